This design comes from an exercise in tuning for small area on the open sky130 flow, not from production work. RTL that was checked went through simulation tests only; none was proved equivalent to the original. The runs stand in the order in which they began. Some may have run side by side, so a run need not build on the results above it, and the first need not be the original design. The series may have gaps, and a smaller design here may also do less where the tests do not look. Only the layout flow was run in run 3; the RTL was not checked for function there.

==> flow/constraint.sdc <==
create_clock -name core_clock -period 40.0 [get_ports {CLK}]
set_input_delay 8.0000 -clock core_clock [delete_from_list [all_inputs] [get_ports {CLK}]]
set_output_delay 8.0000 -clock core_clock [all_outputs]
set_load 0.01 [all_outputs]
==> flow/config.mk <==
export PLATFORM = sky130hd
export DESIGN_NAME = TRON_game
export DESIGN_NICKNAME = TRON_game
export VERILOG_FILES = /design/flow/design.v
export SDC_FILE = /design/flow/constraint.sdc
export NUM_CORES = 4
export LEC_CHECK = 0
export CAP_MARGIN = 20
export CORE_MARGIN = 2
export CORE_UTILIZATION = 40
export PLACE_DENSITY = 0.6
export SLEW_MARGIN = 20
==> flow/design.v <==
module VGA_controller(H_sync_out, V_sync_out, COLOR_OUT, COMP_ADDR, xpos, ypos,   CLK_VGA, RST, VIDBUFF);
	input CLK_VGA, RST;
	input [7:0] VIDBUFF;
	output H_sync_out;
	output V_sync_out;
	output [9:0] xpos;
	output [9:0] ypos;
	output [7:0] COLOR_OUT;
	output [17:0] COMP_ADDR;
	reg [9:0] xpos;
	reg [9:0] ypos;
	reg H_sync_out, V_sync_out;
	reg H_data_on, V_data_on;
	assign COMP_ADDR = (xpos - 100) + (440 * (ypos - 20));
	always @(posedge CLK_VGA)
		if (RST)
		begin
			xpos = 0;
			ypos = 0;
			H_sync_out = 1;
			V_sync_out = 1;
			H_data_on = 1;
			V_data_on = 1;
		end
		else
		begin
			xpos = xpos + 1;
			if (xpos == 640) H_data_on = 0;
			if (xpos == 660) H_sync_out = 0;
			if (xpos == 755) H_sync_out = 1;
			if (xpos == 800)
				begin
					H_data_on = 1;
					xpos = 0;
					ypos = ypos + 1;
				end
			if (ypos == 480) V_data_on = 0;
			if (ypos == 494) V_sync_out = 0;
			if (ypos == 496) V_sync_out = 1;
			if (ypos == 528)
				begin
					V_data_on = 1;
					ypos = 0;
				end
		end
	assign RED_out2 = (VIDBUFF[7] && H_data_on && V_data_on);
	assign RED_out1 = (VIDBUFF[6] && H_data_on && V_data_on);
	assign RED_out0 = (VIDBUFF[5] && H_data_on && V_data_on);
	assign GREEN_out2 = (VIDBUFF[4] && H_data_on && V_data_on);
	assign GREEN_out1 = (VIDBUFF[3] && H_data_on && V_data_on);
	assign GREEN_out0 = (VIDBUFF[2] && H_data_on && V_data_on);
	assign BLUE_out1 = (VIDBUFF[1] && H_data_on && V_data_on);
	assign BLUE_out0 = (VIDBUFF[0] && H_data_on && V_data_on);
	assign COLOR_OUT = {RED_out2, RED_out1, RED_out0, GREEN_out2, GREEN_out1, GREEN_out0, BLUE_out1, BLUE_out0};
endmodule
module VBUFF_controller(VIDBUFF, LOSS_flag,   ypos, xpos, P1_xpos, P1_ypos, P2_xpos, P2_ypos, VRAM_in);
	input [9:0] ypos;
	input [9:0] xpos;
	input [9:0] P1_xpos;
	input [9:0] P2_xpos;
	input [9:0] P1_ypos;
	input [9:0] P2_ypos;
	input VRAM_in;
	output [7:0] VIDBUFF;
	output LOSS_flag;
	reg [7:0] VIDBUFF;
	wire LOSS_flag;
	wire LOSS_status;
	wire traila;
	wire [7:0] wVIDBUFF_LOSS_P1;
	wire [7:0] wVIDBUFF_LOSS_P2;
	DISP_OUTLINE border(outline_true, xpos, ypos);
	COLLISION_WALL wall_p1(collision_wall_true_p1, P1_xpos, P1_ypos);
	COLLISION_WALL wall_p2(collision_wall_true_p2, P2_xpos, P2_ypos);
	COLLISION_TRAIL trail_p1(collision_trail_true_p1, xpos, xpos, P1_xpos, P1_ypos, P2_xpos, P2_xpos, VRAM_in);
	COLLISION_TRAIL trail_p2(collision_trail_true_p2, xpos, xpos, P2_xpos, P2_ypos, P1_xpos, P1_xpos, VRAM_in);
	LOSS_P1 loss_p1(wVIDBUFF_LOSS_P1, xpos, ypos);
	LOSS_P2 loss_p2(wVIDBUFF_LOSS_P2, xpos, ypos);
	assign LOSS_flag = (collision_wall_true_p2 || collision_trail_true_p2 || collision_wall_true_p1 || collision_trail_true_p1 || traila);
	assign LOSS_status = (collision_wall_true_p1 || collision_trail_true_p1) ? 0:1;
	always @ (*)
		begin
			if(LOSS_flag)
				begin
					if(LOSS_status == 0)  
						begin
							VIDBUFF = wVIDBUFF_LOSS_P1;
						end
					else  
						begin
							VIDBUFF = wVIDBUFF_LOSS_P2;
						end
				end
			else if((!outline_true) && (!LOSS_flag))
				begin
					if((ypos == P1_ypos) && (xpos == P1_xpos)) VIDBUFF[7:0] = 8'b00011100;  
					else if((ypos == P2_ypos) && (xpos == P2_xpos)) VIDBUFF[7:0] = 8'b11100000;  
					else if(VRAM_in == 1) VIDBUFF[7:0] = 8'b00000010;  
					else VIDBUFF[7:0] = 8'b00000000;
				end
			else
				VIDBUFF = 8'b00000001;  
		end
		assign traila = ((P2_ypos == P1_ypos) && (P2_xpos == P1_xpos));  
	endmodule
module DISP_OUTLINE(outline_true, xpos, ypos);
		input [9:0] xpos;
		input [9:0] ypos;
		output outline_true;
		wire outline_true;
		wire xbound_left_low = (0 <= xpos[9:0]);
		wire xbound_left_high = (xpos[9:0] < 100);
		wire xbound_right_low = (540 <= xpos[9:0]);
		wire xbound_right_high = (xpos[9:0] < 641);
		wire ybound_top_low = (0 <= ypos[9:0]);
		wire ybound_top_high = (ypos[9:0] < 20);
		wire ybound_bottom_low = (460 <= ypos[9:0]);
		wire ybound_bottom_high = (ypos[9:0] < 481);
		and(xbound_left, xbound_left_low, xbound_left_high);
		and(xbound_right, xbound_right_low, xbound_right_high);
		and(ybound_top, ybound_top_low, ybound_top_high);
		and(ybound_bottom, ybound_bottom_low, ybound_bottom_high);
		or(outline_true, xbound_left, xbound_right, ybound_top, ybound_bottom);
endmodule
module COLLISION_WALL(collision_wall_true, pxpos, pypos);
		input [9:0] pxpos;
		input [9:0] pypos;
		output collision_wall_true;
		wire collision_wall_true;
		wire xbound_left = (pxpos[9:0] <= 100);
		wire xbound_right = (pxpos[9:0] >= 540);
		wire ybound_top = (pypos[9:0] <= 20);
		wire ybound_bottom = (pypos[9:0] >= 460);
		or(collision_wall_true, xbound_left, xbound_right, ybound_top, ybound_bottom);
endmodule
module COLLISION_TRAIL(collision_trail_true, xpos, ypos, p1xpos, p1ypos, p2xpos, p2ypos, VRAM_in);
		input [9:0] xpos;
		input [9:0] ypos;
		input [9:0] p1xpos;
		input [9:0] p1ypos;
		input [9:0] p2xpos;
		input [9:0] p2ypos;
		input VRAM_in;
		output collision_trail_true;
		wire collision_trail_true;
			wire present_x = (xpos == p1xpos);
			wire present_y = (ypos == p1ypos);
			and(present, present_x, present_y);
			and(collision_trail_true, present, VRAM_in);
endmodule
module LOSS_P1(VIDBUFF_LOSS_P1, xpos, ypos);
	input [9:0] xpos;
	input [9:0] ypos;
	output [7:0] VIDBUFF_LOSS_P1;
	reg [7:0] VIDBUFF_LOSS_P1;
	wire [4:0] ptext;
	wire [4:0] wintext;
	wire text;
	always @ (*)
		begin
			if(text) VIDBUFF_LOSS_P1 = 8'b11100000;
			else VIDBUFF_LOSS_P1 = 8'b00000000;
		end
		assign text = (ptext[0] | ptext[1] | ptext[2] | ptext[3] | ptext[4] | wintext[0] | wintext[1] | wintext[2] | wintext[3] | wintext[4]);
		assign ptext[0] = ( (((223<=xpos)&&(xpos<=334)) || ((372<=xpos)&&(xpos<=488))) && ((28<=ypos)&&(ypos<=65)) );
		assign ptext[1] = ( (((223<=xpos)&&(xpos<=260)) || ((298<=xpos)&&(xpos<=334))) && ((66<=ypos)&&(ypos<=102)) );
		assign ptext[2] = ( ((223<=xpos)&&(xpos<=334)) && ((103<=ypos)&&(ypos<=139)) );
		assign ptext[3] = ( ((223<=xpos)&&(xpos<=260)) && ((140<=ypos)&&(ypos<=213)) );
		assign ptext[4] = ( (((223<=xpos)&&(xpos<=260)) || ((372<=xpos)&&(xpos<=488))) && ((140<=ypos)&&(ypos<=213)) );
		assign wintext[0] = ( (((52<=xpos)&&(xpos <= 88)) || ((126<=xpos)&&(xpos<=162)) || ((200<=xpos)&&(xpos<=236)) || ((274<=xpos)&&(xpos<=310)) || ((348<=xpos)&&(xpos<=458)) || ((496<=xpos)&&(xpos<=606))) && ((286<=ypos)&&(ypos<=323)) );
		assign wintext[1] = ( (((52<=xpos)&&(xpos <= 88)) || ((126<=xpos)&&(xpos<=162)) || ((200<=xpos)&&(xpos<=236)) || ((274<=xpos)&&(xpos<=310)) || ((348<=xpos)&&(xpos<=384)) || ((422<=xpos)&&(xpos<=458)) || ((496<=xpos)&&(xpos<=532)) ) && ((324<=ypos)&&(ypos<=360)));
		assign wintext[2] = ( (((52<=xpos)&&(xpos <= 88)) || ((126<=xpos)&&(xpos<=162)) || ((200<=xpos)&&(xpos<=236)) || ((274<=xpos)&&(xpos<=310)) || ((348<=xpos)&&(xpos<=384)) || ((422<=xpos)&&(xpos<=458)) || ((496<=xpos)&&(xpos<=606)) ) && ((361<=ypos)&&(ypos<=397)));
		assign wintext[3] = ( (((52<=xpos)&&(xpos <= 236)) || ((274<=xpos)&&(xpos<=310)) || ((348<=xpos)&&(xpos<=384)) || ((422<=xpos)&&(xpos<=458)) || ((570<=xpos)&&(xpos<=606))) && ((398<=ypos)&&(ypos<=434)) );
		assign wintext[4] = ( (((52<=xpos)&&(xpos <= 236)) || ((274<=xpos)&&(xpos<=310)) || ((348<=xpos)&&(xpos<=384)) || ((422<=xpos)&&(xpos<=458)) || ((496<=xpos)&&(xpos<=606))) && ((435<=ypos)&&(ypos<=471)) );
endmodule
module LOSS_P2(VIDBUFF_LOSS_P2, xpos, ypos);
	input [9:0] xpos;
	input [9:0] ypos;
	output [7:0] VIDBUFF_LOSS_P2;
	reg [7:0] VIDBUFF_LOSS_P2;
	wire [3:0] ptext;
	wire [4:0] wintext;
	wire text;
	always @ (*)
		begin
			if (text) VIDBUFF_LOSS_P2 = 8'b11100000;
			else VIDBUFF_LOSS_P2 = 8'b00000000;
		end
		assign text = (ptext[0] | ptext[1] | ptext[2] | ptext[3] | wintext[0] | wintext[1] | wintext[2] | wintext[3] | wintext[4]);
		assign ptext[0] = ( (((223<=xpos)&&(xpos<=334)) || ((372<=xpos)&&(xpos<=488))) && ((28<=ypos)&&(ypos<=65)) );
		assign ptext[1] = ( (((223<=xpos)&&(xpos<=260)) || ((298<=xpos)&&(xpos<=334)) || ((372<=xpos)&&(xpos<=488))) && ((66<=ypos)&&(ypos<=102)) );
		assign ptext[2] = ( (((223<=xpos)&&(xpos<=334)) || ((372<=xpos)&&(xpos<=488))) && ((103<=ypos)&&(ypos<=139)) );
		assign ptext[3] = ( (((223<=xpos)&&(xpos<=260)) || ((372<=xpos)&&(xpos<=488))) && ((140<=ypos)&&(ypos<=213)) );
		assign wintext[0] = ( (((52<=xpos)&&(xpos <= 88)) || ((126<=xpos)&&(xpos<=162)) || ((200<=xpos)&&(xpos<=236)) || ((274<=xpos)&&(xpos<=310)) || ((348<=xpos)&&(xpos<=458)) || ((496<=xpos)&&(xpos<=606))) && ((286<=ypos)&&(ypos<=323)));
		assign wintext[1] = ( (((52<=xpos)&&(xpos <= 88)) || ((126<=xpos)&&(xpos<=162)) || ((200<=xpos)&&(xpos<=236)) || ((274<=xpos)&&(xpos<=310)) || ((348<=xpos)&&(xpos<=384)) || ((422<=xpos)&&(xpos<=458)) || ((496<=xpos)&&(xpos<=532))) && ((324<=ypos)&&(ypos<=360)));
		assign wintext[2] = ( (((52<=xpos)&&(xpos <= 88)) || ((126<=xpos)&&(xpos<=162)) || ((200<=xpos)&&(xpos<=236)) || ((274<=xpos)&&(xpos<=310)) || ((348<=xpos)&&(xpos<=384)) || ((422<=xpos)&&(xpos<=458)) || ((496<=xpos)&&(xpos<=606))) && ((361<=ypos)&&(ypos<=397)));
		assign wintext[3] = ( (((52<=xpos)&&(xpos <= 236)) || ((274<=xpos)&&(xpos<=310)) || ((348<=xpos)&&(xpos<=384)) || ((422<=xpos)&&(xpos<=458)) || ((570<=xpos)&&(xpos<=606))) && ((398<=ypos)&&(ypos<=434)));
		assign wintext[4] = ( (((52<=xpos)&&(xpos <= 236)) || ((274<=xpos)&&(xpos<=310)) || ((348<=xpos)&&(xpos<=384)) || ((422<=xpos)&&(xpos<=458)) || ((496<=xpos)&&(xpos<=606))) && ((435<=ypos)&&(ypos<=471)));
endmodule
module PLAYERS(P1_xpos, P1_ypos, P2_xpos, P2_ypos, WEB, COMP_ADDR_B,   CLK_VGA, P1_left, P1_right, P2_left, P2_right, RST, LOSS_flag);
	input CLK_VGA, RST, LOSS_flag;
	input P1_left, P1_right, P2_left, P2_right;
	output [9:0] P1_xpos;
	output [9:0] P1_ypos;
	output [9:0] P2_xpos;
	output [9:0] P2_ypos;
	output WEB;
	output [17:0] COMP_ADDR_B;
	reg [9:0] P1_xpos, P1_xpos_old;
	reg [9:0] P1_ypos, P1_ypos_old;
	reg [9:0] P2_xpos, P2_xpos_old;
	reg [9:0] P2_ypos, P2_ypos_old;
	reg [1:0] P1_dir;
	reg [1:0] P2_dir;
	reg WEB;
	reg RAM_toggle;
	reg [21:0] CLK_GAME;
	reg [21:0] CLK_RAM;
	wire [17:0] COMP_ADDR_B;
	wire P1_left, P1_right, P2_left, P2_right;
	wire wP1_left_down, wP1_right_down, wP2_left_down, wP2_right_down;
	assign COMP_ADDR_B = RAM_toggle ? (P1_xpos_old - 100) + (440 * (P1_ypos_old - 20)):(P2_xpos_old - 100) + (440 * (P2_ypos_old - 20));
	always @ (posedge CLK_VGA)
		begin
				if(!LOSS_flag)
					begin
						CLK_GAME = CLK_GAME + 1;
						CLK_RAM = CLK_RAM + 1;
					end
			if(RST)
				begin
					P1_xpos = 300;
					P1_ypos = 240;
					P2_xpos = 340;
					P2_ypos = 240;
					P1_xpos_old = 0;
					P1_ypos_old = 0;
					P2_xpos_old = 0;
					P2_ypos_old = 0;
					P1_dir = 1;
					P2_dir = 3;
					CLK_GAME = 0;
					CLK_RAM = 0;
					RAM_toggle = 0;
					WEB = 0;
				end
			if(CLK_GAME == 62500)
				begin
					CLK_GAME = 0; 
						P1_xpos_old = P1_xpos;
						P1_ypos_old = P1_ypos;
						P2_xpos_old = P2_xpos;
						P2_ypos_old = P2_ypos;
						if(P1_dir == 0) P1_ypos = P1_ypos - 1;
						else if(P1_dir == 1) P1_xpos = P1_xpos + 1;
						else if(P1_dir == 2) P1_ypos = P1_ypos + 1;
						else if(P1_dir == 3) P1_xpos = P1_xpos - 1;
						if(P2_dir == 0) P2_ypos = P2_ypos - 1;
						else if(P2_dir == 1) P2_xpos = P2_xpos + 1;
						else if(P2_dir == 2) P2_ypos = P2_ypos + 1;
						else if(P2_dir == 3) P2_xpos = P2_xpos - 1;
				end
				if(CLK_RAM == 1)
					begin
						RAM_toggle = 1;
						WEB = 1;
					end
				if(CLK_RAM == 15625)WEB = 0;
				if(CLK_RAM == 31250)
					begin
						RAM_toggle = 0;
						WEB = 1;
					end
				if(CLK_RAM == 62500)
					begin
						WEB = 0;
						CLK_RAM = 0;
					end
			if(wP1_left_down == 1) P1_dir = P1_dir - 1;
			else if(wP1_right_down == 1) P1_dir = P1_dir + 1;
			if(wP2_left_down == 1) P2_dir = P2_dir - 1;
			else if(wP2_right_down == 1) P2_dir = P2_dir + 1;
		end
		DEBOUNCE P1L(CLK_VGA, RST, P1_left, wP1_left_down); 
		DEBOUNCE P1R(CLK_VGA, RST, P1_right, wP1_right_down);
		DEBOUNCE P2L(CLK_VGA, RST, P2_left, wP2_left_down);
		DEBOUNCE P2R(CLK_VGA, RST, P2_right, wP2_right_down);
endmodule
module DEBOUNCE(clk, rst, button, button_down);  
	input clk;
	input rst;
	input button;
	output button_down;
	reg button_sync_0;  always @(posedge clk) button_sync_0 <= rst ? 1'b1 : ~button;
	reg button_sync_1;  always @(posedge clk) button_sync_1 <= rst ? 1'b1 : button_sync_0;
	reg [15:0] button_cnt;
	reg button_state;
	wire button_idle = (button_state == button_sync_1);
	wire button_cnt_ovf = &button_cnt;
	always @(posedge clk)
		if(rst)
			begin
				button_cnt <= 0;
				button_state <= 1'b1;
			end
		else if(button_idle)
			button_cnt <= 0;
		else
			begin
				button_cnt <= button_cnt + 1;
				if(button_cnt_ovf) button_state <= ~button_state;
			end
	wire button_down = ~button_state & ~button_idle & button_cnt_ovf;
endmodule
module TRON_game(CLK, P1_left, P1_right, P2_left, P2_right, H_sync_out, V_sync_out, COLOR_OUT, RST,
	VRAM_ADDR_A, VRAM_WE_A, VRAM_DOUT_A, VRAM_ADDR_B, VRAM_WE_B);
	input CLK, RST;
	input P1_left, P1_right, P2_left, P2_right;
	output H_sync_out, V_sync_out;
	output [7:0] COLOR_OUT;
	output [17:0] VRAM_ADDR_A;
	output VRAM_WE_A;
	input VRAM_DOUT_A;
	output [17:0] VRAM_ADDR_B;
	output VRAM_WE_B;
	wire [9:0] wP1_xpos, wP1_ypos, wP2_xpos, wP2_ypos;
	wire [17:0] wCOMP_ADDR_A;
	wire [17:0] wCOMP_ADDR_B;
	wire [9:0] wxpos, wypos;
	wire [7:0] wVIDBUFF;
	wire web;
	wire LOSS_flag;
	wire douta = VRAM_DOUT_A & ~RST;
	assign VRAM_ADDR_A = wCOMP_ADDR_A;
	assign VRAM_WE_A = RST;
	assign VRAM_ADDR_B = wCOMP_ADDR_B;
	assign VRAM_WE_B = web;
	VGA_controller display(H_sync_out, V_sync_out, COLOR_OUT, wCOMP_ADDR_A, wxpos, wypos,   CLK, RST, wVIDBUFF);
	VBUFF_controller vmem(wVIDBUFF, LOSS_flag,  wypos, wxpos, wP1_xpos, wP1_ypos, wP2_xpos, wP2_ypos, douta);
	PLAYERS controls(wP1_xpos, wP1_ypos, wP2_xpos, wP2_ypos, web, wCOMP_ADDR_B,   CLK, P1_left, P1_right, P2_left, P2_right, RST, LOSS_flag);
endmodule
==> flow/run.sh <==
#!/bin/bash
# synth_recipe.tcl (not shown) runs the flow's synth.tcl, then flattens the netlist and writes it again
# the make line also repeats each setting of config.mk as NAME=value (left out here)
make -C /OpenROAD-flow-scripts/flow DESIGN_CONFIG=/design/flow/config.mk WORK_HOME=/design/flow/orfs CLKGATE_MAP_FILE= SYNTH_SCRIPT=/design/flow/synth_recipe.tcl finish
==> run notes, run 1 <==
Detailed Routing Iterations Pass 1 5; share of layout cells above drive strength 1 4.53%; status no timing/DRC/antenna violations; cell type with the highest aggregate area in the netlist sky130_fd_sc_hd__dfxtp_1; Cells after Synth 2568; wire length of the first global-routing pass 82800 µm; # resized after CTS 0; unique cell type count in the Yosys netlist 83; detailed placer's ending HPWL 37200 µm; final clock period utilization by the worst path 48.7%; endpoint kind of the worst setup timing path output port; antenna diode count 0; core region area 51200 µm²; final max-slew violation count 0; worst setup path category in2out; Area contributors post-synth sky130_fd_sc_hd__dfxtp_1 18%, sky130_fd_sc_hd__ha_1 10%, sky130_fd_sc_hd__xnor2_1 8.2%; proportion of synthesized chip area in sequential cells 24.2%; number of global-route vias before repair 16.6k; Worst EP required 32.00 ns; clock insertion delay at the later pin of the skew report 0.54 ns; number of antenna violations at the first check in global routing 0; Register Area 5000 µm²; via count of the routed design 17.1k; synthesized area per cell 8.04 µm²; Initial Util 40.3%; Detail Route Antenna Nets 0; count of flip-flops with a built-in enable after synthesis 40; Area growth syn-to-layout 8.53%; unrepaired setup endpoints after global routing false; residual DRC count 0; PortBufs 54; Finished Cell Area 22400 µm²; Mapped Nets 2811; setup-violating endpoint count in the final report 0; skew final 0.00792 ns; CTS Root Buffer Type sky130_fd_sc_hd__clkbuf_16; type of the tightest min-delay check reg2reg; actual transition at the worst max-transition pin 0.924 ns; area share of the largest cell type after synthesis 18.4%; pin count of the biggest net entering global routing 69; DIE WIDTH 231 µm; number of filler instances in the final layout 5023; number of synthesized register bits 230; post-synthesis instance area 20700 µm²; height of the die 231 µm; count leader, synth sky130_fd_sc_hd__nor2_1; area occupied by multi-input gates 14000 µm²; WP data arrival 11.48 ns; Yosys warning count 24; remaining global-route overflow 0; maximum clock insertion buffer count 3; postcts setup bufs 0; Synth top cells by count 309 x sky130_fd_sc_hd__nor2_1, 244 x sky130_fd_sc_hd__inv_1, 194 x sky130_fd_sc_hd__xnor2_1; Setup crit start kind primary input; Final Hold Vio Count 0; vias per inst 5.30; total CTS buffers 26; overall fraction of global-route tracks in use 18.3%; sum of negative setup slack 0 ns; async set-or-reset flop fraction in the synthesized netlist 0%; iteration-0 DRC count of the detailed router 1162; gp weighted congestion 0.889; quantity of hold-fixing buffers added after cts 0; Relative slew margins 38.4%; clock sinks 230; maximum capacitance violations 0; num ports 55; top_reg_cell synth sky130_fd_sc_hd__dfxtp_1; H-tree depth reported by CTS 1; clock tree from TritonCTS built; row count 83; achievable frequency 51.3 MHz; clock slew at reported path FFs 0.06 ns; wire per inst 15.4 µm; Die Footprint 53500 µm²; Placement Cell Area 21500 µm²; layout net count 2763; DRT Wirelength 49500 µm; min cycle time layout 19.48 ns; maximum fanout along the worst path 55
==> kinds of logic after synthesis <==
family / share of synthesized area [%]
simple gates: 23.4
buf+inv: 7.86
compound gates: 11.7
xor+xnor: 15.0
fa+ha+maj: 16.8
flops: 24.2
mux: 1.08
==> layout make-up <==
class,count,area share (%)
Inverter,246,4.12
Clock inverter,12,0.726
Tap cell,680,3.80
Clock buffer,35,3.29
Timing Repair Buffer,74,3.07
Sequential cell,230,22.3
Multi-Input combinational cell,1942,62.7
==> metrics by stage <==
stage / utilization, % / hold slack [ns] / setup slack [ns] / instances
global placement: 42.0 / 0.405 / 20.56 / 3172
CTS: 43.8 / 0.416 / 20.45 / 3219
global route: 43.8 / 0.424 / 20.20 / 3219
floorplan: - / 0.389 / 21.87 / 2568
detailed placement: 42.0 / 0.404 / 20.47 / 3172
finish: 43.8 / 0.411 / 20.52 / 3219
==> sequential cells by signal, indices dropped and copies added (netlist names), 16 cells and up <==
| register | cells |
|---|---|
| controls.P1L.button_cnt | 16 |
| controls.CLK_RAM | 22 |
| controls.P2L.button_cnt | 16 |
| controls.P1R.button_cnt | 16 |
| controls.CLK_GAME | 22 |
| controls.P2R.button_cnt | 16 |
==> layout by cell type, fill, tap and decap left out, types with 69 or more instances in the layout <==
cell,n
sky130_fd_sc_hd__nor2_1,309
sky130_fd_sc_hd__inv_1,244
sky130_fd_sc_hd__xnor2_1,194
sky130_fd_sc_hd__dfxtp_1,190
sky130_fd_sc_hd__nand2_1,179
sky130_fd_sc_hd__ha_1,167
sky130_fd_sc_hd__xor2_1,159
sky130_fd_sc_hd__a21oi_1,105
sky130_fd_sc_hd__o21ai_0,88
sky130_fd_sc_hd__nand3_1,86
sky130_fd_sc_hd__fa_1,69
==> critical path: stages <==
cell	delay, ns
sky130_fd_sc_hd__buf_4	0.28
sky130_fd_sc_hd__nand2b_1	0.35
sky130_fd_sc_hd__or4_4	0.46
sky130_fd_sc_hd__nor3_2	0.24
sky130_fd_sc_hd__a21oi_1	0.15
sky130_fd_sc_hd__nand3_1	0.66
sky130_fd_sc_hd__nor2_1	0.11
sky130_fd_sc_hd__a211oi_1	0.55
sky130_fd_sc_hd__clkdlybuf4s50_1	0.65
==> path summary, 6_finish.rpt <==
path / startpoint / to / slack, ns / cells past startpoint
worst max-delay path: RST / COLOR_OUT[7] / 20.52 / 9
worst min-delay path: controls.P2L.button_sync_0 / controls.P2L.button_sync_1 / 0.41 / 1
worst max register to register: display.xpos[2] / controls.P2_ypos_old[8] / 34.95 / 12
worst min register to register: controls.P2L.button_sync_0 / controls.P2L.button_sync_1 / 0.41 / 1
==> per-layer routing <==
layer	vias up	track usage [%]	routed length (µm)
li1	8584	-	-
met1	8075	25.0	23400
met2	338	31.2	23200
met3	60	2.01	2180
met4	0	3.87	789
met5	-	0	0
Power of run 1 is not shown: the default activity estimate is doubtful for this run.
==> run 2: changes to the inputs <==
==> flow/design.v (replaced) <==
module VGA_controller(CLK, RST, xpos, ypos, H_sync_out, V_sync_out, ADDR);
	input CLK, RST;
	output reg [9:0] xpos;
	output reg [9:0] ypos;
	output H_sync_out, V_sync_out;
	output reg [17:0] ADDR;
	wire x_end = xpos[9] & xpos[8] & (&xpos[4:0]);    
	wire y_end = ypos[9] & (&ypos[3:0]);              
	always @(posedge CLK)
		if (RST | (x_end & y_end)) begin
			xpos <= 0;
			ypos <= 0;
			ADDR <= 18'd253244;                       
		end else if (x_end) begin
			xpos <= 0;
			ypos <= ypos + 1'b1;
			ADDR <= ADDR - 18'd359;
		end else begin
			xpos <= xpos + 1'b1;
			ADDR <= ADDR + 1'b1;
		end
	assign H_sync_out = ~((xpos >= 660) & (xpos <= 754));
	assign V_sync_out = ~(ypos[9:1] == 9'd247);       
endmodule
module VBUFF_controller(xpos, ypos, P1_xpos, P1_ypos, P2_xpos, P2_ypos, VRAM_in, LOSS_flag, COLOR_OUT);
	input [9:0] xpos, ypos;
	input [9:0] P1_xpos, P2_xpos;
	input [8:0] P1_ypos, P2_ypos;
	input VRAM_in;
	output LOSS_flag;
	output [7:0] COLOR_OUT;
	wire data_on = (xpos < 640) & (ypos < 480);
	wire outline = (xpos < 100) | (xpos >= 540) | (ypos < 20) | (ypos >= 460);
	wire wall1 = (P1_xpos <= 100) | (P1_xpos >= 540) | (P1_ypos <= 20) | (P1_ypos >= 460);
	wire wall2 = (P2_xpos <= 100) | (P2_xpos >= 540) | (P2_ypos <= 20) | (P2_ypos >= 460);
	wire x_p1 = (xpos == P1_xpos);
	wire x_p2 = (xpos == P2_xpos);
	wire trail1 = x_p1 & (xpos == {1'b0, P1_ypos}) & VRAM_in;
	wire trail2 = x_p2 & (xpos == {1'b0, P2_ypos}) & VRAM_in;
	wire meet = (P1_xpos == P2_xpos) & (P1_ypos == P2_ypos);
	wire p1_lost = wall1 | trail1;
	assign LOSS_flag = p1_lost | wall2 | trail2 | meet;
	wire p1_here = x_p1 & (ypos == {1'b0, P1_ypos});
	wire p2_here = x_p2 & (ypos == {1'b0, P2_ypos});
	wire t1, t2;
	LOSS_TEXT ltext(.xpos(xpos), .ypos(ypos), .t_p1_lost(t1), .t_p2_lost(t2));
	wire text = p1_lost ? t1 : t2;
	wire field = ~LOSS_flag & ~outline;
	wire red   = LOSS_flag ? text : (field & ~p1_here & p2_here);
	wire green = field & p1_here;
	wire blue1 = field & ~p1_here & ~p2_here & VRAM_in;
	wire blue0 = ~LOSS_flag & outline;
	assign COLOR_OUT = {red, red, red, green, green, green, blue1, blue0} & {8{data_on}};
endmodule
module LOSS_TEXT(xpos, ypos, t_p1_lost, t_p2_lost);
	input [9:0] xpos, ypos;
	output t_p1_lost, t_p2_lost;
	wire xa = (223 <= xpos) & (xpos <= 260);
	wire xb = (261 <= xpos) & (xpos <= 297);
	wire xc = (298 <= xpos) & (xpos <= 334);
	wire xd = (372 <= xpos) & (xpos <= 488);
	wire y0 = (28 <= ypos) & (ypos <= 65);
	wire y1 = (66 <= ypos) & (ypos <= 102);
	wire y2 = (103 <= ypos) & (ypos <= 139);
	wire y3 = (140 <= ypos) & (ypos <= 213);
	wire p_common = (y0 & (xa | xb | xc | xd)) | (y1 & (xa | xc)) | (y2 & (xa | xb | xc)) | (y3 & xa);
	wire p2_extra = y3 & xd;                        
	wire p1_extra = (y1 | y2 | y3) & xd;            
	wire w0 = (286 <= ypos) & (ypos <= 323);
	wire w1 = (324 <= ypos) & (ypos <= 360);
	wire w2 = (361 <= ypos) & (ypos <= 397);
	wire w3 = (398 <= ypos) & (ypos <= 434);
	wire w4 = (435 <= ypos) & (ypos <= 471);
	wire c1 = (52 <= xpos) & (xpos <= 88);
	wire c2 = (89 <= xpos) & (xpos <= 125);
	wire c3 = (126 <= xpos) & (xpos <= 162);
	wire c4 = (163 <= xpos) & (xpos <= 199);
	wire c5 = (200 <= xpos) & (xpos <= 236);
	wire c6 = (274 <= xpos) & (xpos <= 310);
	wire c7 = (348 <= xpos) & (xpos <= 384);
	wire c8 = (385 <= xpos) & (xpos <= 421);
	wire c9 = (422 <= xpos) & (xpos <= 458);
	wire c10 = (496 <= xpos) & (xpos <= 532);
	wire c11 = (533 <= xpos) & (xpos <= 569);
	wire c12 = (570 <= xpos) & (xpos <= 606);
	wire wcol = c1 | c3 | c5 | c6 | c7 | c9;
	wire wins = (w0 & (wcol | c8 | c10 | c11 | c12)) |
	            (w1 & (wcol | c10)) |
	            (w2 & (wcol | c10 | c11 | c12)) |
	            (w3 & (wcol | c2 | c4 | c12)) |
	            (w4 & (wcol | c2 | c4 | c10 | c11 | c12));
	assign t_p1_lost = p_common | p2_extra | wins;
	assign t_p2_lost = p_common | p1_extra | wins;
endmodule
module PLAYERS(CLK, RST, LOSS_flag, P1_left, P1_right, P2_left, P2_right,
	P1_xpos, P1_ypos, P2_xpos, P2_ypos, WEB, ADDR_B);
	input CLK, RST, LOSS_flag;
	input P1_left, P1_right, P2_left, P2_right;
	output reg [9:0] P1_xpos, P2_xpos;
	output reg [8:0] P1_ypos, P2_ypos;           
	output WEB;
	output [17:0] ADDR_B;
	reg [1:0] P1_dir, P2_dir;
	reg [1:0] P1_last, P2_last;                  
	reg fresh;                                   
	reg [1:0] phase;
	reg [13:0] sub;
	wire sub_end = (sub == 14'b01011110001010);   
	wire sub_zero = (sub == 14'd0);
	wire [13:0] sub_next = {sub[12:0], ~(sub[13] ^ sub[12] ^ sub[11] ^ sub[1])};
	wire tick = ~LOSS_flag;
	wire move = tick & sub_end & (&phase);
	always @(posedge CLK)
		if (RST) begin
			phase <= 0;
			sub <= 0;
		end else if (tick) begin
			if (sub_end) begin
				sub <= 0;
				phase <= phase + 1'b1;
			end else
				sub <= sub_next;
		end
	assign WEB = phase[1] | (~phase[0] & ~sub_zero);
	wire d1l, d1r, d2l, d2r;
	DEBOUNCE P1L(CLK, RST, P1_left, d1l);
	DEBOUNCE P1R(CLK, RST, P1_right, d1r);
	DEBOUNCE P2L(CLK, RST, P2_left, d2l);
	DEBOUNCE P2R(CLK, RST, P2_right, d2r);
	wire [1:0] P1_dir_r = RST ? 2'd1 : P1_dir;
	wire [1:0] P2_dir_r = RST ? 2'd3 : P2_dir;
	always @(posedge CLK) begin
		P1_dir <= d1l ? P1_dir_r - 1'b1 : d1r ? P1_dir_r + 1'b1 : P1_dir_r;
		P2_dir <= d2l ? P2_dir_r - 1'b1 : d2r ? P2_dir_r + 1'b1 : P2_dir_r;
	end
	always @(posedge CLK)
		if (RST) begin
			P1_xpos <= 300;
			P1_ypos <= 240;
			P2_xpos <= 340;
			P2_ypos <= 240;
			fresh <= 1;
		end else if (move) begin
			fresh <= 0;
			P1_last <= P1_dir;
			P2_last <= P2_dir;
			case (P1_dir)
				2'd0: P1_ypos <= P1_ypos - 1'b1;
				2'd1: P1_xpos <= P1_xpos + 1'b1;
				2'd2: P1_ypos <= P1_ypos + 1'b1;
				2'd3: P1_xpos <= P1_xpos - 1'b1;
			endcase
			case (P2_dir)
				2'd0: P2_ypos <= P2_ypos - 1'b1;
				2'd1: P2_xpos <= P2_xpos + 1'b1;
				2'd2: P2_ypos <= P2_ypos + 1'b1;
				2'd3: P2_xpos <= P2_xpos - 1'b1;
			endcase
		end
	wire sel1 = ~phase[1];
	wire [9:0] xs = fresh ? 10'd0 : sel1 ? P1_xpos : P2_xpos;
	wire [8:0] ys = fresh ? 9'd0 : sel1 ? P1_ypos : P2_ypos;
	wire [1:0] ls = sel1 ? P1_last : P2_last;
	reg [17:0] k;
	always @(*)
		if (fresh) k = -18'd8900;
		else case (ls)
			2'd0: k = -18'd8900 + 18'd440;       
			2'd1: k = -18'd8900 - 18'd1;         
			2'd2: k = -18'd8900 - 18'd440;       
			default: k = -18'd8900 + 18'd1;      
		endcase
	assign ADDR_B = xs + 18'd440 * ys + k;
endmodule
module DEBOUNCE(clk, rst, button, button_down);
	input clk, rst, button;
	output button_down;
	reg sync_0, sync_1, state;
	reg [16:0] cnt;
	always @(posedge clk) begin
		sync_0 <= rst | ~button;
		sync_1 <= rst | sync_0;
	end
	wire idle = (state == sync_1);
	wire ovf = (cnt == 17'b11111111100000001);
	always @(posedge clk)
		if (rst) begin
			cnt <= 0;
			state <= 1'b1;
		end else if (idle | ovf) begin
			cnt <= 0;
			if (~idle) state <= ~state;
		end else
			cnt <= {cnt[15:0], ~(cnt[16] ^ cnt[13])};
	assign button_down = ~state & ~idle & ovf;
endmodule
module TRON_game(CLK, P1_left, P1_right, P2_left, P2_right, H_sync_out, V_sync_out, COLOR_OUT, RST,
	VRAM_ADDR_A, VRAM_WE_A, VRAM_DOUT_A, VRAM_ADDR_B, VRAM_WE_B);
	input CLK, RST;
	input P1_left, P1_right, P2_left, P2_right;
	output H_sync_out, V_sync_out;
	output [7:0] COLOR_OUT;
	output [17:0] VRAM_ADDR_A;
	output VRAM_WE_A;
	input VRAM_DOUT_A;
	output [17:0] VRAM_ADDR_B;
	output VRAM_WE_B;
	wire [9:0] xpos, ypos;
	wire [9:0] P1_xpos, P2_xpos;
	wire [8:0] P1_ypos, P2_ypos;
	wire LOSS_flag;
	wire douta = VRAM_DOUT_A & ~RST;
	assign VRAM_WE_A = RST;
	VGA_controller display(.CLK(CLK), .RST(RST), .xpos(xpos), .ypos(ypos),
		.H_sync_out(H_sync_out), .V_sync_out(V_sync_out), .ADDR(VRAM_ADDR_A));
	VBUFF_controller vmem(.xpos(xpos), .ypos(ypos), .P1_xpos(P1_xpos), .P1_ypos(P1_ypos),
		.P2_xpos(P2_xpos), .P2_ypos(P2_ypos), .VRAM_in(douta), .LOSS_flag(LOSS_flag), .COLOR_OUT(COLOR_OUT));
	PLAYERS controls(.CLK(CLK), .RST(RST), .LOSS_flag(LOSS_flag),
		.P1_left(P1_left), .P1_right(P1_right), .P2_left(P2_left), .P2_right(P2_right),
		.P1_xpos(P1_xpos), .P1_ypos(P1_ypos), .P2_xpos(P2_xpos), .P2_ypos(P2_ypos),
		.WEB(VRAM_WE_B), .ADDR_B(VRAM_ADDR_B));
endmodule
==> run 2 against run 1 <==
Critical path type unchanged. Register-to-register slack improved by 1.4 ns. Largest cell class unchanged. Area after synthesis decreased by 36%. Core utilization grew 1.2 points. Still clean. Cell count fell by 37%. First-iteration DRC count is 33% lower. Sequential share of layout area up 2.7 points. Count of clock-buffer cells in the layout down 18. Die area fell by 35%. Routed wire length is 36% lower. Critical endpoint is now COLOR_OUT[4]. Via count fell by 35%. Global-route usage increased by 0.37 points. Sequential cell count down 49.
==> run notes, run 2 <==
status no timing/DRC/antenna violations; via count of the routed design 11.1k; Die Footprint 34500 µm²; number of synthesized register bits 181; quantity of hold-fixing buffers added after cts 0; height of the die 186 µm; Final Worst Setup Slack 20.32 ns; Relative slew margins 40.5%; Cells after Synth 1587; overall fraction of global-route tracks in use 18.7%; Area growth syn-to-layout 10.6%; maximum clock insertion buffer count 2; actual transition at the worst max-transition pin 0.884 ns; Initial Util 40.7%; end-of-flow core utilization 45.0%; iteration-0 DRC count of the detailed router 780; worst hold path cell count 1; Area contributors post-synth sky130_fd_sc_hd__dfxtp_1 27%, sky130_fd_sc_hd__ha_1 10%, sky130_fd_sc_hd__xnor2_1 7.7%; hold wc startpoint controls.P1R.sync_0; achievable frequency 50.8 MHz; Mapped Nets 1730; skew final 0.0149 ns; row count 66; worst r2r dst display.ADDR[16]; postcts setup bufs 0; flip-flop count of the largest register, all copies and words added 18; Final Hold Vio Count 0; remaining global-route overflow 0; WP data arrival 11.68 ns; number of filler instances in the final layout 3195; delay of the slowest cell on the worst path 0.79 ns; ordered list of cells on the worst path clkdlybuf4s50_1 > nor3b_1 > nand4_1 > nor4_1 > a211oi_1 > nand3_1 > or2_2 > nor3b_1 > clkdlybuf4s50_1; Yosys warning count 3; Detailed Routing Iterations Pass 1 5; FF-to-FF path depth 14; detailed placer's ending HPWL 22600 µm; sum of negative setup slack 0 ns; Setup crit start kind primary input; residual DRC count 0; clock slew at reported path FFs 0.09 ns; area share of the largest cell type after synthesis 26.8%; number of global-route vias before repair 10.5k; cell type with the highest aggregate area in the netlist sky130_fd_sc_hd__dfxtp_1; final max-slew violation count 0; register containing the most flip-flops in the final layout display.ADDR; # resized after CTS 0; clock insertion delay at the later pin of the skew report 0.44 ns; count of flip-flops with a built-in enable after synthesis 4; Worst EP required 32.00 ns; num ports 55; min cycle time layout 19.68 ns; wire length of the first global-routing pass 52600 µm; final clock period utilization by the worst path 49.2%; PortBufs 54; setup-violating endpoint count in the final report 0; R2R Path Start display.xpos[1]; post-synthesis instance area 13200 µm²; layout net count 1713; share of layout cells above drive strength 1 6.06%; endpoint kind of the worst setup timing path output port; pin count of the biggest net entering global routing 65; top_reg_cell synth sky130_fd_sc_hd__dfxtp_1; commonest cells after routing, fill and taps aside 177 x sky130_fd_sc_hd__dfxtp_1, 119 x sky130_fd_sc_hd__nor2_1, 117 x sky130_fd_sc_hd__xnor2_1; Detail Route Antenna Nets 0; wire per inst 15.7 µm; async set-or-reset flop fraction in the synthesized netlist 0%; total CTS buffers 17; maximum fanout along the worst path 23; maximum capacitance violations 0; most frequent standard cell in the layout excluding fill and tap cells sky130_fd_sc_hd__dfxtp_1; clock tree from TritonCTS built; H-tree depth reported by CTS 4; worst setup path category in2out; number of antenna violations at the first check in global routing 0; type of the tightest min-delay check reg2reg; unrepaired setup endpoints after global routing false; CP endpoint COLOR_OUT[4]; slowest library cell on the worst path sky130_fd_sc_hd__nand3_1; synthesized area per cell 8.33 µm²; clock sinks 181; proportion of synthesized chip area in sequential cells 27.7%; minimum setup slack among reg-to-reg paths 36.39 ns; vias per inst 5.48; unique cell type count in the Yosys netlist 79; gp weighted congestion 0.905; antenna diode count 0; start point of the critical path VRAM_DOUT_A; Synth top cells by count 177 x sky130_fd_sc_hd__dfxtp_1, 119 x sky130_fd_sc_hd__nor2_1, 117 x sky130_fd_sc_hd__xnor2_1; pre-CTS worst setup slack 20.30 ns; CTS Root Buffer Type sky130_fd_sc_hd__clkbuf_16; core region area 32500 µm²; DRT Wirelength 31700 µm; DIE WIDTH 186 µm; count leader, synth sky130_fd_sc_hd__dfxtp_1
==> run 2: cell type report <==
type                            count  area, µm²  area share, %
Clock buffer                       17        425           2.91
Tap cell                          442        553           3.78
Inverter                           98        368           2.51
Sequential cell                   181       3660           25.0
Timing Repair Buffer               71        658           4.50
Clock inverter                     15        219           1.50
Multi-Input combinational cell   1201       8750           59.8
==> run 2: kinds of logic (layout without fill, tap and decap cells) <==
kind of cell / Yosys count / count (layout) / synth area share (%)
compound gates: 290 / 290 / 14.6
xor+xnor: 173 / 173 / 11.5
fa+ha+maj: 136 / 136 / 14.5
buf+inv: 205 / 201 / 6.37
flops: 181 / 181 / 27.7
mux: 45 / 45 / 3.51
simple gates: 557 / 557 / 21.9
==> run 2: worst max-delay path: cells and delay by family <==
family	cells	cell delay, ns
compound gates	1	0.61
simple gates	6	2.03
buf+inv	2	1.03
==> run 2: per-layer routing <==
layer	wire, µm	global-route usage (%)	part of all wire [%]	vias to the layer above
met3	1920	2.72	6.1	41
met2	14200	30.6	45	345
met4	528	5.04	1.7	0
met5	0	0	0	-
li1	-	-	-	5508
met1	15100	25.7	48	5194
==> run 2: worst min path at each step <==
stage | endpoint | slack [ns]
floorplan | controls.P1L.sync_1 | 0.39
global placement | controls.P1L.sync_1 | 0.39
detailed placement | controls.P1R.sync_1 | 0.39
CTS | controls.P1R.sync_1 | 0.41
finish | controls.P1R.sync_1 | 0.41
global route | controls.P1L.sync_1 | 0.43
==> run 2: through the flow <==
step	cells	hold WS, ns	instance area [µm²]
after floorplan	1587	0.389	13200
after global placement	1991	0.390	14000
after detailed placement	1993	0.393	14000
after CTS	2025	0.415	14600
after global routing	2025	0.430	14600
final	2025	0.413	14600
Power of run 2 is not shown: the default activity estimate is doubtful for this run.
==> run 3: changes to the inputs <==
--- a/flow/design.v
+++ b/flow/design.v
@@ -3,21 +3,33 @@
 	output reg [9:0] xpos;
 	output reg [9:0] ypos;
 	output H_sync_out, V_sync_out;
-	output reg [17:0] ADDR;
+	output [17:0] ADDR;
+	reg [14:0] hi;
+	assign ADDR = {hi, ~xpos[2], xpos[1:0]};
 	wire x_end = xpos[9] & xpos[8] & (&xpos[4:0]);    
 	wire y_end = ypos[9] & (&ypos[3:0]);              
+	wire lo_wrap = ~xpos[2] & xpos[1] & xpos[0];      
+	wire [14:0] k = {{9{x_end}}, 1'b0, x_end, 2'b00, x_end, x_end | lo_wrap};
+	wire [14:0] hi_sum;
+	wire [15:0] cy;
+	assign cy[0] = 1'b0;
+	genvar i;
+	generate for (i = 0; i < 15; i = i + 1) begin : add
+		assign hi_sum[i] = hi[i] ^ k[i] ^ cy[i];
+		assign cy[i+1] = (hi[i] & k[i]) | (cy[i] & (hi[i] ^ k[i]));
+	end endgenerate
 	always @(posedge CLK)
 		if (RST | (x_end & y_end)) begin
 			xpos <= 0;
 			ypos <= 0;
-			ADDR <= 18'd253244;                       
-		end else if (x_end) begin
-			xpos <= 0;
-			ypos <= ypos + 1'b1;
-			ADDR <= ADDR - 18'd359;
+			hi <= 15'd31655;                           
 		end else begin
-			xpos <= xpos + 1'b1;
-			ADDR <= ADDR + 1'b1;
+			hi <= hi_sum;
+			if (x_end) begin
+				xpos <= 0;
+				ypos <= ypos + 1'b1;
+			end else
+				xpos <= xpos + 1'b1;
 		end
 	assign H_sync_out = ~((xpos >= 660) & (xpos <= 754));
 	assign V_sync_out = ~(ypos[9:1] == 9'd247);       
@@ -96,13 +108,10 @@
 	P1_xpos, P1_ypos, P2_xpos, P2_ypos, WEB, ADDR_B);
 	input CLK, RST, LOSS_flag;
 	input P1_left, P1_right, P2_left, P2_right;
-	output reg [9:0] P1_xpos, P2_xpos;
-	output reg [8:0] P1_ypos, P2_ypos;           
+	output [9:0] P1_xpos, P2_xpos;
+	output [8:0] P1_ypos, P2_ypos;               
 	output WEB;
 	output [17:0] ADDR_B;
-	reg [1:0] P1_dir, P2_dir;
-	reg [1:0] P1_last, P2_last;                  
-	reg fresh;                                   
 	reg [1:0] phase;
 	reg [13:0] sub;
 	wire sub_end = (sub == 14'b01011110001010);   
@@ -127,50 +136,81 @@
 	DEBOUNCE P1R(CLK, RST, P1_right, d1r);
 	DEBOUNCE P2L(CLK, RST, P2_left, d2l);
 	DEBOUNCE P2R(CLK, RST, P2_right, d2r);
+	reg [1:0] P1_dir, P2_dir;
 	wire [1:0] P1_dir_r = RST ? 2'd1 : P1_dir;
 	wire [1:0] P2_dir_r = RST ? 2'd3 : P2_dir;
 	always @(posedge CLK) begin
 		P1_dir <= d1l ? P1_dir_r - 1'b1 : d1r ? P1_dir_r + 1'b1 : P1_dir_r;
 		P2_dir <= d2l ? P2_dir_r - 1'b1 : d2r ? P2_dir_r + 1'b1 : P2_dir_r;
 	end
+	reg [9:0] P1_xold, P2_xold;
+	reg [8:0] P1_yold, P2_yold;
+	reg [1:0] P1_last, P2_last;
+	reg fresh;                                   
+	STEP #(10) s1x(P1_xold, P1_last[0], P1_last[1], P1_xpos);
+	STEP #(9)  s1y(P1_yold, ~P1_last[0], ~P1_last[1], P1_ypos);
+	STEP #(10) s2x(P2_xold, P2_last[0], P2_last[1], P2_xpos);
+	STEP #(9)  s2y(P2_yold, ~P2_last[0], ~P2_last[1], P2_ypos);
 	always @(posedge CLK)
 		if (RST) begin
-			P1_xpos <= 300;
-			P1_ypos <= 240;
-			P2_xpos <= 340;
-			P2_ypos <= 240;
+			P1_xold <= 299;
+			P1_yold <= 240;
+			P1_last <= 2'd1;
+			P2_xold <= 341;
+			P2_yold <= 240;
+			P2_last <= 2'd3;
 			fresh <= 1;
 		end else if (move) begin
+			P1_xold <= P1_xpos;
+			P1_yold <= P1_ypos;
+			P1_last <= P1_dir;
+			P2_xold <= P2_xpos;
+			P2_yold <= P2_ypos;
+			P2_last <= P2_dir;
 			fresh <= 0;
-			P1_last <= P1_dir;
-			P2_last <= P2_dir;
-			case (P1_dir)
-				2'd0: P1_ypos <= P1_ypos - 1'b1;
-				2'd1: P1_xpos <= P1_xpos + 1'b1;
-				2'd2: P1_ypos <= P1_ypos + 1'b1;
-				2'd3: P1_xpos <= P1_xpos - 1'b1;
-			endcase
-			case (P2_dir)
-				2'd0: P2_ypos <= P2_ypos - 1'b1;
-				2'd1: P2_xpos <= P2_xpos + 1'b1;
-				2'd2: P2_ypos <= P2_ypos + 1'b1;
-				2'd3: P2_xpos <= P2_xpos - 1'b1;
-			endcase
 		end
-	wire sel1 = ~phase[1];
-	wire [9:0] xs = fresh ? 10'd0 : sel1 ? P1_xpos : P2_xpos;
-	wire [8:0] ys = fresh ? 9'd0 : sel1 ? P1_ypos : P2_ypos;
-	wire [1:0] ls = sel1 ? P1_last : P2_last;
-	reg [17:0] k;
-	always @(*)
-		if (fresh) k = -18'd8900;
-		else case (ls)
-			2'd0: k = -18'd8900 + 18'd440;       
-			2'd1: k = -18'd8900 - 18'd1;         
-			2'd2: k = -18'd8900 - 18'd440;       
-			default: k = -18'd8900 + 18'd1;      
-		endcase
-	assign ADDR_B = xs + 18'd440 * ys + k;
+	wire s1 = ~fresh & ~phase[1];
+	wire s2 = ~fresh & phase[1];
+	wire [9:0] xs = (P1_xold & {10{s1}}) | (P2_xold & {10{s2}});
+	wire [8:0] ys = (P1_yold & {9{s1}}) | (P2_yold & {9{s2}});
+	ADDR440 ab(xs, ys, ADDR_B);
+endmodule
+module STEP(in, en, dn, out);
+	parameter W = 10;
+	input [W-1:0] in;
+	input en, dn;
+	output [W-1:0] out;
+	wire [W-1:0] b = {{(W-1){en & dn}}, en};
+	wire [W:0] cy;
+	assign cy[0] = 1'b0;
+	genvar i;
+	generate for (i = 0; i < W; i = i + 1) begin : add
+		assign out[i] = in[i] ^ b[i] ^ cy[i];
+		assign cy[i+1] = (in[i] & b[i]) | (cy[i] & (in[i] ^ b[i]));
+	end endgenerate
+endmodule
+module ADDR440(x, y, a);
+	input [9:0] x;
+	input [8:0] y;
+	output [17:0] a;
+	wire [17:0] t0 = {8'd0, x};
+	wire [17:0] t1 = {y, 9'd0};
+	wire [17:0] t2 = ~{3'd0, y, 6'd0};
+	wire [17:0] t3 = ~{6'd0, y, 3'd0};
+	wire [17:0] t4 = -18'd8900 + 18'd2;
+	wire [17:0] s1 = t0 ^ t1 ^ t2;
+	wire [17:0] c1 = {(t0 & t1) | (t0 & t2) | (t1 & t2), 1'b0};
+	wire [17:0] s2 = s1 ^ c1 ^ t3;
+	wire [17:0] c2 = {(s1 & c1) | (s1 & t3) | (c1 & t3), 1'b0};
+	wire [17:0] s3 = s2 ^ c2 ^ t4;
+	wire [17:0] c3 = {(s2 & c2) | (s2 & t4) | (c2 & t4), 1'b0};
+	wire [18:0] cy;
+	assign cy[0] = 1'b0;
+	genvar i;
+	generate for (i = 0; i < 18; i = i + 1) begin : add
+		assign a[i] = s3[i] ^ c3[i] ^ cy[i];
+		assign cy[i+1] = (s3[i] & c3[i]) | (cy[i] & (s3[i] ^ c3[i]));
+	end endgenerate
 endmodule
 module DEBOUNCE(clk, rst, button, button_down);
 	input clk, rst, button;
--- a/flow/config.mk
+++ b/flow/config.mk
@@ -8,5 +8,8 @@
 export CAP_MARGIN = 20
 export CORE_MARGIN = 2
 export CORE_UTILIZATION = 40
+export CTS_BUF_LIST = sky130_fd_sc_hd__clkbuf_8
+export CTS_CLUSTER_DIAMETER = 100
+export CTS_CLUSTER_SIZE = 30
 export PLACE_DENSITY = 0.6
 export SLEW_MARGIN = 20
==> run 3 against run 2 <==
Core utilization fell by 0.51 points. Die area fell by 13%. Worst hold slack improved by 0.012 ns. Maximum frequency rose by 3.5%. Still clean. Worst setup slack improved by 0.67 ns. Design area fell by 13%. Critical endpoint is now COLOR_OUT[5]. First-iteration DRC count fell by 49%. Count of clock-buffer cells in the layout did not move.
==> run notes, run 3 <==
type of the tightest min-delay check reg2reg; share of layout cells above drive strength 1 5.00%; CP endpoint COLOR_OUT[5]; number of synthesized register bits 178; area fraction in compound gates after synthesis 8.28%; FF-to-FF path depth 19; Most common cell on crit path sky130_fd_sc_hd__clkdlybuf4s50_1; gp weighted congestion 0.882; DRT Wirelength 25400 µm; final clock period utilization by the worst path 47.5%; top_reg_cell synth sky130_fd_sc_hd__dfxtp_1; post-route insts no fill 1684; unrepaired setup endpoints after global routing false; most frequent standard cell in the layout excluding fill and tap cells sky130_fd_sc_hd__dfxtp_1; count of flip-flops with a built-in enable after synthesis 0; Setup crit start kind primary input; wire length of the first global-routing pass 42900 µm; antenna diode count 0; WP data arrival 11.01 ns; core region area 28500 µm²; maximum fanout along the worst path 3; share of cell area taken by muxes after synthesis 6.34%; clock sinks 178; number of filler instances in the final layout 2825; clock slew at reported path FFs 0.11 ns; setup-violating endpoint count in the final report 0; unique cell type count in the Yosys netlist 76; row count 62; Die Footprint 30100 µm²; quantity of hold-fixing buffers added after cts 0; CTS Root Buffer Type sky130_fd_sc_hd__clkbuf_8; skew final 0.0182 ns; adder-cell share of the synthesized area 16.3%; PortBufs 54; pin count of the biggest net entering global routing 52; main combinational cell family by area after synthesis simple AND/OR/NAND/NOR gates; Relative slew margins 29.1%; vias per inst 5.18; layout net count 1411; number of antenna violations at the first check in global routing 0; count leader, synth sky130_fd_sc_hd__dfxtp_1; Detailed Routing Iterations Pass 1 5; simple-gate area share of the yosys netlist 20.7%; DIE WIDTH 174 µm; number of global-route vias before repair 8399; detailed placer's ending HPWL 18300 µm; synthesized area per cell 8.92 µm²; maximum clock insertion buffer count 2; H-tree depth reported by CTS 4; actual transition at the worst max-transition pin 1.06 ns; remaining global-route overflow 0; Area growth syn-to-layout 10.1%; ordered list of cells on the worst path clkdlybuf4s50_1 > nor3b_1 > nand2_1 > or4_1 > o31ai_2 > o31ai_1 > nand3_1 > nor4bb_1 > a21oi_1 > clkdlybuf4s50_1; delay of the slowest cell on the worst path 0.53 ns; worst setup path category in2out; worst hold path cell count 1; clock insertion delay at the later pin of the skew report 0.47 ns; proportion of synthesized chip area in sequential cells 31.0%; Final Hold Vio Count 0; Final Worst Setup Slack 20.99 ns; # resized after CTS 0; residual DRC count 0; cell type with the highest aggregate area in the netlist sky130_fd_sc_hd__dfxtp_1; Synth top cells by count 178 x sky130_fd_sc_hd__dfxtp_1, 112 x sky130_fd_sc_hd__inv_1, 107 x sky130_fd_sc_hd__nor2_1; num ports 55; total CTS buffers 17; pre-CTS worst setup slack 21.01 ns; Yosys warning count 3; status no timing/DRC/antenna violations; achievable frequency 52.6 MHz; clock tree from TritonCTS built; slowest library cell on the worst path sky130_fd_sc_hd__or4_1; sum of negative setup slack 0 ns; post-synthesis instance area 11500 µm²; Detail Route Antenna Nets 0; wire per inst 15.1 µm; xor and xnor fraction of the mapped netlist area 10.2%; final max-slew violation count 0; iteration-0 DRC count of the detailed router 397; minimum setup slack among reg-to-reg paths 33.10 ns; postcts setup bufs 0; commonest cells after routing, fill and taps aside 178 x sky130_fd_sc_hd__dfxtp_1, 112 x sky130_fd_sc_hd__inv_1, 107 x sky130_fd_sc_hd__nor2_1; via count of the routed design 8719; maximum capacitance violations 0; worst r2r dst controls.P2_xold[7]; overall fraction of global-route tracks in use 17.3%; start point of the critical path VRAM_DOUT_A; height of the die 174 µm; Mapped Nets 1414; endpoint kind of the worst setup timing path output port; Area contributors post-synth sky130_fd_sc_hd__dfxtp_1 31%, sky130_fd_sc_hd__fa_1 9.2%, sky130_fd_sc_hd__ha_1 7.0%; Initial Util 40.4%; area share of the largest cell type after synthesis 31.0%; min cycle time layout 19.01 ns; R2R Path Start controls.P2_last[0]; Cells after Synth 1290; Placed Instances 1652; async set-or-reset flop fraction in the synthesized netlist 0%; Worst EP required 32.00 ns
==> run 3: layout make-up <==
type / instances / area (µm²) / share of cell area, %
multi-input cells: 912 / 7130 / 56.3
inverters: 113 / 424 / 3.35
well taps: 384 / 480 / 3.80
clock buffers: 17 / 234 / 1.85
flip-flops and latches: 178 / 3560 / 28.1
clock inverters: 15 / 211 / 1.67
repair buffers: 65 / 618 / 4.88
==> run 3: critical path: cells and delay by family <==
family | cells | cell delay [ns]
AO/OA/AOI/OAI | 3 | 0.60
buffers and inverters | 2 | 1.03
AND/OR/NAND/NOR | 5 | 1.38
==> run 3: worst min path at each step <==
stage	start	endpoint
after floorplan	controls.P1L.sync_0	controls.P1L.sync_1
after global placement	controls.P1R.sync_0	controls.P1R.sync_1
after detailed placement	controls.P2R.sync_0	controls.P2R.sync_1
after CTS	controls.P2L.sync_0	controls.P2L.sync_1
after global routing	controls.P2L.sync_0	controls.P2L.sync_1
final	controls.P2L.sync_0	controls.P2L.sync_1
==> run 3: routing by layer <==
metal,routed length [µm],vias to the layer above,GRT usage (%)
met5,0,-,0
met4,380,0,5.01
met3,981,26,2.48
met2,12100,201,28.3
met1,12000,4162,23.7
li1,-,4330,-
==> run 3: through the flow <==
step	hold slack (ns)	utilization, %	cell area [µm²]
after floorplan	0.389	-	11500
after global placement	0.392	42.8	12200
after detailed placement	0.395	42.9	12200
after CTS	0.426	44.4	12700
after global routing	0.439	44.5	12700
final	0.424	44.5	12700
==> run 3: cells by family after synthesis <==
family / after synthesis
adder cells (fa/ha/maj): 118
AO/OA/AOI/OAI: 137
XOR/XNOR: 128
flip-flops: 178
multiplexers: 70
buffers and inverters: 200
AND/OR/NAND/NOR: 459
Power of run 3 is not shown: the default activity estimate is doubtful for this run.
==> run 4: changes to the inputs <==
--- a/flow/design.v
+++ b/flow/design.v
@@ -1,4 +1,14 @@
 module VGA_controller(CLK, RST, xpos, ypos, H_sync_out, V_sync_out, ADDR);
+	function ge10(input [9:0] v, input [9:0] c);
+		integer i;
+		reg r;
+		begin
+			r = 1'b1;
+			for (i = 0; i < 10; i = i + 1)
+				r = c[i] ? (v[i] & r) : (v[i] | r);
+			ge10 = r;
+		end
+	endfunction
 	input CLK, RST;
 	output reg [9:0] xpos;
 	output reg [9:0] ypos;
@@ -31,20 +41,30 @@
 			end else
 				xpos <= xpos + 1'b1;
 		end
-	assign H_sync_out = ~((xpos >= 660) & (xpos <= 754));
+	assign H_sync_out = ~(ge10(xpos, 10'd660) & ~ge10(xpos, 10'd755));
 	assign V_sync_out = ~(ypos[9:1] == 9'd247);       
 endmodule
 module VBUFF_controller(xpos, ypos, P1_xpos, P1_ypos, P2_xpos, P2_ypos, VRAM_in, LOSS_flag, COLOR_OUT);
+	function ge10(input [9:0] v, input [9:0] c);
+		integer i;
+		reg r;
+		begin
+			r = 1'b1;
+			for (i = 0; i < 10; i = i + 1)
+				r = c[i] ? (v[i] & r) : (v[i] | r);
+			ge10 = r;
+		end
+	endfunction
 	input [9:0] xpos, ypos;
 	input [9:0] P1_xpos, P2_xpos;
 	input [8:0] P1_ypos, P2_ypos;
 	input VRAM_in;
 	output LOSS_flag;
 	output [7:0] COLOR_OUT;
-	wire data_on = (xpos < 640) & (ypos < 480);
-	wire outline = (xpos < 100) | (xpos >= 540) | (ypos < 20) | (ypos >= 460);
-	wire wall1 = (P1_xpos <= 100) | (P1_xpos >= 540) | (P1_ypos <= 20) | (P1_ypos >= 460);
-	wire wall2 = (P2_xpos <= 100) | (P2_xpos >= 540) | (P2_ypos <= 20) | (P2_ypos >= 460);
+	wire data_on = ~ge10(xpos, 10'd640) & ~ge10(ypos, 10'd480);
+	wire outline = ~ge10(xpos, 10'd100) | ge10(xpos, 10'd540) | ~ge10(ypos, 10'd20) | ge10(ypos, 10'd460);
+	wire wall1 = ~ge10(P1_xpos, 10'd101) | ge10(P1_xpos, 10'd540) | ~ge10(P1_ypos, 10'd21) | ge10(P1_ypos, 10'd460);
+	wire wall2 = ~ge10(P2_xpos, 10'd101) | ge10(P2_xpos, 10'd540) | ~ge10(P2_ypos, 10'd21) | ge10(P2_ypos, 10'd460);
 	wire x_p1 = (xpos == P1_xpos);
 	wire x_p2 = (xpos == P2_xpos);
 	wire trail1 = x_p1 & (xpos == {1'b0, P1_ypos}) & VRAM_in;
@@ -65,36 +85,46 @@
 	assign COLOR_OUT = {red, red, red, green, green, green, blue1, blue0} & {8{data_on}};
 endmodule
 module LOSS_TEXT(xpos, ypos, t_p1_lost, t_p2_lost);
+	function ge10(input [9:0] v, input [9:0] c);
+		integer i;
+		reg r;
+		begin
+			r = 1'b1;
+			for (i = 0; i < 10; i = i + 1)
+				r = c[i] ? (v[i] & r) : (v[i] | r);
+			ge10 = r;
+		end
+	endfunction
 	input [9:0] xpos, ypos;
 	output t_p1_lost, t_p2_lost;
-	wire xa = (223 <= xpos) & (xpos <= 260);
-	wire xb = (261 <= xpos) & (xpos <= 297);
-	wire xc = (298 <= xpos) & (xpos <= 334);
-	wire xd = (372 <= xpos) & (xpos <= 488);
-	wire y0 = (28 <= ypos) & (ypos <= 65);
-	wire y1 = (66 <= ypos) & (ypos <= 102);
-	wire y2 = (103 <= ypos) & (ypos <= 139);
-	wire y3 = (140 <= ypos) & (ypos <= 213);
+	wire xa = ge10(xpos, 10'd223) & ~ge10(xpos, 10'd261);
+	wire xb = ge10(xpos, 10'd261) & ~ge10(xpos, 10'd298);
+	wire xc = ge10(xpos, 10'd298) & ~ge10(xpos, 10'd335);
+	wire xd = ge10(xpos, 10'd372) & ~ge10(xpos, 10'd489);
+	wire y0 = ge10(ypos, 10'd28) & ~ge10(ypos, 10'd66);
+	wire y1 = ge10(ypos, 10'd66) & ~ge10(ypos, 10'd103);
+	wire y2 = ge10(ypos, 10'd103) & ~ge10(ypos, 10'd140);
+	wire y3 = ge10(ypos, 10'd140) & ~ge10(ypos, 10'd214);
 	wire p_common = (y0 & (xa | xb | xc | xd)) | (y1 & (xa | xc)) | (y2 & (xa | xb | xc)) | (y3 & xa);
 	wire p2_extra = y3 & xd;                        
 	wire p1_extra = (y1 | y2 | y3) & xd;            
-	wire w0 = (286 <= ypos) & (ypos <= 323);
-	wire w1 = (324 <= ypos) & (ypos <= 360);
-	wire w2 = (361 <= ypos) & (ypos <= 397);
-	wire w3 = (398 <= ypos) & (ypos <= 434);
-	wire w4 = (435 <= ypos) & (ypos <= 471);
-	wire c1 = (52 <= xpos) & (xpos <= 88);
-	wire c2 = (89 <= xpos) & (xpos <= 125);
-	wire c3 = (126 <= xpos) & (xpos <= 162);
-	wire c4 = (163 <= xpos) & (xpos <= 199);
-	wire c5 = (200 <= xpos) & (xpos <= 236);
-	wire c6 = (274 <= xpos) & (xpos <= 310);
-	wire c7 = (348 <= xpos) & (xpos <= 384);
-	wire c8 = (385 <= xpos) & (xpos <= 421);
-	wire c9 = (422 <= xpos) & (xpos <= 458);
-	wire c10 = (496 <= xpos) & (xpos <= 532);
-	wire c11 = (533 <= xpos) & (xpos <= 569);
-	wire c12 = (570 <= xpos) & (xpos <= 606);
+	wire w0 = ge10(ypos, 10'd286) & ~ge10(ypos, 10'd324);
+	wire w1 = ge10(ypos, 10'd324) & ~ge10(ypos, 10'd361);
+	wire w2 = ge10(ypos, 10'd361) & ~ge10(ypos, 10'd398);
+	wire w3 = ge10(ypos, 10'd398) & ~ge10(ypos, 10'd435);
+	wire w4 = ge10(ypos, 10'd435) & ~ge10(ypos, 10'd472);
+	wire c1 = ge10(xpos, 10'd52) & ~ge10(xpos, 10'd89);
+	wire c2 = ge10(xpos, 10'd89) & ~ge10(xpos, 10'd126);
+	wire c3 = ge10(xpos, 10'd126) & ~ge10(xpos, 10'd163);
+	wire c4 = ge10(xpos, 10'd163) & ~ge10(xpos, 10'd200);
+	wire c5 = ge10(xpos, 10'd200) & ~ge10(xpos, 10'd237);
+	wire c6 = ge10(xpos, 10'd274) & ~ge10(xpos, 10'd311);
+	wire c7 = ge10(xpos, 10'd348) & ~ge10(xpos, 10'd385);
+	wire c8 = ge10(xpos, 10'd385) & ~ge10(xpos, 10'd422);
+	wire c9 = ge10(xpos, 10'd422) & ~ge10(xpos, 10'd459);
+	wire c10 = ge10(xpos, 10'd496) & ~ge10(xpos, 10'd533);
+	wire c11 = ge10(xpos, 10'd533) & ~ge10(xpos, 10'd570);
+	wire c12 = ge10(xpos, 10'd570) & ~ge10(xpos, 10'd607);
 	wire wcol = c1 | c3 | c5 | c6 | c7 | c9;
 	wire wins = (w0 & (wcol | c8 | c10 | c11 | c12)) |
 	            (w1 & (wcol | c10)) |
@@ -193,30 +223,32 @@
 	input [9:0] x;
 	input [8:0] y;
 	output [17:0] a;
-	wire [17:0] t0 = {8'd0, x};
-	wire [17:0] t1 = {y, 9'd0};
-	wire [17:0] t2 = ~{3'd0, y, 6'd0};
-	wire [17:0] t3 = ~{6'd0, y, 3'd0};
-	wire [17:0] t4 = -18'd8900 + 18'd2;
-	wire [17:0] s1 = t0 ^ t1 ^ t2;
-	wire [17:0] c1 = {(t0 & t1) | (t0 & t2) | (t1 & t2), 1'b0};
-	wire [17:0] s2 = s1 ^ c1 ^ t3;
-	wire [17:0] c2 = {(s1 & c1) | (s1 & t3) | (c1 & t3), 1'b0};
-	wire [17:0] s3 = s2 ^ c2 ^ t4;
-	wire [17:0] c3 = {(s2 & c2) | (s2 & t4) | (c2 & t4), 1'b0};
-	wire [18:0] cy;
-	assign cy[0] = 1'b0;
-	genvar i;
-	generate for (i = 0; i < 18; i = i + 1) begin : add
-		assign a[i] = s3[i] ^ c3[i] ^ cy[i];
-		assign cy[i+1] = (s3[i] & c3[i]) | (cy[i] & (s3[i] ^ c3[i]));
-	end endgenerate
+	function [17:0] radd(input [17:0] p, input [17:0] q);
+		integer i;
+		reg c;
+		reg [17:0] s;
+		begin
+			c = 1'b0;
+			for (i = 0; i < 18; i = i + 1) begin
+				s[i] = p[i] ^ q[i] ^ c;
+				c = (p[i] & q[i]) | (c & (p[i] ^ q[i]));
+			end
+			radd = s;
+		end
+	endfunction
+	wire [8:0] ny = ~y;
+	wire [17:0] n9 = radd({9'd0, ny}, {6'd0, ny, 3'd0});           
+	wire [17:0] u = radd({y, 9'd0}, {n9[14:0], 3'd0});             
+	wire [17:0] t = radd({8'd0, x}, -18'd45692);
+	assign a = radd(u, t);
 endmodule
 module DEBOUNCE(clk, rst, button, button_down);
 	input clk, rst, button;
 	output button_down;
+	localparam [16:0] INV = 17'b10101010101010101;
 	reg sync_0, sync_1, state;
-	reg [16:0] cnt;
+	reg [16:0] r;
+	wire [16:0] cnt = r ^ INV;
 	always @(posedge clk) begin
 		sync_0 <= rst | ~button;
 		sync_1 <= rst | sync_0;
@@ -225,13 +257,13 @@
 	wire ovf = (cnt == 17'b11111111100000001);
 	always @(posedge clk)
 		if (rst) begin
-			cnt <= 0;
+			r <= INV;
 			state <= 1'b1;
 		end else if (idle | ovf) begin
-			cnt <= 0;
+			r <= INV;
 			if (~idle) state <= ~state;
 		end else
-			cnt <= {cnt[15:0], ~(cnt[16] ^ cnt[13])};
+			r <= {cnt[15:0], ~(cnt[16] ^ cnt[13])} ^ INV;
 	assign button_down = ~state & ~idle & ovf;
 endmodule
 module TRON_game(CLK, P1_left, P1_right, P2_left, P2_right, H_sync_out, V_sync_out, COLOR_OUT, RST,
--- a/flow/config.mk
+++ b/flow/config.mk
@@ -7,9 +7,9 @@
 export LEC_CHECK = 0
 export CAP_MARGIN = 20
 export CORE_MARGIN = 2
-export CORE_UTILIZATION = 40
+export CORE_UTILIZATION = 55
 export CTS_BUF_LIST = sky130_fd_sc_hd__clkbuf_8
-export CTS_CLUSTER_DIAMETER = 100
-export CTS_CLUSTER_SIZE = 30
-export PLACE_DENSITY = 0.6
+export CTS_CLUSTER_DIAMETER = 60
+export CTS_CLUSTER_SIZE = 20
+export PLACE_DENSITY = 0.7
 export SLEW_MARGIN = 20
==> run 4 against run 3 <==
Worst hold slack worse by 0.040 ns. Core utilization up 17 points. Still clean. Routed wire length down 2.4%. Area after synthesis down 4.4%. Largest cell class unchanged. Maximum frequency up 0.67%. Via count down 2.0%. Register-to-register slack worse by 0.72 ns. Critical endpoint is now COLOR_OUT[6]. Critical path type unchanged.
==> run notes, run 4 <==
clock tree from TritonCTS built; Mapped Nets 1361; num ports 55; height of the die 145 µm; async set-or-reset flop fraction in the synthesized netlist 0%; maximum fanout along the worst path 28; via count of the routed design 8546; sum of negative setup slack 0 ns; H-tree depth reported by CTS 4; area share of the largest cell type after synthesis 32.4%; final clock period utilization by the worst path 47.2%; top_reg_cell synth sky130_fd_sc_hd__dfxtp_1; total CTS buffers 17; Detail Route Antenna Nets 0; PortBufs 54; status no timing/DRC/antenna violations; number of global-route vias before repair 7993; Die Footprint 21100 µm²; number of synthesized register bits 178; layout net count 1349; count of flip-flops with a built-in enable after synthesis 0; iteration-0 DRC count of the detailed router 909; pin count of the biggest net entering global routing 70; cell type with the highest aggregate area in the netlist sky130_fd_sc_hd__dfxtp_1; quantity of hold-fixing buffers added after cts 0; residual DRC count 0; worst setup path category in2out; antenna diode count 0; WP data arrival 10.88 ns; commonest cells after routing, fill and taps aside 178 x sky130_fd_sc_hd__dfxtp_1, 136 x sky130_fd_sc_hd__nor2_1, 97 x sky130_fd_sc_hd__inv_1; number of filler instances in the final layout 1736; DRT Wirelength 24800 µm; Initial Util 56.3%; Synth top cells by count 178 x sky130_fd_sc_hd__dfxtp_1, 137 x sky130_fd_sc_hd__nor2_1, 97 x sky130_fd_sc_hd__inv_1; endpoint kind of the worst setup timing path output port; Detailed Routing Iterations Pass 1 5; postcts setup bufs 0; wire length of the first global-routing pass 41000 µm; Setup crit start kind primary input; clock insertion delay at the later pin of the skew report 0.47 ns; count leader, synth sky130_fd_sc_hd__dfxtp_1; CTS Root Buffer Type sky130_fd_sc_hd__clkbuf_8; post-synthesis instance area 11000 µm²; final max-slew violation count 0; clock slew at reported path FFs 0.10 ns; Yosys warning count 6; gp weighted congestion 0.892; most frequent standard cell in the layout excluding fill and tap cells sky130_fd_sc_hd__dfxtp_1; share of layout cells above drive strength 1 5.91%; Area contributors post-synth sky130_fd_sc_hd__dfxtp_1 32%, sky130_fd_sc_hd__fa_1 11%, sky130_fd_sc_hd__ha_1 4.8%; number of antenna violations at the first check in global routing 0; type of the tightest min-delay check reg2reg; unrepaired setup endpoints after global routing false; overall fraction of global-route tracks in use 23.6%; actual transition at the worst max-transition pin 0.961 ns; achievable frequency 53.0 MHz; area occupied by multi-input gates 6630 µm²; row count 51; Cells after Synth 1252; Relative slew margins 35.5%; wire per inst 16.3 µm; vias per inst 5.63; Register Area 3560 µm²; maximum capacitance violations 0; Area growth syn-to-layout 8.69%; Worst EP required 32.00 ns; synthesized area per cell 8.78 µm²; unique cell type count in the Yosys netlist 73; core region area 19500 µm²; Final Hold Vio Count 0; proportion of synthesized chip area in sequential cells 32.4%; maximum clock insertion buffer count 2; remaining global-route overflow 0; skew final 0.0190 ns; detailed placer's ending HPWL 17800 µm; clock sinks 178; DIE WIDTH 145 µm; # resized after CTS 0; min cycle time layout 18.88 ns; setup-violating endpoint count in the final report 0
-- run 4: path summary, 6_finish.rpt --
kind                                        start                end  slack [ns]  cells after the start
worst min register to register  controls.P1R.r[3]  controls.P1R.r[4]        0.38                      1
worst min-delay path            controls.P1R.r[3]  controls.P1R.r[4]        0.38                      1
worst max register to register    display.xpos[1]     display.hi[14]       32.38                     22
worst max-delay path                  VRAM_DOUT_A       COLOR_OUT[6]       21.12                      9
-- run 4: through the flow --
stage	worst slack, ns	area [µm²]	util (%)	hold slack, ns	instances
floorplan	22.16	11000	-	0.352	1252
global placement	21.16	11500	59.0	0.357	1486
detailed placement	21.10	11500	59.0	0.362	1486
CTS	21.10	11900	61.2	0.385	1518
global route	20.93	11900	61.2	0.398	1518
finish	21.12	11900	61.2	0.384	1518
-- run 4: cell type report --
cell class | count | share of cell area [%]
clock buffer | 17 | 1.96
clock inverter | 15 | 1.63
inverter | 99 | 3.11
multi-input combinational | 879 | 55.5
sequential | 178 | 29.8
tap | 265 | 2.78
timing repair buffer | 65 | 5.19
-- run 4: worst max-delay path, cell delays in order --
cell and delay [ns]:
sky130_fd_sc_hd__clkdlybuf4s50_1 0.45, sky130_fd_sc_hd__nor2b_1 0.15, sky130_fd_sc_hd__nor2b_1 0.24, sky130_fd_sc_hd__nand2_1 0.06
sky130_fd_sc_hd__or4_1 0.51, sky130_fd_sc_hd__nand3_2 0.47, sky130_fd_sc_hd__nor3_1 0.12, sky130_fd_sc_hd__a31oi_1 0.29
sky130_fd_sc_hd__clkdlybuf4s50_1 0.60
-- run 4: cells by family (layout without fill, tap and decap cells) --
logic type | Yosys count | after routing | share of synthesized area [%]
AOI/OAI and AO/OA | 160 | 160 | 9.61
xor gates and xnor gates | 109 | 109 | 9.00
adders and majority gates | 102 | 102 | 15.7
buffers and inverters | 195 | 196 | 7.32
DFF | 178 | 178 | 32.4
muxes | 40 | 40 | 3.67
and+or+nand+nor | 468 | 468 | 22.3
-- run 4: metal layers --
layer  part of all wire, %  up-vias  global-route usage [%]
li1                      -     4217                       -
met1                    47     4094                    33.8
met2                    46      219                    37.5
met3                   5.7       16                    4.33
met4                   1.2        0                    5.05
met5                     0        -                       0
Power of run 4 is not shown: the default activity estimate is doubtful for this run.
==> run 5: changes to the inputs <==
==> flow/flow/run.sh (new file) <==
#!/bin/bash
set -euo pipefail
export BUFFER_PORTS_ARGS="-buffer_cell sky130_fd_sc_hd__buf_1"
export CTS_ARGS="-sink_clustering_enable -repair_clock_nets -dont_use_dummy_load -buf_list sky130_fd_sc_hd__clkbuf_8 -sink_clustering_size 20 -sink_clustering_max_diameter 60"
bash standard.sh > standard_flow.log 2>&1
==> flow/standard.sh (new file) <==
#!/bin/bash
# synth_recipe.tcl (not shown) runs the flow's synth.tcl, then flattens the netlist and writes it again
# the make line also repeats each setting of config.mk as NAME=value (left out here)
make -C /OpenROAD-flow-scripts/flow DESIGN_CONFIG=/design/flow/config.mk WORK_HOME=/design/flow/orfs CLKGATE_MAP_FILE= SYNTH_SCRIPT=/design/flow/synth_recipe.tcl "${@:-finish}"
removed: flow/run.sh
==> run 5 against run 4 <==
Worst setup slack gained 0.24 ns. Count of clock-buffer cells in the layout is the same. Clock skew grew 0.017 ns. Still clean on timing, DRC and antenna. Critical endpoint unchanged. Global-route usage is essentially flat. Via count is essentially flat. Routed wire length shrank 0.42%. Worst hold slack lost 0.018 ns. Largest cell class unchanged. Cell count shrank 0.99%. Sequential cell count is the same. Maximum frequency grew 1.3%. First-iteration DRC count shrank 21%. Sequential share of layout area grew 1.4 points.
==> run notes, run 5 <==
status no timing/DRC/antenna violations; # resized after CTS 0; delay of the slowest cell on the worst path 0.76 ns; Detailed Routing Iterations Pass 1 5; Area contributors post-synth sky130_fd_sc_hd__dfxtp_1 32%, sky130_fd_sc_hd__fa_1 11%, sky130_fd_sc_hd__ha_1 4.8%; top_reg_cell synth sky130_fd_sc_hd__dfxtp_1; vias per inst 5.68; clock slew at reported path FFs 0.09 ns; adder-cell share of the synthesized area 15.7%; area fraction in compound gates after synthesis 9.61%; sum of negative setup slack 0 ns; unrepaired setup endpoints after global routing false; commonest cells after routing, fill and taps aside 178 x sky130_fd_sc_hd__dfxtp_1, 136 x sky130_fd_sc_hd__nor2_1, 97 x sky130_fd_sc_hd__inv_1; actual transition at the worst max-transition pin 1.04 ns; slowest library cell on the worst path sky130_fd_sc_hd__or2_1; Most common cell on crit path sky130_fd_sc_hd__nor2b_1; setup-violating endpoint count in the final report 0; clock tree from TritonCTS built; achievable frequency 53.6 MHz; share of cell area taken by muxes after synthesis 3.67%; postcts setup bufs 0; Final Hold Vio Count 0; WP data arrival 10.65 ns; GR Layer Usage met3 4.08%; endpoint kind of the worst setup timing path output port; DIE WIDTH 145 µm; Area growth syn-to-layout 3.86%; count of flip-flops with a built-in enable after synthesis 0; gp weighted congestion 0.900; number of filler instances in the final layout 1803; Relative slew margins 30.9%; GRT met2 Usage 36.7%; Yosys warning count 6; quantity of hold-fixing buffers added after cts 0; async set-or-reset flop fraction in the synthesized netlist 0%; overall fraction of global-route tracks in use 23.6%; core region area 19500 µm²; synthesized area per cell 8.78 µm²; most frequent standard cell in the layout excluding fill and tap cells sky130_fd_sc_hd__dfxtp_1; layer carrying the most global-route usage met2; wire per inst 16.4 µm; pin count of the biggest net entering global routing 90; Placement Cell Area 11200 µm²; post-synthesis instance area 11000 µm²; maximum fanout along the worst path 33; layout net count 1349; buffering stage count on the worst path with inverters included 2; ordered list of cells on the worst path clkbuf_4 > nor2b_1 > nor2b_1 > nand4_1 > nor4_4 > or2_1 > nor3_1 > a31oi_1 > buf_1; PortBufs 54; detailed placer's ending HPWL 17700 µm; proportion of synthesized chip area in sequential cells 32.4%; type of the tightest min-delay check reg2reg; iteration-0 DRC count of the detailed router 722; cell type with the highest aggregate area in the netlist sky130_fd_sc_hd__dfxtp_1; number of antenna violations at the first check in global routing 0; end-of-flow core utilization 58.5%; skew final 0.0362 ns; total CTS buffers 17; Worst EP required 32.00 ns; Finished Cell Area 11400 µm²; wire length of the first global-routing pass 40900 µm; family of cells with the greatest summed delay on the critical path simple AND/OR/NAND/NOR gates; antenna diode count 0; Setup crit start kind primary input; unique cell type count in the Yosys netlist 73; num ports 55; main combinational cell family by area after synthesis simple AND/OR/NAND/NOR gates; xor and xnor fraction of the mapped netlist area 9.00%; remaining global-route overflow 0; maximum capacitance violations 0; Die Footprint 21100 µm²; height of the die 145 µm; number of global-route vias before repair 8041; clock sinks 178; min cycle time layout 18.65 ns; number of synthesized register bits 178; clock insertion delay at the later pin of the skew report 0.45 ns; DRT Wirelength 24700 µm; Initial Util 56.3%; CTS Root Buffer Type sky130_fd_sc_hd__clkbuf_8; via count of the routed design 8543; Cells after Synth 1252; H-tree depth reported by CTS 4; count leader, synth sky130_fd_sc_hd__dfxtp_1; share of layout cells above drive strength 1 4.68%; simple-gate area share of the yosys netlist 22.3%; Detail Route Antenna Nets 0; final max-slew violation count 0; final clock period utilization by the worst path 46.6%; Mapped Nets 1361; Synth top cells by count 178 x sky130_fd_sc_hd__dfxtp_1, 137 x sky130_fd_sc_hd__nor2_1, 97 x sky130_fd_sc_hd__inv_1; area share of the largest cell type after synthesis 32.4%; maximum clock insertion buffer count 2; worst setup path category in2out; residual DRC count 0; row count 51; GRT met1 Usage 33.9%
==> run 5: cell types whose count changed in the layout (fill, tap and decap cells not counted), sizes merged <==
cell,delta
clkbuf,+1
inv,-9
clkinvlp,-1
clkinv,-5
buf,+52
clkdlybuf4s50,-53
==> run 5: area by class of cell <==
cell class / count / area [µm²] / area share [%]
multi-input combinational: 879 / 6630 / 58.0
inverter: 99 / 372 / 3.26
clock buffer: 17 / 234 / 2.05
sequential: 178 / 3560 / 31.2
timing repair buffer: 65 / 289 / 2.53
tap: 265 / 332 / 2.90
==> run 5: through the flow <==
stage / worst slack (ns) / cells / hold WS, ns
after global routing: 21.14 / 1503 / 0.391
after CTS: 21.33 / 1503 / 0.372
final: 21.35 / 1503 / 0.366
after detailed placement: 21.33 / 1486 / 0.361
after floorplan: 22.16 / 1252 / 0.352
after global placement: 21.38 / 1486 / 0.356
==> run 5: cell families after synthesis <==
| family | after synthesis |
|---|---|
| mux | 40 |
| fa+ha+maj | 102 |
| compound gates | 160 |
| xor+xnor | 109 |
| simple gates | 468 |
| flops | 178 |
| buf+inv | 195 |
==> run 5: routing by layer <==
layer | vias to the layer above | part of all wire (%)
li1 | 4182 | -
met1 | 4064 | 46
met2 | 267 | 46
met3 | 30 | 5.6
met4 | 0 | 2.0
met5 | - | 0
==> run 5: path summary, 6_finish.rpt <==
kind,depth (start not counted),startpoint,endpoint,slack (ns)
setup reg to reg,22,display.xpos[1],display.hi[14],32.56
setup / recovery,9,RST,COLOR_OUT[6],21.35
hold / removal,1,controls.P2R.r[5],controls.P2R.r[6],0.37
hold reg to reg,1,controls.P2R.r[5],controls.P2R.r[6],0.37
Power of run 5 is not shown: the default activity estimate is doubtful for this run.
==> run 6: changes to the inputs <==
--- a/flow/config.mk
+++ b/flow/config.mk
@@ -7,9 +7,9 @@
 export LEC_CHECK = 0
 export CAP_MARGIN = 20
 export CORE_MARGIN = 2
-export CORE_UTILIZATION = 55
+export CORE_UTILIZATION = 70
 export CTS_BUF_LIST = sky130_fd_sc_hd__clkbuf_8
 export CTS_CLUSTER_DIAMETER = 60
 export CTS_CLUSTER_SIZE = 20
-export PLACE_DENSITY = 0.7
+export PLACE_DENSITY = 0.85
 export SLEW_MARGIN = 20
==> run 6 against run 5 <==
Largest cell class unchanged. First-iteration DRC count grew 54%. Die area shrank 21%. Via count up 3.6%. Cell count decreased by 3.7%. Routed wire length is 0.62% higher. Still clean on timing, DRC and antenna. Register-to-register slack lost 0.28 ns. Global-route usage grew 7.4 points.
==> run notes, run 6 <==
status no timing/DRC/antenna violations; worst r2r dst controls.P1_yold[4]; wire length of the first global-routing pass 41000 µm; Detailed Routing Iterations Pass 1 6; post-synthesis instance area 11000 µm²; Relative slew margins 26.6%; Synth top cells by count 178 x sky130_fd_sc_hd__dfxtp_1, 137 x sky130_fd_sc_hd__nor2_1, 97 x sky130_fd_sc_hd__inv_1; residual DRC count 0; maximum clock insertion buffer count 2; height of the die 129 µm; Worst EP required 32.00 ns; layout net count 1348; GR Layer Usage met3 6.11%; Detail Route Antenna Nets 0; R2R Path Start controls.P2_last[0]; area occupied by multi-input gates 6630 µm²; most frequent standard cell in the layout excluding fill and tap cells sky130_fd_sc_hd__dfxtp_1; # resized after CTS 0; minimum setup slack among reg-to-reg paths 32.28 ns; async set-or-reset flop fraction in the synthesized netlist 0%; type of the tightest min-delay check reg2reg; row count 45; skew final 0.0259 ns; hold_ws 0.379 ns; maximum fanout along the worst path 28; Area growth syn-to-layout 3.21%; Die Footprint 16700 µm²; DIE WIDTH 129 µm; share of layout cells above drive strength 1 4.69%; FF-to-FF path depth 19; Initial Util 72.0%; setup-violating endpoint count in the final report 0; actual transition at the worst max-transition pin 1.10 ns; core region area 15300 µm²; overall fraction of global-route tracks in use 31.0%; layer carrying the most global-route usage met2; achievable frequency 53.8 MHz; Register Area 3560 µm²; Cells after Synth 1252; num ports 55; via count of the routed design 8852; clock insertion delay at the later pin of the skew report 0.47 ns; number of synthesized register bits 178; pre-CTS worst setup slack 21.47 ns; Yosys warning count 6; pin count of the biggest net entering global routing 109; clock tree from TritonCTS built; count leader, synth sky130_fd_sc_hd__dfxtp_1; worst setup path category in2out; maximum capacitance violations 0; final clock period utilization by the worst path 46.4%; start point of the critical path RST; endpoint kind of the worst setup timing path output port; final max-slew violation count 0; DRT Wirelength 24800 µm; detailed placer's ending HPWL 17900 µm; clock slew at reported path FFs 0.08 ns; postcts setup bufs 0; wire per inst 17.2 µm; count of flip-flops with a built-in enable after synthesis 0; min cycle time layout 18.58 ns; area share of the largest cell type after synthesis 32.4%; CTS Root Buffer Type sky130_fd_sc_hd__clkbuf_8; remaining global-route overflow 0; Setup crit start kind primary input; Area contributors post-synth sky130_fd_sc_hd__dfxtp_1 32%, sky130_fd_sc_hd__fa_1 11%, sky130_fd_sc_hd__ha_1 4.8%; number of global-route vias before repair 8337; total CTS buffers 17; proportion of synthesized chip area in sequential cells 32.4%; commonest cells after routing, fill and taps aside 178 x sky130_fd_sc_hd__dfxtp_1, 136 x sky130_fd_sc_hd__nor2_1, 97 x sky130_fd_sc_hd__inv_1; gp weighted congestion 0.921; CP endpoint COLOR_OUT[6]; number of filler instances in the final layout 1137; top_reg_cell synth sky130_fd_sc_hd__dfxtp_1; PortBufs 54; antenna diode count 0; GRT met2 Usage 49.8%; unique cell type count in the Yosys netlist 73; iteration-0 DRC count of the detailed router 1115; synthesized area per cell 8.78 µm²; number of antenna violations at the first check in global routing 0; GRT met1 Usage 41.9%; cell type with the highest aggregate area in the netlist sky130_fd_sc_hd__dfxtp_1; sum of negative setup slack 0 ns; Final Hold Vio Count 0; Mapped Nets 1361; unrepaired setup endpoints after global routing false; H-tree depth reported by CTS 4; Final Worst Setup Slack 21.42 ns; WP data arrival 10.58 ns; end-of-flow core utilization 74.4%; quantity of hold-fixing buffers added after cts 0; vias per inst 6.11; clock sinks 178
[run 6: final cells by class]
type                            count  area share (%)
Inverter                           99            3.28
Tap cell                          211            2.33
Timing Repair Buffer               64            2.48
Sequential cell                   178            31.4
Multi-Input combinational cell    879            58.4
Clock buffer                       17            2.06
[run 6: per-stage QoR]
stage | cell area, µm² | cells
final | 11300 | 1448
after global routing | 11300 | 1448
after CTS | 11300 | 1448
after detailed placement | 11100 | 1431
after global placement | 11100 | 1431
after floorplan | 11000 | 1252
[run 6: worst min-delay path by stage]
stage	cells past startpoint	slack (ns)	startpoint	endpoint
floorplan	1	0.35	controls.P2L.r[7]	controls.P2L.r[8]
global placement	1	0.36	controls.P1R.r[11]	controls.P1R.r[12]
detailed placement	1	0.36	controls.P1L.r[1]	controls.P1L.r[2]
CTS	1	0.38	controls.P1R.r[1]	controls.P1R.r[2]
global route	1	0.39	controls.P2R.r[1]	controls.P2R.r[2]
finish	1	0.38	controls.P2R.r[1]	controls.P2R.r[2]
[run 6: critical path: stages]
cell	delay (ns)
sky130_fd_sc_hd__clkbuf_4	0.18
sky130_fd_sc_hd__nor2b_1	0.22
sky130_fd_sc_hd__nor2b_1	0.23
sky130_fd_sc_hd__nand4_1	0.17
sky130_fd_sc_hd__nor4_4	0.33
sky130_fd_sc_hd__or2_1	0.74
sky130_fd_sc_hd__nor3_1	0.19
sky130_fd_sc_hd__a31oi_1	0.30
sky130_fd_sc_hd__buf_1	0.19
[run 6: kinds of logic after synthesis]
| kind of cell | synth area share, % |
|---|---|
| buf+inv | 7.32 |
| flops | 32.4 |
| compound gates | 9.61 |
| fa+ha+maj | 15.7 |
| xor+xnor | 9.00 |
| simple gates | 22.3 |
| mux | 3.67 |
[run 6: routing by layer]
| layer | part of all wire [%] | up-vias |
|---|---|---|
| met5 | 0 | - |
| met1 | 42 | 4176 |
| met4 | 2.6 | 0 |
| met3 | 7.7 | 69 |
| li1 | - | 4181 |
| met2 | 47 | 426 |
Power of run 6 is not shown: the default activity estimate is doubtful for this run.
==> run 7: changes to the inputs <==
==> flow/flow/run.sh (replaced) <==
#!/bin/bash
set -euo pipefail
export BUFFER_PORTS_ARGS="-buffer_cell sky130_fd_sc_hd__buf_1"
export CTS_ARGS="-sink_clustering_enable -repair_clock_nets -dont_use_dummy_load -buf_list sky130_fd_sc_hd__clkbuf_16 -sink_clustering_size 30 -sink_clustering_max_diameter 80"
bash standard.sh > standard_flow.log 2>&1
==> run 7 against run 6 <==
Worst hold slack got worse by 0.0019 ns. Sequential share of layout area fell by 0.52 points. First-iteration DRC count rose by 1.6%. Still clean. Via count barely moved. Count of clock-buffer cells in the layout did not move. Sequential cell count did not move. Cell count did not move. Largest cell class unchanged.
==> run notes, run 7 <==
slowest library cell on the worst path sky130_fd_sc_hd__or2_1; count leader, synth sky130_fd_sc_hd__dfxtp_1; most frequent standard cell in the layout excluding fill and tap cells sky130_fd_sc_hd__dfxtp_1; unrepaired setup endpoints after global routing false; share of cell area taken by muxes after synthesis 3.67%; actual transition at the worst max-transition pin 1.11 ns; antenna diode count 0; core region area 15300 µm²; DIE WIDTH 129 µm; gp weighted congestion 0.921; number of global-route vias before repair 8375; layout net count 1348; share of layout cells above drive strength 1 4.69%; residual DRC count 0; PortBufs 54; CTS Root Buffer Type sky130_fd_sc_hd__clkbuf_16; ordered list of cells on the worst path clkbuf_4 > nor2b_1 > nor2b_1 > nand4_1 > nor4_4 > or2_1 > nor3_1 > a31oi_1 > buf_1; cell type with the highest aggregate area in the netlist sky130_fd_sc_hd__dfxtp_1; detailed placer's ending HPWL 17900 µm; min cycle time layout 18.61 ns; Detailed Routing Iterations Pass 1 6; xor and xnor fraction of the mapped netlist area 9.00%; type of the tightest min-delay check reg2reg; maximum capacitance violations 0; Area growth syn-to-layout 4.95%; height of the die 129 µm; WP data arrival 10.61 ns; iteration-0 DRC count of the detailed router 1133; number of antenna violations at the first check in global routing 0; end-of-flow core utilization 75.6%; remaining global-route overflow 0; maximum fanout along the worst path 28; wire per inst 17.4 µm; total number of cells along the worst setup path 9; setup-violating endpoint count in the final report 0; pin count of the biggest net entering global routing 109; post-synthesis instance area 11000 µm²; sum of negative setup slack 0 ns; via count of the routed design 8854; count of flip-flops with a built-in enable after synthesis 0; Synth top cells by count 178 x sky130_fd_sc_hd__dfxtp_1, 137 x sky130_fd_sc_hd__nor2_1, 97 x sky130_fd_sc_hd__inv_1; Yosys warning count 6; proportion of synthesized chip area in sequential cells 32.4%; Final Hold Vio Count 0; family of cells with the greatest summed delay on the critical path simple AND/OR/NAND/NOR gates; maximum clock insertion buffer count 2; area fraction in compound gates after synthesis 9.61%; status no timing/DRC/antenna violations; area share of the largest cell type after synthesis 32.4%; total CTS buffers 17; Die Footprint 16700 µm²; top_reg_cell synth sky130_fd_sc_hd__dfxtp_1; worst hold path cell count 1; quantity of hold-fixing buffers added after cts 0; Mapped Nets 1361; Cells after Synth 1252; simple-gate area share of the yosys netlist 22.3%; num ports 55; detailed-routed wire length on met2 11800 µm; wire length of the first global-routing pass 41600 µm; overall fraction of global-route tracks in use 31.3%; number of synthesized register bits 178; Worst EP required 32.00 ns; buffering stage count on the worst path with inverters included 2; postcts setup bufs 0; skew final 0.0250 ns; Most common cell on crit path sky130_fd_sc_hd__nor2b_1; Initial Util 72.0%; endpoint kind of the worst setup timing path output port; main combinational cell family by area after synthesis simple AND/OR/NAND/NOR gates; row count 45; Detail Route Antenna Nets 0; Detail Route met3 WL 1840 µm; delay of the slowest cell on the worst path 0.71 ns; synthesized area per cell 8.78 µm²; final max-slew violation count 0; DRT Wirelength 25300 µm; vias per inst 6.11; async set-or-reset flop fraction in the synthesized netlist 0%; FF-to-FF path depth 19; clock insertion delay at the later pin of the skew report 0.44 ns; unique cell type count in the Yosys netlist 73; clock tree from TritonCTS built; clock sinks 178; clock slew at reported path FFs 0.06 ns; achievable frequency 53.7 MHz; Setup crit start kind primary input; # resized after CTS 0; uppermost signal routing layer after detailed routing met4; commonest cells after routing, fill and taps aside 178 x sky130_fd_sc_hd__dfxtp_1, 136 x sky130_fd_sc_hd__nor2_1, 97 x sky130_fd_sc_hd__inv_1; met1 WL 10900 µm; adder-cell share of the synthesized area 15.7%; Area contributors post-synth sky130_fd_sc_hd__dfxtp_1 32%, sky130_fd_sc_hd__fa_1 11%, sky130_fd_sc_hd__ha_1 4.8%; H-tree depth reported by CTS 4; worst setup path category in2out; final clock period utilization by the worst path 46.5%; Relative slew margins 26.0%
==> run 7: path summary, 6_finish.rpt <==
| check | to | startpoint | slack, ns |
|---|---|---|---|
| max | COLOR_OUT[6] | RST | 21.39 |
| min | controls.P1L.r[2] | controls.P1L.r[1] | 0.38 |
| max reg2reg | controls.P1_yold[4] | controls.P1_last[0] | 32.21 |
| min reg2reg | controls.P1L.r[2] | controls.P1L.r[1] | 0.38 |
==> run 7: cell type report <==
| class | instances | area (µm²) |
|---|---|---|
| tap | 211 | 264 |
| clock buffer | 17 | 425 |
| sequential | 178 | 3560 |
| multi-input combinational | 879 | 6630 |
| timing repair buffer | 64 | 282 |
| fill | 1095 | 3720 |
| inverter | 99 | 372 |
==> run 7: routing by layer <==
layer,global-route usage (%),vias to the layer above
met5,0,-
met4,12.6,0
met3,5.24,76
met2,50.4,414
met1,42.3,4185
li1,-,4179
==> run 7: cells by family after synthesis <==
family	count (synthesis)
and+or+nand+nor	468
buffers and inverters	195
DFF	178
AOI/OAI and AO/OA	160
xor gates and xnor gates	109
adders and majority gates	102
muxes	40
==> run 7: worst reg2reg max path, stage by stage, from the launching register on <==
cell                        delay [ns]
sky130_fd_sc_hd__dfxtp_1          0.39
sky130_fd_sc_hd__and2_1           0.40
sky130_fd_sc_hd__fa_1             0.54
sky130_fd_sc_hd__fa_1             0.42
sky130_fd_sc_hd__fa_1             0.43
sky130_fd_sc_hd__fa_1             0.43
sky130_fd_sc_hd__fa_1             0.43
sky130_fd_sc_hd__fa_1             0.40
sky130_fd_sc_hd__inv_1            0.09
sky130_fd_sc_hd__fa_1             0.18
sky130_fd_sc_hd__inv_1            0.05
sky130_fd_sc_hd__fa_1             0.54
sky130_fd_sc_hd__nand2b_1         0.22
sky130_fd_sc_hd__nor4_1           0.43
sky130_fd_sc_hd__o2bb2ai_1        0.09
sky130_fd_sc_hd__or3_1            0.46
sky130_fd_sc_hd__or2_1            0.57
sky130_fd_sc_hd__nor3_4           0.93
sky130_fd_sc_hd__buf_4            0.45
sky130_fd_sc_hd__mux2i_1          0.25
==> run 7: metrics by stage <==
stage	cells	setup slack, ns	hold WS, ns	instance area (µm²)
2_1_floorplan	1252	22.16	0.352	11000
4_1_cts	1448	21.48	0.377	11500
6_report	1448	21.39	0.377	11500
5_1_grt	1448	21.34	0.387	11500
3_5_place_dp	1431	21.47	0.361	11100
3_3_place_gp	1431	21.57	0.357	11100
Power of run 7 is not shown: the default activity estimate is doubtful for this run.
==> run 8: changes to the inputs <==
==> flow/flow/run.sh (replaced) <==
#!/bin/bash
set -euo pipefail
export BUFFER_PORTS_ARGS="-buffer_cell sky130_fd_sc_hd__buf_1"
export CTS_ARGS="-sink_clustering_enable -repair_clock_nets -dont_use_dummy_load -buf_list sky130_fd_sc_hd__clkbuf_8 -sink_clustering_size 30 -sink_clustering_max_diameter 80"
bash standard.sh > standard_flow.log 2>&1
==> run 8 against run 7 <==
Sequential share of layout area rose by 0.52 points. Synthesized cell count did not move. Count of clock-buffer cells in the layout did not move. Critical endpoint unchanged. Still clean. Area after synthesis did not move. Maximum frequency rose by 0.19%.
==> run notes, run 8 <==
gp weighted congestion 0.921; DIE WIDTH 129 µm; endpoint kind of the worst setup timing path output port; count of flip-flops with a built-in enable after synthesis 0; Setup crit start kind primary input; clock slew at reported path FFs 0.08 ns; Mapped Nets 1361; commonest cells after routing, fill and taps aside 178 x sky130_fd_sc_hd__dfxtp_1, 136 x sky130_fd_sc_hd__nor2_1, 97 x sky130_fd_sc_hd__inv_1; maximum capacitance violations 0; status no timing/DRC/antenna violations; clock tree from TritonCTS built; final clock period utilization by the worst path 46.4%; unique cell type count in the Yosys netlist 73; type of the tightest min-delay check reg2reg; Detailed Routing Iterations Pass 1 6; Relative slew margins 26.6%; count leader, synth sky130_fd_sc_hd__dfxtp_1; num ports 55; overall fraction of global-route tracks in use 31.0%; Final Hold Vio Count 0; quantity of hold-fixing buffers added after cts 0; post-synthesis instance area 11000 µm²; skew final 0.0259 ns; vias per inst 6.11; H-tree depth reported by CTS 4; actual transition at the worst max-transition pin 1.10 ns; clock sinks 178; wire length of the first global-routing pass 41000 µm; clock insertion delay at the later pin of the skew report 0.47 ns; achievable frequency 53.8 MHz; minimum setup slack among reg-to-reg paths 32.28 ns; row count 45; setup-violating endpoint count in the final report 0; Final Worst Setup Slack 21.42 ns; area share of the largest cell type after synthesis 32.4%; via count of the routed design 8852; height of the die 129 µm; pin count of the biggest net entering global routing 109; pre-CTS worst setup slack 21.47 ns; CTS Root Buffer Type sky130_fd_sc_hd__clkbuf_8; worst setup path category in2out; synthesized area per cell 8.78 µm²; number of global-route vias before repair 8337; Placement Cell Area 11100 µm²; wire per inst 17.2 µm; Placed Instances 1431; most frequent standard cell in the layout excluding fill and tap cells sky130_fd_sc_hd__dfxtp_1; min cycle time layout 18.58 ns; postcts setup bufs 0; layout net count 1348; detailed placer's ending HPWL 17900 µm; sum of negative setup slack 0 ns; number of antenna violations at the first check in global routing 0; Finished Cell Area 11300 µm²; number of synthesized register bits 178; WP data arrival 10.58 ns; cell type with the highest aggregate area in the netlist sky130_fd_sc_hd__dfxtp_1; maximum clock insertion buffer count 2; Worst EP required 32.00 ns; total CTS buffers 17; Synth top cells by count 178 x sky130_fd_sc_hd__dfxtp_1, 137 x sky130_fd_sc_hd__nor2_1, 97 x sky130_fd_sc_hd__inv_1; core region area 15300 µm²; Initial Util 72.0%; # resized after CTS 0; residual DRC count 0; final max-slew violation count 0; Area contributors post-synth sky130_fd_sc_hd__dfxtp_1 32%, sky130_fd_sc_hd__fa_1 11%, sky130_fd_sc_hd__ha_1 4.8%; Die Footprint 16700 µm²; DRT Wirelength 24800 µm; maximum fanout along the worst path 28; post-route insts no fill 1448; antenna diode count 0; top_reg_cell synth sky130_fd_sc_hd__dfxtp_1; Detail Route Antenna Nets 0; Cells after Synth 1252; remaining global-route overflow 0; async set-or-reset flop fraction in the synthesized netlist 0%; share of layout cells above drive strength 1 4.69%; number of filler instances in the final layout 1137; Area growth syn-to-layout 3.21%; iteration-0 DRC count of the detailed router 1115; Yosys warning count 6; unrepaired setup endpoints after global routing false; PortBufs 54; proportion of synthesized chip area in sequential cells 32.4%
==> run 8: worst paths after layout <==
kind,start,end,depth (start not counted)
worst max-delay path,RST,COLOR_OUT[6],9
worst min-delay path,controls.P2R.r[1],controls.P2R.r[2],1
worst max register to register,controls.P2_last[0],controls.P1_yold[4],19
worst min register to register,controls.P2R.r[1],controls.P2R.r[2],1
==> run 8: logic make-up after synthesis <==
| kind of cell | after synthesis | share of synthesized area [%] |
|---|---|---|
| AO/OA/AOI/OAI | 160 | 9.61 |
| XOR/XNOR | 109 | 9.00 |
| adder cells (fa/ha/maj) | 102 | 15.7 |
| buffers and inverters | 195 | 7.32 |
| flip-flops | 178 | 32.4 |
| multiplexers | 40 | 3.67 |
| AND/OR/NAND/NOR | 468 | 22.3 |
==> run 8: worst max-delay path, cell delays in order <==
cell,delay [ns]
sky130_fd_sc_hd__clkbuf_4,0.18
sky130_fd_sc_hd__nor2b_1,0.22
sky130_fd_sc_hd__nor2b_1,0.23
sky130_fd_sc_hd__nand4_1,0.17
sky130_fd_sc_hd__nor4_4,0.33
sky130_fd_sc_hd__or2_1,0.74
sky130_fd_sc_hd__nor3_1,0.19
sky130_fd_sc_hd__a31oi_1,0.30
sky130_fd_sc_hd__buf_1,0.19
==> run 8: layout make-up <==
cell class	count	area, µm²	area share [%]
multi-input combinational	879	6630	58.4
sequential	178	3560	31.4
inverter	99	372	3.28
timing repair buffer	64	282	2.48
tap	211	264	2.33
clock buffer	17	234	2.06
==> run 8: metrics by stage <==
stage	hold WS [ns]	utilization, %
floorplan	0.352	-
global placement	0.357	72.8
detailed placement	0.361	72.8
CTS	0.376	74.3
global route	0.387	74.4
finish	0.379	74.4
==> run 8: per-layer routing <==
metal	share of wire, %	global-route usage [%]	wire (µm)
met1	42	41.9	10500
met2	47	49.8	11700
met3	7.7	6.11	1930
met4	2.6	11.0	643
met5	0	0	0
Power of run 8 is not shown: the default activity estimate is doubtful for this run.
==> run 9: changes to the inputs <==
--- a/flow/design.v
+++ b/flow/design.v
@@ -28,6 +28,11 @@
 		assign hi_sum[i] = hi[i] ^ k[i] ^ cy[i];
 		assign cy[i+1] = (hi[i] & k[i]) | (cy[i] & (hi[i] ^ k[i]));
 	end endgenerate
+	wire [9:0] y_tog;
+	assign y_tog[0] = x_end;
+	generate for (i = 1; i < 10; i = i + 1) begin : ytog
+		assign y_tog[i] = y_tog[i-1] & ypos[i-1];
+	end endgenerate
 	always @(posedge CLK)
 		if (RST | (x_end & y_end)) begin
 			xpos <= 0;
@@ -35,10 +40,10 @@
 			hi <= 15'd31655;                           
 		end else begin
 			hi <= hi_sum;
-			if (x_end) begin
+			ypos <= ypos ^ y_tog;
+			if (x_end)
 				xpos <= 0;
-				ypos <= ypos + 1'b1;
-			end else
+			else
 				xpos <= xpos + 1'b1;
 		end
 	assign H_sync_out = ~(ge10(xpos, 10'd660) & ~ge10(xpos, 10'd755));
@@ -61,10 +66,16 @@
 	input VRAM_in;
 	output LOSS_flag;
 	output [7:0] COLOR_OUT;
-	wire data_on = ~ge10(xpos, 10'd640) & ~ge10(ypos, 10'd480);
+	wire data_on = ~(xpos[9] & (xpos[8] | xpos[7])) & ~(ypos[9] | (&ypos[8:5]));
 	wire outline = ~ge10(xpos, 10'd100) | ge10(xpos, 10'd540) | ~ge10(ypos, 10'd20) | ge10(ypos, 10'd460);
-	wire wall1 = ~ge10(P1_xpos, 10'd101) | ge10(P1_xpos, 10'd540) | ~ge10(P1_ypos, 10'd21) | ge10(P1_ypos, 10'd460);
-	wire wall2 = ~ge10(P2_xpos, 10'd101) | ge10(P2_xpos, 10'd540) | ~ge10(P2_ypos, 10'd21) | ge10(P2_ypos, 10'd460);
+	function wall(input [9:0] x, input [8:0] y);
+		wall = (~x[0] & ~x[1] & ~x[3] & ~x[4] & x[5] & ~x[7] & ~x[8]) |    
+		       (x[2] & x[3] & x[4] & x[9]) |                              
+		       (~y[0] & ~y[1] & ~y[3] & ~y[5] & ~y[6] & ~y[7] & ~y[8]) |   
+		       (y[2] & y[3] & y[6] & y[7] & y[8]);                         
+	endfunction
+	wire wall1 = wall(P1_xpos, P1_ypos);
+	wire wall2 = wall(P2_xpos, P2_ypos);
 	wire x_p1 = (xpos == P1_xpos);
 	wire x_p2 = (xpos == P2_xpos);
 	wire trail1 = x_p1 & (xpos == {1'b0, P1_ypos}) & VRAM_in;
==> flow/flow/run.sh (replaced) <==
#!/bin/bash
set -euo pipefail
export BUFFER_PORTS_ARGS="-buffer_cell sky130_fd_sc_hd__buf_1"
export CTS_ARGS="-sink_clustering_enable -repair_clock_nets -dont_use_dummy_load -buf_list sky130_fd_sc_hd__clkbuf_8 -sink_clustering_size 20 -sink_clustering_max_diameter 60"
bash standard.sh > standard_flow.log 2>&1
==> run 9 against run 8 <==
Area after synthesis is 2.2% lower. Cell count is 5.8% lower. Design area is 2.3% lower. Sequential share of layout area is 0.76 points higher. Synthesized cell count is 5.7% lower. Worst hold slack hardly changed. Critical path type unchanged. Clock skew is 0.0010 ns higher. Sequential cell count stayed put. Routed wire length is 10% lower. Non-clock buffer count is 4 lower.
==> run notes, run 9 <==
count leader, synth sky130_fd_sc_hd__dfxtp_1; DIE WIDTH 128 µm; maximum fanout along the worst path 41; skew final 0.0270 ns; number of global-route vias before repair 7785; top_reg_cell synth sky130_fd_sc_hd__dfxtp_1; detailed-routed wire length on met2 10700 µm; iteration-0 DRC count of the detailed router 687; main combinational cell family by area after synthesis simple AND/OR/NAND/NOR gates; simple-gate area share of the yosys netlist 20.7%; quantity of hold-fixing buffers added after cts 0; async set-or-reset flop fraction in the synthesized netlist 0%; actual transition at the worst max-transition pin 0.965 ns; post-synthesis instance area 10700 µm²; clock slew at reported path FFs 0.08 ns; height of the die 128 µm; DRT Wirelength 22300 µm; Relative slew margins 35.2%; adder-cell share of the synthesized area 16.6%; Detail Route met3 WL 1280 µm; number of antenna violations at the first check in global routing 0; num ports 55; maximum capacitance violations 0; Synth top cells by count 178 x sky130_fd_sc_hd__dfxtp_1, 129 x sky130_fd_sc_hd__nor2_1, 94 x sky130_fd_sc_hd__inv_1; type of the tightest min-delay check reg2reg; # resized after CTS 0; slowest library cell on the worst path sky130_fd_sc_hd__or3b_4; residual DRC count 0; Detailed Routing Iterations Pass 1 5; vias per inst 5.94; clock sinks 178; number of synthesized register bits 178; H-tree depth reported by CTS 4; wire per inst 16.3 µm; count of flip-flops with a built-in enable after synthesis 0; most frequent standard cell in the layout excluding fill and tap cells sky130_fd_sc_hd__dfxtp_1; setup-violating endpoint count in the final report 0; worst setup path category in2out; commonest cells after routing, fill and taps aside 178 x sky130_fd_sc_hd__dfxtp_1, 129 x sky130_fd_sc_hd__nor2_1, 94 x sky130_fd_sc_hd__inv_1; final clock period utilization by the worst path 46.1%; PortBufs 54; cell type with the highest aggregate area in the netlist sky130_fd_sc_hd__dfxtp_1; via count of the routed design 8102; min cycle time layout 18.42 ns; Yosys warning count 6; area fraction in compound gates after synthesis 7.85%; Die Footprint 16400 µm²; overall fraction of global-route tracks in use 28.5%; Area contributors post-synth sky130_fd_sc_hd__dfxtp_1 33%, sky130_fd_sc_hd__fa_1 11%, sky130_fd_sc_hd__ha_1 5.5%; Mapped Nets 1295; Cells after Synth 1181; Final Worst Setup Slack 21.58 ns; achievable frequency 54.3 MHz; postcts setup bufs 0; sum of negative setup slack 0 ns; clock insertion delay at the later pin of the skew report 0.46 ns; wire length of the first global-routing pass 37700 µm; WP data arrival 10.42 ns; Area growth syn-to-layout 3.09%; unrepaired setup endpoints after global routing false; status no timing/DRC/antenna violations; remaining global-route overflow 0; met1 WL 9820 µm; Final Hold Vio Count 0; final max-slew violation count 0; synthesized area per cell 9.10 µm²; Setup crit start kind primary input; antenna diode count 0; detailed placer's ending HPWL 16300 µm; area share of the largest cell type after synthesis 33.2%; pin count of the biggest net entering global routing 72; clock tree from TritonCTS built; endpoint kind of the worst setup timing path output port; uppermost signal routing layer after detailed routing met4; gp weighted congestion 0.955; CTS Root Buffer Type sky130_fd_sc_hd__clkbuf_8; ordered list of cells on the worst path clkbuf_4 > or3b_4 > nor4_2 > nand4_1 > or4_4 > nand2_2 > nor3_4 > a21o_1 > a31oi_1 > buf_1; proportion of synthesized chip area in sequential cells 33.2%; maximum clock insertion buffer count 2; Initial Util 71.2%; share of cell area taken by muxes after synthesis 5.43%; xor and xnor fraction of the mapped netlist area 9.10%; Worst EP required 32.00 ns; unique cell type count in the Yosys netlist 73; pre-CTS worst setup slack 21.26 ns; layout net count 1292; core region area 15100 µm²; delay of the slowest cell on the worst path 0.45 ns; Detail Route Antenna Nets 0; share of layout cells above drive strength 1 4.51%; total CTS buffers 17; row count 45
run 9: metal layers:
metal	up-vias	GRT usage (%)
met5	-	0
met4	0	10.5
met3	40	4.80
met2	247	47.2
met1	3899	38.0
li1	3916	-
run 9: cells by family (layout without fill, tap and decap cells):
| group | Yosys count | after routing |
|---|---|---|
| adders and majority gates | 107 | 107 |
| DFF | 178 | 178 |
| buffers and inverters | 177 | 172 |
| and+or+nand+nor | 429 | 429 |
| muxes | 58 | 58 |
| xor gates and xnor gates | 107 | 107 |
| AOI/OAI and AO/OA | 125 | 125 |
run 9: path summary, 6_finish.rpt:
check / from / endpoint / slack, ns / depth (start not counted)
setup / recovery: RST / COLOR_OUT[7] / 21.58 / 10
hold / removal: controls.P1L.r[7] / controls.P1L.r[8] / 0.38 / 1
setup reg to reg: display.xpos[3] / display.hi[14] / 32.73 / 21
hold reg to reg: controls.P1L.r[7] / controls.P1L.r[8] / 0.38 / 1
run 9: critical path: cells and delay by family:
family	cells	cell delay [ns]
buffers and inverters	2	0.47
AND/OR/NAND/NOR	6	1.54
AO/OA/AOI/OAI	2	0.40
run 9: area by class of cell:
class / instances / area, µm²
multi-input combinational: 826 / 6430
fill: 1113 / 4010
sequential: 178 / 3560
inverter: 95 / 357
timing repair buffer: 60 / 259
tap: 188 / 235
clock buffer: 17 / 234
run 9: metrics by stage:
step                std cells  hold WS [ns]  area, µm²  utilization, %
floorplan                1181         0.353      10700               -
detailed placement       1346         0.363      10800            71.8
global placement         1346         0.357      10800            71.8
global route             1364         0.392      11100            73.4
finish                   1364         0.379      11100            73.4
CTS                      1363         0.382      11100            73.3
Power of run 9 is not shown: the default activity estimate is doubtful for this run.
==> run 10: changes to the inputs <==
--- a/flow/design.v
+++ b/flow/design.v
@@ -85,9 +85,8 @@
 	assign LOSS_flag = p1_lost | wall2 | trail2 | meet;
 	wire p1_here = x_p1 & (ypos == {1'b0, P1_ypos});
 	wire p2_here = x_p2 & (ypos == {1'b0, P2_ypos});
-	wire t1, t2;
-	LOSS_TEXT ltext(.xpos(xpos), .ypos(ypos), .t_p1_lost(t1), .t_p2_lost(t2));
-	wire text = p1_lost ? t1 : t2;
+	wire text;
+	LOSS_TEXT ltext(.xpos(xpos), .ypos(ypos), .p1_lost(p1_lost), .text(text));
 	wire field = ~LOSS_flag & ~outline;
 	wire red   = LOSS_flag ? text : (field & ~p1_here & p2_here);
 	wire green = field & p1_here;
@@ -95,7 +94,7 @@
 	wire blue0 = ~LOSS_flag & outline;
 	assign COLOR_OUT = {red, red, red, green, green, green, blue1, blue0} & {8{data_on}};
 endmodule
-module LOSS_TEXT(xpos, ypos, t_p1_lost, t_p2_lost);
+module LOSS_TEXT(xpos, ypos, p1_lost, text);
 	function ge10(input [9:0] v, input [9:0] c);
 		integer i;
 		reg r;
@@ -107,7 +106,8 @@
 		end
 	endfunction
 	input [9:0] xpos, ypos;
-	output t_p1_lost, t_p2_lost;
+	input p1_lost;
+	output text;
 	wire xa = ge10(xpos, 10'd223) & ~ge10(xpos, 10'd261);
 	wire xb = ge10(xpos, 10'd261) & ~ge10(xpos, 10'd298);
 	wire xc = ge10(xpos, 10'd298) & ~ge10(xpos, 10'd335);
@@ -142,8 +142,7 @@
 	            (w2 & (wcol | c10 | c11 | c12)) |
 	            (w3 & (wcol | c2 | c4 | c12)) |
 	            (w4 & (wcol | c2 | c4 | c10 | c11 | c12));
-	assign t_p1_lost = p_common | p2_extra | wins;
-	assign t_p2_lost = p_common | p1_extra | wins;
+	assign text = p_common | wins | (p1_lost ? p2_extra : p1_extra);
 endmodule
 module PLAYERS(CLK, RST, LOSS_flag, P1_left, P1_right, P2_left, P2_right,
 	P1_xpos, P1_ypos, P2_xpos, P2_ypos, WEB, ADDR_B);
==> run 10 against run 9 <==
Clock skew about the same. Synthesized cell count up 0.17%. Count of clock-buffer cells in the layout unchanged. Worst setup slack better by 0.29 ns. Still clean on timing, DRC and antenna.
==> run notes, run 10 <==
Area growth syn-to-layout 2.79%; Register Area 3560 µm²; DRT Wirelength 23100 µm; most frequent standard cell in the layout excluding fill and tap cells sky130_fd_sc_hd__dfxtp_1; status no timing/DRC/antenna violations; number of antenna violations at the first check in global routing 0; # resized after CTS 0; Mapped Nets 1297; H-tree depth reported by CTS 4; Setup crit start kind primary input; number of global-route vias before repair 7970; async set-or-reset flop fraction in the synthesized netlist 0%; num ports 55; WP data arrival 10.14 ns; clock tree from TritonCTS built; row count 45; pin count of the biggest net entering global routing 73; PortBufs 54; CTS Root Buffer Type sky130_fd_sc_hd__clkbuf_8; maximum fanout along the worst path 38; cell type with the highest aggregate area in the netlist sky130_fd_sc_hd__dfxtp_1; gp weighted congestion 0.961; Initial Util 71.0%; number of filler instances in the final layout 1137; share of layout cells above drive strength 1 4.71%; final clock period utilization by the worst path 45.3%; vias per inst 6.15; endpoint kind of the worst setup timing path output port; wire per inst 17.0 µm; remaining global-route overflow 0; minimum setup slack among reg-to-reg paths 32.65 ns; height of the die 128 µm; total CTS buffers 17; worst setup path category in2out; count of flip-flops with a built-in enable after synthesis 0; hold path endpoint controls.P2L.r[6]; Cells after Synth 1183; detailed placer's ending HPWL 16800 µm; count leader, synth sky130_fd_sc_hd__dfxtp_1; via count of the routed design 8339; Detail Route Antenna Nets 0; skew final 0.0272 ns; Placed Instances 1338; worst hold path cell count 1; hold wc startpoint controls.P2L.r[5]; antenna diode count 0; sum of negative setup slack 0 ns; achievable frequency 55.1 MHz; R2R Path Start controls.P2_last[0]; Area contributors post-synth sky130_fd_sc_hd__dfxtp_1 33%, sky130_fd_sc_hd__fa_1 11%, sky130_fd_sc_hd__ha_1 5.5%; final max-slew violation count 0; layout net count 1283; unrepaired setup endpoints after global routing false; residual DRC count 0; area share of the largest cell type after synthesis 33.3%; maximum clock insertion buffer count 2; commonest cells after routing, fill and taps aside 178 x sky130_fd_sc_hd__dfxtp_1, 95 x sky130_fd_sc_hd__inv_1, 95 x sky130_fd_sc_hd__nor2_1; overall fraction of global-route tracks in use 29.4%; actual transition at the worst max-transition pin 0.996 ns; clock sinks 178; Finished Cell Area 11000 µm²; min cycle time layout 18.14 ns; quantity of hold-fixing buffers added after cts 0; DIE WIDTH 128 µm; FF-to-FF path depth 19; Placement Cell Area 10800 µm²; Relative slew margins 33.5%; worst r2r dst controls.P1_xold[9]; wire length of the first global-routing pass 38500 µm; area occupied by multi-input gates 6350 µm²; unique cell type count in the Yosys netlist 72; Die Footprint 16300 µm²; Worst EP required 32.00 ns; top_reg_cell synth sky130_fd_sc_hd__dfxtp_1; post-route insts no fill 1355; maximum capacitance violations 0; postcts setup bufs 0; Yosys warning count 6; Synth top cells by count 178 x sky130_fd_sc_hd__dfxtp_1, 95 x sky130_fd_sc_hd__inv_1, 95 x sky130_fd_sc_hd__nor2_1; clock slew at reported path FFs 0.10 ns; Detailed Routing Iterations Pass 1 5; clock insertion delay at the later pin of the skew report 0.46 ns; number of synthesized register bits 178; type of the tightest min-delay check reg2reg; proportion of synthesized chip area in sequential cells 33.3%; post-synthesis instance area 10700 µm²; setup-violating endpoint count in the final report 0; iteration-0 DRC count of the detailed router 661; core region area 15100 µm²; Final Hold Vio Count 0; synthesized area per cell 9.06 µm²
run 10: changes by cell type after synthesis, sizes merged, moves of 8 or more:
| cell | previous run | this run |
|---|---|---|
| nand2b | 44 | 14 |
| nand2 | 75 | 91 |
| o21ai | 12 | 23 |
| a211oi | 5 | 17 |
| and3 | 13 | 5 |
| nor2 | 130 | 96 |
| a21oi | 43 | 32 |
| mux2i | 56 | 39 |
| a31oi | 5 | 13 |
run 10: cells by family (layout without fill, tap and decap cells):
group | after synthesis | after routing | synth area share, %
simple gates | 399 | 399 | 19.0
buf+inv | 192 | 176 | 7.48
flops | 178 | 178 | 33.3
compound gates | 161 | 161 | 10.9
fa+ha+maj | 107 | 107 | 16.7
xor+xnor | 104 | 104 | 8.70
mux | 42 | 42 | 3.96
run 10: area by class of cell:
type | count | area share (%)
clock buffers | 17 | 2.12
inverters | 97 | 3.31
multi-input cells | 813 | 57.7
flip-flops and latches | 178 | 32.4
well taps | 188 | 2.14
repair buffers | 62 | 2.40
run 10: how the worst max path moves through the flow:
stage | start | end | slack, ns | cells past startpoint
floorplan | RST | COLOR_OUT[6] | 22.07 | 10
global placement | RST | COLOR_OUT[5] | 21.91 | 10
detailed placement | RST | COLOR_OUT[5] | 21.88 | 10
CTS | RST | COLOR_OUT[5] | 21.88 | 10
global route | RST | COLOR_OUT[7] | 21.67 | 10
finish | RST | COLOR_OUT[5] | 21.86 | 10
run 10: worst max-delay path: stages:
cell and delay [ns]:
sky130_fd_sc_hd__buf_2 0.17, sky130_fd_sc_hd__inv_1 0.09, sky130_fd_sc_hd__and3_1 0.18, sky130_fd_sc_hd__nand2_1 0.06, sky130_fd_sc_hd__nor4_1 0.49, sky130_fd_sc_hd__a21oi_2 0.10
sky130_fd_sc_hd__buf_4 0.27, sky130_fd_sc_hd__nand2_1 0.23, sky130_fd_sc_hd__mux2i_1 0.35, sky130_fd_sc_hd__buf_1 0.19
run 10: routing by layer:
metal	vias to the layer above	share of wire (%)	global-route usage, %	routed length (µm)
li1	3986	-	-	-
met1	3919	43	39.7	9940
met4	0	2.2	11.2	511
met2	385	47	47.9	10900
met5	-	0	0	0
met3	49	7.4	4.84	1710
run 10: stage by stage:
stage,util (%),setup WS [ns],hold WS (ns)
floorplan,-,22.07,0.353
global placement,71.4,21.91,0.360
detailed placement,71.4,21.88,0.364
CTS,73.0,21.88,0.380
global route,73.0,21.67,0.386
finish,73.0,21.86,0.375
Power of run 10 is not shown: the default activity estimate is doubtful for this run.
==> run 11: changes to the inputs <==
--- a/flow/config.mk
+++ b/flow/config.mk
@@ -5,11 +5,11 @@
 export SDC_FILE = /design/flow/constraint.sdc
 export NUM_CORES = 4
 export LEC_CHECK = 0
-export CAP_MARGIN = 20
+export CAP_MARGIN = 0
 export CORE_MARGIN = 2
 export CORE_UTILIZATION = 70
 export CTS_BUF_LIST = sky130_fd_sc_hd__clkbuf_8
 export CTS_CLUSTER_DIAMETER = 60
 export CTS_CLUSTER_SIZE = 20
 export PLACE_DENSITY = 0.85
-export SLEW_MARGIN = 20
+export SLEW_MARGIN = 0
==> run 11 against run 10 <==
Count of clock-buffer cells in the layout stayed put. Maximum frequency stayed put. Die area stayed put. Highest routed layer unchanged.
==> run notes, run 11 <==
PortBufs 54; total CTS buffers 17; pin count of the biggest net entering global routing 73; worst hold path cell count 1; setup-violating endpoint count in the final report 0; minimum setup slack among reg-to-reg paths 32.65 ns; wire per inst 17.0 µm; Synth top cells by count 178 x sky130_fd_sc_hd__dfxtp_1, 95 x sky130_fd_sc_hd__inv_1, 95 x sky130_fd_sc_hd__nor2_1; core region area 15100 µm²; quantity of hold-fixing buffers added after cts 0; status no timing/DRC/antenna violations; gp weighted congestion 0.961; ordered list of cells on the worst path buf_2 > inv_1 > and3_1 > nand2_1 > nor4_1 > a21oi_2 > buf_4 > nand2_1 > mux2i_1 > buf_1; Worst EP required 32.00 ns; Cells after Synth 1183; Detail Route Antenna Nets 0; Area contributors post-synth sky130_fd_sc_hd__dfxtp_1 33%, sky130_fd_sc_hd__fa_1 11%, sky130_fd_sc_hd__ha_1 5.5%; actual transition at the worst max-transition pin 0.996 ns; hold wc startpoint controls.P2L.r[5]; residual DRC count 0; # resized after CTS 0; area share of the largest cell type after synthesis 33.3%; delay of the slowest cell on the worst path 0.49 ns; min cycle time layout 18.14 ns; post-synthesis instance area 10700 µm²; hold path endpoint controls.P2L.r[6]; Mapped Nets 1297; post-route insts no fill 1355; iteration-0 DRC count of the detailed router 661; unique cell type count in the Yosys netlist 72; clock tree from TritonCTS built; CTS Root Buffer Type sky130_fd_sc_hd__clkbuf_8; layout net count 1283; Relative slew margins 33.5%; final max-slew violation count 0; detailed placer's ending HPWL 16800 µm; DIE WIDTH 128 µm; Most common cell on crit path sky130_fd_sc_hd__nand2_1; most frequent standard cell in the layout excluding fill and tap cells sky130_fd_sc_hd__dfxtp_1; Final Hold Vio Count 0; endpoint kind of the worst setup timing path output port; number of synthesized register bits 178; wire length of the first global-routing pass 38500 µm; via count of the routed design 8339; share of layout cells above drive strength 1 4.71%; number of global-route vias before repair 7970; skew final 0.0272 ns; type of the tightest min-delay check reg2reg; count leader, synth sky130_fd_sc_hd__dfxtp_1; worst r2r dst controls.P1_xold[9]; achievable frequency 55.1 MHz; remaining global-route overflow 0; slowest library cell on the worst path sky130_fd_sc_hd__nor4_1; height of the die 128 µm; maximum clock insertion buffer count 2; Initial Util 71.0%; final clock period utilization by the worst path 45.3%; overall fraction of global-route tracks in use 29.4%; Die Footprint 16300 µm²; clock sinks 178; R2R Path Start controls.P2_last[0]; number of antenna violations at the first check in global routing 0; worst setup path category in2out; clock slew at reported path FFs 0.10 ns; top_reg_cell synth sky130_fd_sc_hd__dfxtp_1; sum of negative setup slack 0 ns; antenna diode count 0; cell type with the highest aggregate area in the netlist sky130_fd_sc_hd__dfxtp_1; num ports 55; FF-to-FF path depth 19; Area growth syn-to-layout 2.79%; count of flip-flops with a built-in enable after synthesis 0; vias per inst 6.15; row count 45; commonest cells after routing, fill and taps aside 178 x sky130_fd_sc_hd__dfxtp_1, 95 x sky130_fd_sc_hd__inv_1, 95 x sky130_fd_sc_hd__nor2_1; synthesized area per cell 9.06 µm²; DRT Wirelength 23100 µm; WP data arrival 10.14 ns; H-tree depth reported by CTS 4; postcts setup bufs 0; clock insertion delay at the later pin of the skew report 0.46 ns; Yosys warning count 6; maximum capacitance violations 0; async set-or-reset flop fraction in the synthesized netlist 0%; Setup crit start kind primary input; Placed Instances 1338; unrepaired setup endpoints after global routing false; Detailed Routing Iterations Pass 1 5; maximum fanout along the worst path 38; proportion of synthesized chip area in sequential cells 33.3%
## run 11: cell counts after synthesis
Identical to the previous run, type by type.
## run 11: routing by layer
| metal | vias to the layer above | GRT usage, % | part of all wire, % | wire, µm |
|---|---|---|---|---|
| met5 | - | 0 | 0 | 0 |
| met3 | 49 | 4.84 | 7.4 | 1710 |
| met2 | 385 | 47.9 | 47 | 10900 |
| met1 | 3919 | 39.7 | 43 | 9940 |
| met4 | 0 | 11.2 | 2.2 | 511 |
| li1 | 3986 | - | - | - |
## run 11: layout make-up
type / count / area (µm²)
fillers: 1137 / 4080
repair buffers: 62 / 264
inverters: 97 / 364
flip-flops and latches: 178 / 3560
multi-input cells: 813 / 6350
clock buffers: 17 / 234
well taps: 188 / 235
## run 11: worst max path at each step
stage,end,cells after the start,from
after floorplan,COLOR_OUT[6],10,RST
after global placement,COLOR_OUT[5],10,RST
after detailed placement,COLOR_OUT[5],10,RST
after CTS,COLOR_OUT[5],10,RST
after global routing,COLOR_OUT[7],10,RST
final,COLOR_OUT[5],10,RST
## run 11: logic make-up (layout without fill, tap and decap cells)
kind of cell | after synthesis | after routing | synth area share [%]
and+or+nand+nor | 399 | 399 | 19.0
buffers and inverters | 192 | 176 | 7.48
DFF | 178 | 178 | 33.3
AOI/OAI and AO/OA | 161 | 161 | 10.9
adders and majority gates | 107 | 107 | 16.7
xor gates and xnor gates | 104 | 104 | 8.70
muxes | 42 | 42 | 3.96
## run 11: through the flow
| step | setup slack (ns) | hold slack [ns] | cell area, µm² | utilization, % |
|---|---|---|---|---|
| finish | 21.86 | 0.375 | 11000 | 73.0 |
| global route | 21.67 | 0.386 | 11000 | 73.0 |
| CTS | 21.88 | 0.380 | 11000 | 73.0 |
| detailed placement | 21.88 | 0.364 | 10800 | 71.4 |
| global placement | 21.91 | 0.360 | 10800 | 71.4 |
| floorplan | 22.07 | 0.353 | 10700 | - |
## run 11: critical path: cells and delay by family
family / cells / cell delay, ns
multiplexers: 1 / 0.35
AO/OA/AOI/OAI: 1 / 0.10
AND/OR/NAND/NOR: 4 / 0.96
buffers and inverters: 4 / 0.72
Power of run 11 is not shown: the default activity estimate is doubtful for this run.
==> run 12: changes to the inputs <==
--- a/flow/design.v
+++ b/flow/design.v
@@ -183,37 +183,46 @@
 		P1_dir <= d1l ? P1_dir_r - 1'b1 : d1r ? P1_dir_r + 1'b1 : P1_dir_r;
 		P2_dir <= d2l ? P2_dir_r - 1'b1 : d2r ? P2_dir_r + 1'b1 : P2_dir_r;
 	end
-	reg [9:0] P1_xold, P2_xold;
-	reg [8:0] P1_yold, P2_yold;
+	reg [9:0] P1_x, P2_x;
+	reg [8:0] P1_y, P2_y;
 	reg [1:0] P1_last, P2_last;
 	reg fresh;                                   
-	STEP #(10) s1x(P1_xold, P1_last[0], P1_last[1], P1_xpos);
-	STEP #(9)  s1y(P1_yold, ~P1_last[0], ~P1_last[1], P1_ypos);
-	STEP #(10) s2x(P2_xold, P2_last[0], P2_last[1], P2_xpos);
-	STEP #(9)  s2y(P2_yold, ~P2_last[0], ~P2_last[1], P2_ypos);
+	assign P1_xpos = P1_x;
+	assign P1_ypos = P1_y;
+	assign P2_xpos = P2_x;
+	assign P2_ypos = P2_y;
+	wire [9:0] P1_xn, P2_xn;
+	wire [8:0] P1_yn, P2_yn;
+	STEP #(10) s1x(P1_x, move & P1_dir[0], P1_dir[1], P1_xn);
+	STEP #(9)  s1y(P1_y, move & ~P1_dir[0], ~P1_dir[1], P1_yn);
+	STEP #(10) s2x(P2_x, move & P2_dir[0], P2_dir[1], P2_xn);
+	STEP #(9)  s2y(P2_y, move & ~P2_dir[0], ~P2_dir[1], P2_yn);
 	always @(posedge CLK)
 		if (RST) begin
-			P1_xold <= 299;
-			P1_yold <= 240;
-			P1_last <= 2'd1;
-			P2_xold <= 341;
-			P2_yold <= 240;
-			P2_last <= 2'd3;
+			P1_x <= 300;
+			P1_y <= 240;
+			P2_x <= 340;
+			P2_y <= 240;
+		end else begin
+			P1_x <= P1_xn;
+			P1_y <= P1_yn;
+			P2_x <= P2_xn;
+			P2_y <= P2_yn;
+		end
+	always @(posedge CLK)
+		if (RST)
 			fresh <= 1;
-		end else if (move) begin
-			P1_xold <= P1_xpos;
-			P1_yold <= P1_ypos;
+		else if (move) begin
 			P1_last <= P1_dir;
-			P2_xold <= P2_xpos;
-			P2_yold <= P2_ypos;
 			P2_last <= P2_dir;
 			fresh <= 0;
 		end
 	wire s1 = ~fresh & ~phase[1];
 	wire s2 = ~fresh & phase[1];
-	wire [9:0] xs = (P1_xold & {10{s1}}) | (P2_xold & {10{s2}});
-	wire [8:0] ys = (P1_yold & {9{s1}}) | (P2_yold & {9{s2}});
-	ADDR440 ab(xs, ys, ADDR_B);
+	wire [9:0] xs = (P1_x & {10{s1}}) | (P2_x & {10{s2}});
+	wire [8:0] ys = (P1_y & {9{s1}}) | (P2_y & {9{s2}});
+	wire [1:0] ls = phase[1] ? P2_last : P1_last;
+	ADDR440 ab(xs, ys, fresh, ls, ADDR_B);
 endmodule
 module STEP(in, en, dn, out);
 	parameter W = 10;
@@ -229,10 +238,21 @@
 		assign cy[i+1] = (in[i] & b[i]) | (cy[i] & (in[i] ^ b[i]));
 	end endgenerate
 endmodule
-module ADDR440(x, y, a);
+module ADDR440(x, y, fresh, ls, a);
 	input [9:0] x;
 	input [8:0] y;
+	input fresh;
+	input [1:0] ls;
 	output [17:0] a;
+	reg [17:0] k;
+	always @(*)
+		if (fresh) k = -18'd45692;
+		else case (ls)
+			2'd0: k = -18'd45692 + 18'd440;
+			2'd1: k = -18'd45692 - 18'd1;
+			2'd2: k = -18'd45692 - 18'd440;
+			default: k = -18'd45692 + 18'd1;
+		endcase
 	function [17:0] radd(input [17:0] p, input [17:0] q);
 		integer i;
 		reg c;
@@ -249,7 +269,7 @@
 	wire [8:0] ny = ~y;
 	wire [17:0] n9 = radd({9'd0, ny}, {6'd0, ny, 3'd0});           
 	wire [17:0] u = radd({y, 9'd0}, {n9[14:0], 3'd0});             
-	wire [17:0] t = radd({8'd0, x}, -18'd45692);
+	wire [17:0] t = radd({8'd0, x}, k);
 	assign a = radd(u, t);
 endmodule
 module DEBOUNCE(clk, rst, button, button_down);
--- a/flow/config.mk
+++ b/flow/config.mk
@@ -5,11 +5,11 @@
 export SDC_FILE = /design/flow/constraint.sdc
 export NUM_CORES = 4
 export LEC_CHECK = 0
-export CAP_MARGIN = 0
+export CAP_MARGIN = 20
 export CORE_MARGIN = 2
 export CORE_UTILIZATION = 70
 export CTS_BUF_LIST = sky130_fd_sc_hd__clkbuf_8
 export CTS_CLUSTER_DIAMETER = 60
 export CTS_CLUSTER_SIZE = 20
 export PLACE_DENSITY = 0.85
-export SLEW_MARGIN = 0
+export SLEW_MARGIN = 20
==> run 12 against run 11 <==
Still clean. First-iteration DRC count rose by 25%. Core utilization rose by 0.32 points. Non-clock buffer count fell by 4. Highest routed layer unchanged. Area after synthesis fell by 4.3%. Worst hold slack got worse by 0.0091 ns. Maximum frequency barely moved. Via count fell by 8.2%.
==> run notes, run 12 <==
worst hold path cell count 1; Setup crit start kind primary input; Die Footprint 15600 µm²; post-synthesis instance area 10300 µm²; count of flip-flops with a built-in enable after synthesis 4; proportion of synthesized chip area in sequential cells 35.1%; Cells after Synth 1097; Placed Instances 1261; Detailed Routing Iterations Pass 1 8; cell type with the highest aggregate area in the netlist sky130_fd_sc_hd__dfxtp_1; type of the tightest min-delay check reg2reg; R2R Path Start display.xpos[4]; total CTS buffers 17; unique cell type count in the Yosys netlist 63; pin count of the biggest net entering global routing 78; Synth top cells by count 174 x sky130_fd_sc_hd__dfxtp_1, 100 x sky130_fd_sc_hd__nand2_1, 90 x sky130_fd_sc_hd__nor2_1; clock sinks 178; vias per inst 5.99; maximum capacitance violations 0; iteration-0 DRC count of the detailed router 826; wire per inst 16.4 µm; area share of the largest cell type after synthesis 34.0%; antenna diode count 0; endpoint kind of the worst setup timing path output port; Worst EP required 32.00 ns; number of synthesized register bits 178; postcts setup bufs 0; top_reg_cell synth sky130_fd_sc_hd__dfxtp_1; via count of the routed design 7654; most frequent standard cell in the layout excluding fill and tap cells sky130_fd_sc_hd__dfxtp_1; clock tree from TritonCTS built; # resized after CTS 0; detailed placer's ending HPWL 15100 µm; setup-violating endpoint count in the final report 0; H-tree depth reported by CTS 4; synthesized area per cell 9.35 µm²; Relative slew margins 35.5%; Initial Util 71.1%; remaining global-route overflow 0; post-route insts no fill 1278; worst setup path category in2out; overall fraction of global-route tracks in use 28.4%; async set-or-reset flop fraction in the synthesized netlist 0%; height of the die 125 µm; achievable frequency 55.2 MHz; gp weighted congestion 0.916; maximum clock insertion buffer count 2; wire length of the first global-routing pass 36300 µm; commonest cells after routing, fill and taps aside 174 x sky130_fd_sc_hd__dfxtp_1, 100 x sky130_fd_sc_hd__nand2_1, 90 x sky130_fd_sc_hd__nor2_1; skew final 0.0348 ns; Final Hold Vio Count 0; sum of negative setup slack 0 ns; number of antenna violations at the first check in global routing 0; quantity of hold-fixing buffers added after cts 0; core region area 14400 µm²; actual transition at the worst max-transition pin 0.960 ns; Yosys warning count 6; DRT Wirelength 21000 µm; minimum setup slack among reg-to-reg paths 32.71 ns; layout net count 1214; DIE WIDTH 125 µm; min cycle time layout 18.13 ns; CTS Root Buffer Type sky130_fd_sc_hd__clkbuf_8; PortBufs 54; num ports 55; FF-to-FF path depth 18; status no timing/DRC/antenna violations; worst r2r dst controls.P1_x[9]; count leader, synth sky130_fd_sc_hd__dfxtp_1; WP data arrival 10.13 ns; Area contributors post-synth sky130_fd_sc_hd__dfxtp_1 34%, sky130_fd_sc_hd__fa_1 13%, sky130_fd_sc_hd__ha_1 5.2%; final clock period utilization by the worst path 45.3%; Area growth syn-to-layout 3.15%; unrepaired setup endpoints after global routing false; Detail Route Antenna Nets 0; hold wc startpoint controls.P1L.r[3]; residual DRC count 0; clock slew at reported path FFs 0.10 ns; row count 44; share of layout cells above drive strength 1 5.03%; number of global-route vias before repair 7509; maximum fanout along the worst path 31; clock insertion delay at the later pin of the skew report 0.47 ns; Mapped Nets 1215; final max-slew violation count 0; hold path endpoint controls.P1L.r[4]
[run 12: cell types whose count changed in the layout (fill, tap and decap cells not counted), moves of 8 or more]
cell	before	now
sky130_fd_sc_hd__a31oi_1	13	4
sky130_fd_sc_hd__fa_1	60	68
sky130_fd_sc_hd__mux2i_1	39	26
sky130_fd_sc_hd__nand2_1	91	100
sky130_fd_sc_hd__xor2_1	42	52
sky130_fd_sc_hd__a211oi_2	9	0
sky130_fd_sc_hd__or2_2	7	21
sky130_fd_sc_hd__inv_1	95	75
sky130_fd_sc_hd__nand4_1	26	14
sky130_fd_sc_hd__a311oi_1	12	1
sky130_fd_sc_hd__nor2b_1	9	23
sky130_fd_sc_hd__xnor2_1	60	47
[run 12: cell families after synthesis]
kind of cell	count (synthesis)	synth area share (%)
buffers and inverters	154	6.44
adder cells (fa/ha/maj)	111	18.5
XOR/XNOR	99	8.46
AND/OR/NAND/NOR	427	21.9
flip-flops	178	35.1
AO/OA/AOI/OAI	99	6.64
multiplexers	29	2.87
[run 12: through the flow]
| step | util, % | instance area (µm²) | hold WS [ns] | setup WS (ns) |
|---|---|---|---|---|
| after floorplan | - | 10300 | 0.353 | 22.20 |
| after global placement | 71.7 | 10300 | 0.354 | 21.92 |
| after detailed placement | 71.7 | 10300 | 0.361 | 21.90 |
| after CTS | 73.3 | 10600 | 0.366 | 21.89 |
| after global routing | 73.3 | 10600 | 0.379 | 21.76 |
| final | 73.3 | 10600 | 0.366 | 21.87 |
[run 12: cell type report]
class / count / area (µm²)
inverter: 76 / 285
timing repair buffer: 58 / 234
tap: 184 / 230
multi-input combinational: 765 / 5990
fill: 1082 / 3850
sequential: 178 / 3600
clock buffer: 17 / 234
[run 12: routing by layer]
layer	vias to the layer above	GRT usage [%]	share of wire, %
met5	-	0	0
met4	0	9.35	2.2
met3	51	5.78	6.4
met2	279	47.0	48
met1	3668	37.7	43
li1	3656	-	-
[run 12: critical path: stages]
cell,delay [ns]
sky130_fd_sc_hd__buf_1,0.10
sky130_fd_sc_hd__nor3b_1,0.17
sky130_fd_sc_hd__a41o_1,0.29
sky130_fd_sc_hd__or4_4,0.76
sky130_fd_sc_hd__nor4_2,0.59
sky130_fd_sc_hd__buf_1,0.21
[run 12: worst max path at each step]
stage	from	endpoint	slack, ns	cells after the start
floorplan	VRAM_DOUT_A	COLOR_OUT[3]	22.20	7
global placement	VRAM_DOUT_A	COLOR_OUT[4]	21.92	6
detailed placement	VRAM_DOUT_A	COLOR_OUT[2]	21.90	6
CTS	VRAM_DOUT_A	COLOR_OUT[2]	21.89	6
global route	RST	COLOR_OUT[7]	21.76	8
finish	VRAM_DOUT_A	COLOR_OUT[4]	21.87	6
Power of run 12 is not shown: the default activity estimate is doubtful for this run.

what the ideal ports hide:
How much do the figures lean on ideal ports? The routed layouts below were timed once more, with nothing changed but the port constraints.
Step 1: set_driving_cell puts a clkbuf_16 on CLK and a buf_2 on each other input, an assumption about the parent block.
Step 2 also shifts input and output timing later by t, the mid clock arrival at the registers, as if the neighbouring blocks saw the same clock.
Slacks: ideal / step 1 / step 2; pairs: ideal / step 1.
run | t, ns | slack for setup (ns) | worst data-port slew with drivers (ns) | pins driven straight from the clock port
run 1 | 0.591 | 20.524 / 20.500 / 20.500 | 0.03 | 1
run 2 | 0.482 | 20.323 / 20.298 / 20.298 | 0.04 | 1
run 3 | 0.504 | 20.989 / 20.960 / 20.960 | 0.04 | 1
run 4 | 0.496 | 21.116 / 21.087 / 21.087 | 0.04 | 1
run 5 | 0.483 | 21.354 / 21.332 / 21.332 | 0.03 | 1
run 6 | 0.496 | 21.421 / 21.400 / 21.400 | 0.04 | 1
run 7 | 0.467 | 21.385 / 21.365 / 21.365 | 0.04 | 1
run 8 | 0.496 | 21.421 / 21.400 / 21.400 | 0.04 | 1
run 9 | 0.488 | 21.576 / 21.556 / 21.556 | 0.03 | 1
run 10 | 0.482 | 21.861 / 21.843 / 21.843 | 0.03 | 1
run 11 | 0.482 | 21.861 / 21.843 / 21.843 | 0.03 | 1
run 12 | 0.490 | 21.871 / 21.851 / 21.851 | 0.03 | 1
After both steps every run listed still meets setup and hold.
